From an optimization exercise on the open Yosys and OpenROAD flow, aimed at small area; shortcuts taken in it are not production practice. At most, simulation tests tie the RTL to the original design; equivalence was not proved. Runs are listed by start time; runs that overlapped did not see each other's results, and the first one shown may already differ from the original design. Some runs may be left out. An edit can pass the tests and still lose a function that they never use. The RTL of runs 1 and 2 was laid out without a check of its function. Power and IR drop assume default switching activity.

`flow/design.v`:
```
module adder_32b (a , b, cin, cout, sum);
  input [31:0] a, b;
  input cin;
  output cout;
  output [31:0] sum;
  assign {cout, sum} = a + b + cin;
endmodule
module alu (a, b, ctrl, y, zero);
  input [31:0] a, b;
  input [2:0] ctrl;
  output [31:0] y;
  output zero;
  assign y =  (ctrl == 3'b000) ? (a & b) :
              (ctrl == 3'b001) ? (a | b) : 
              (ctrl == 3'b010) ? (a + b) :
              (ctrl == 3'b110) ? (a - b) : ((a<b) ? 32'd1: 32'd0);
  assign zero = (y == 32'd0) ? 1'b1 : 1'b0;
endmodule
module alu_controller (alu_op, func, operation);
  input [1:0] alu_op;
  input [5:0] func;
  output [2:0] operation;
  reg [2:0] operation;
  always @(alu_op, func)
  begin
    operation = 3'b000;
    if (alu_op == 2'b00)         
      operation = 3'b010;
    else if (alu_op == 2'b01)    
      operation = 3'b110;
    else if (alu_op == 2'b11)    
      operation = 3'b111;
    else
      begin
        case (func)
          6'b100000: operation = 3'b010;   
          6'b100011: operation = 3'b110;   
          6'b100100: operation = 3'b000;   
          6'b100101: operation = 3'b001;   
          6'b101010: operation = 3'b111;   
          default:   operation = 3'b000;
        endcase
      end
  end
endmodule
module controller ( opcode, func, zero, reg_dst, mem_to_reg, reg_write, 
                    alu_src, mem_read, mem_write, pc_src, operation,
		    reg_dst2, data_write, pc_src2
                  );
    input [5:0] opcode;
    input [5:0] func;
    input zero;
    output  reg_dst, mem_to_reg, reg_write, alu_src, 
            mem_read, mem_write, pc_src, reg_dst2,
            data_write;
    reg     reg_dst, mem_to_reg, reg_write, 
            alu_src, mem_read, mem_write,
	    reg_dst2, data_write; 
    output [1:0] pc_src2;
    reg [1:0] pc_src2;
    output [2:0] operation;
    reg [1:0] alu_op;     
    reg branch;   
    alu_controller ALU_CTRL(alu_op, func, operation);
    always @(opcode)
    begin
      {reg_dst, alu_src, mem_to_reg, reg_write, mem_read, mem_write, branch, alu_op,
       reg_dst2, data_write, pc_src2} = 13'd0;
      case (opcode)
        6'b000000 : {reg_dst, reg_write, alu_op} = 4'b1110;   
        6'b100011 : {alu_src, mem_to_reg, reg_write, mem_read} = 4'b1111; 
        6'b101011 : {alu_src, mem_write} = 2'b11;                                 
        6'b000100 : {branch, alu_op} = 3'b101; 
        6'b001001 : {reg_write, alu_src} = 2'b11;   
	6'b001010 : {reg_write, alu_src, alu_op} = 4'b1111;
	6'b000010 : pc_src2 = 2'b01;
	6'b000011 : {reg_write, reg_dst2, data_write, pc_src2} = 5'b11101;
	6'b000110 : pc_src2 = 2'b10;       
      endcase
    end
    assign pc_src = branch & zero;
endmodule
module mux2to1_32b (i0, i1, sel, y);
  input [31:0] i0, i1;
  input sel;
  output [31:0] y;
  assign y = (sel==1'b1) ? i1 : i0;
endmodule
module mux2to1_5b (i0, i1, sel, y);
  input [4:0] i0, i1;
  input sel;
  output [4:0] y;
  assign y = (sel==1'b1) ? i1 : i0;
endmodule
module mux3to1_32b (i0, i1, i2, sel, y);
  input [31:0] i0, i1, i2;
  input [1:0] sel;
  output [31:0] y;
  assign y = (sel == 2'b00) ? i0 : 
	     (sel == 2'b01) ? i1 :
	     (sel == 2'b10) ? i2 : i0;
endmodule
module reg_32b (d_in, sclr, ld, clk, d_out);
  input [31:0] d_in;
  input sclr, ld, clk;
  output [31:0] d_out;
  reg [31:0] d_out;
  always @(posedge clk)
  begin
    if (sclr==1'b1)
      d_out <= 32'd0;
    else if (ld)
      d_out <= d_in;
  end
endmodule
module reg_file (wr_data, rd_reg1, rd_reg2, wr_reg, reg_write, rst, clk, rd_data1, rd_data2);
  input [31:0] wr_data;
  input [4:0] rd_reg1, rd_reg2, wr_reg;
  input reg_write, rst, clk;
  output [31:0] rd_data1, rd_data2;
  reg [31:0] register_file [0:31];
  integer i;
  assign rd_data1 = (rd_reg1 == 5'b0) ? 32'd0 : register_file[rd_reg1];
  assign rd_data2 = (rd_reg2 == 5'b0) ? 32'd0 : register_file[rd_reg2];
  always @(posedge clk)
    if (rst == 1'b1)
      for (i=0; i<32 ; i=i+1 )
        register_file[i] <= 32'd0;
    else if (reg_write == 1'b1)
      if(wr_reg != 5'd0)
        register_file[wr_reg] <= wr_data;
endmodule
module shl2 (d_in, d_out);
  input [31:0] d_in;
  output [31:0] d_out;
  assign d_out = d_in << 2;
endmodule
module sign_ext (d_in, d_out);
  input [15:0] d_in;
  output [31:0] d_out;
  assign d_out = {{16{d_in[15]}}, d_in};
endmodule
module datapath ( clk, rst, inst_adr, inst,
                  data_adr, data_out, data_in, 
                  reg_dst, mem_to_reg, alu_src, pc_src, alu_ctrl, reg_write,
                  zero, reg_dst2, data_write, pc_src2
                 );
  input  clk, rst;
  output [31:0] inst_adr;
  input  [31:0] inst;
  output [31:0] data_adr;
  output [31:0] data_out;
  input  [31:0] data_in;
  input  reg_dst, mem_to_reg, alu_src, pc_src, reg_write, reg_dst2, data_write;
  input  [2:0] alu_ctrl;
  input  [1:0] pc_src2;
  output zero;
  wire [31:0] pc_out;
  wire [31:0] adder1_out;
  wire [31:0] read_data1, read_data2;
  wire [31:0] sgn_ext_out;
  wire [31:0] mux2_out;
  wire [31:0] alu_out;
  wire [31:0] adder2_out;
  wire [31:0] shl2_out;
  wire [31:0] mux3_out;
  wire [31:0] mux4_out;
  wire [31:0] mux5_out;
  wire [4:0] mux6_out;
  wire [31:0] mux7_out;
  wire [4:0]  mux1_out;
  wire [31:0] shl2_2_out;
  reg_32b PC(mux5_out, rst, 1'b1, clk, pc_out);
  adder_32b ADDER_1 (pc_out , 32'd4, 1'b0, , adder1_out);
  mux2to1_5b MUX_1(inst[20:16], inst[15:11], reg_dst, mux1_out);
  reg_file  RF(mux7_out, inst[25:21], inst[20:16], mux6_out, reg_write, rst, clk, read_data1, read_data2);
  sign_ext SGN_EXT(inst[15:0], sgn_ext_out);
  mux2to1_32b MUX_2(read_data2, sgn_ext_out, alu_src, mux2_out);
  alu ALU(read_data1, mux2_out, alu_ctrl, alu_out, zero);
  shl2 SHL2(sgn_ext_out, shl2_out);
  adder_32b ADDER_2(adder1_out, shl2_out, 1'b0, , adder2_out);
  mux2to1_32b MUX_3(adder1_out, adder2_out, pc_src, mux3_out);
  mux2to1_32b MUX_4(alu_out, data_in, mem_to_reg, mux4_out);
  mux3to1_32b MUX_5(mux3_out, shl2_2_out, read_data1, pc_src2, mux5_out);
  mux2to1_5b MUX_6(mux1_out, 5'd31, reg_dst2, mux6_out);
  mux2to1_32b MUX_7(mux4_out, adder1_out, data_write, mux7_out); 
  assign inst_adr = pc_out;
  assign data_adr = alu_out;
  assign data_out = read_data2;
  assign shl2_2_out = {adder1_out[31:28], inst[25:0], 2'b00};
endmodule
module mips_single_cycle (rst, clk, inst_adr, inst, data_adr, data_in, data_out, mem_read, mem_write);
  input rst, clk;
  output [31:0] inst_adr;
  input  [31:0] inst;
  output [31:0] data_adr;
  input  [31:0] data_in;
  output [31:0] data_out;
  output mem_read, mem_write;
  wire reg_dst, mem_to_reg, alu_src, pc_src, reg_write, zero, reg_dst2, data_write;
  wire [1:0] pc_src2;
  wire [2:0] alu_ctrl;
  datapath DP(  clk, rst, inst_adr, inst, data_adr, data_out, data_in, 
                reg_dst, mem_to_reg, alu_src, pc_src, alu_ctrl, reg_write, zero,
                reg_dst2, data_write, pc_src2
            );
  controller CU(  inst[31:26], inst[5:0], zero, reg_dst, mem_to_reg, reg_write, 
                  alu_src, mem_read, mem_write, pc_src, alu_ctrl, reg_dst2,
                  data_write, pc_src2
                );
endmodule
```
`flow/run.sh`:
```
#!/bin/bash
# synth_recipe.tcl (not shown) runs the flow's synth.tcl, then flattens the netlist and writes it again
# the make line also repeats each setting of config.mk as NAME=value (left out here)
make -C /OpenROAD-flow-scripts/flow DESIGN_CONFIG=/design/flow/config.mk WORK_HOME=/design/flow/orfs CLKGATE_MAP_FILE= SYNTH_SCRIPT=/design/flow/synth_recipe.tcl finish
```
`flow/config.mk`:
```
export PLATFORM = sky130hd
export DESIGN_NAME = mips_single_cycle
export DESIGN_NICKNAME = mips_single_cycle
export VERILOG_FILES = /design/flow/design.v
export SDC_FILE = /design/flow/constraint.sdc
export NUM_CORES = 4
export LEC_CHECK = 0
export CAP_MARGIN = 20
export CORE_MARGIN = 2
export CORE_UTILIZATION = 40
export SLEW_MARGIN = 20
```
`flow/constraint.sdc`:
```
create_clock -name core_clock -period 11.0 [get_ports {clk}]
set_input_delay 2.2000 -clock core_clock [delete_from_list [all_inputs] [get_ports {clk}]]
set_output_delay 2.2000 -clock core_clock [all_outputs]
set_load 0.01 [all_outputs]
```
==> results of run 1 <==
==> worst paths after layout <==
check             cells after the start              to                       start  slack [ps]
setup / recovery                     23    data_adr[31]                    inst[16]         360
hold / removal                        2  DP.PC.d_out[0]              DP.PC.d_out[0]         630
setup reg to reg                     21  DP.PC.d_out[3]  DP.RF.register_file[13][4]        3150
hold reg to reg                       2  DP.PC.d_out[0]              DP.PC.d_out[0]         630
==> worst max-delay path, stage by stage <==
cell	delay, ps
sky130_fd_sc_hd__buf_12	300
sky130_fd_sc_hd__buf_12	270
sky130_fd_sc_hd__buf_12	170
sky130_fd_sc_hd__mux4_2	490
sky130_fd_sc_hd__mux4_2	530
sky130_fd_sc_hd__mux2i_1	350
sky130_fd_sc_hd__nor2_1	130
sky130_fd_sc_hd__mux2i_1	220
sky130_fd_sc_hd__buf_4	160
sky130_fd_sc_hd__inv_1	40
sky130_fd_sc_hd__ha_1	270
sky130_fd_sc_hd__a2111oi_0	420
sky130_fd_sc_hd__o21ai_0	360
sky130_fd_sc_hd__nand4_1	280
sky130_fd_sc_hd__a21oi_1	150
sky130_fd_sc_hd__a41oi_1	350
sky130_fd_sc_hd__o21ai_0	290
sky130_fd_sc_hd__buf_4	220
sky130_fd_sc_hd__a2bb2oi_1	140
sky130_fd_sc_hd__a211oi_1	290
sky130_fd_sc_hd__buf_4	190
sky130_fd_sc_hd__inv_1	40
sky130_fd_sc_hd__clkdlybuf4s50_1	480
==> per-layer routing <==
metal	routed length, um	GRT usage [%]
met5	17	0
met4	12670	13.65
met2	110600	47.93
met3	29420	6.377
met1	90210	41.25
==> power by group through the flow <==
stage	Sequential, mW	Clock [mW]	Combinational, mW
after floorplan	4.67	0	1.78
after global placement	4.69	0	3.19
after detailed placement	4.70	0	3.19
after CTS	4.62	3.88	3.20
after global routing	4.63	4.03	3.46
final	4.62	3.86	3.33
==> layout make-up <==
class                   instances  share of cell area (%)
diodes                          2                0.007066
clock inverters                75                   1.254
multi-input cells            3164                   40.77
well taps                    2044                   3.611
inverters                     132                  0.7013
flip-flops and latches       1056                   44.32
repair buffers                402                   5.437
clock buffers                 125                   3.906
==> cell usage after synthesis (20+ instances only) <==
| cell type | count |
|---|---|
| sky130_fd_sc_hd__nand2_1 | 178 |
| sky130_fd_sc_hd__o22ai_1 | 33 |
| sky130_fd_sc_hd__a21oi_1 | 170 |
| sky130_fd_sc_hd__a211oi_1 | 24 |
| sky130_fd_sc_hd__dfxtp_1 | 32 |
| sky130_fd_sc_hd__o21ai_0 | 127 |
| sky130_fd_sc_hd__o21bai_1 | 20 |
| sky130_fd_sc_hd__buf_1 | 75 |
| sky130_fd_sc_hd__edfxtp_1 | 1024 |
| sky130_fd_sc_hd__nor3_1 | 29 |
| sky130_fd_sc_hd__clkbuf_1 | 360 |
| sky130_fd_sc_hd__ha_1 | 131 |
| sky130_fd_sc_hd__mux4_2 | 640 |
| sky130_fd_sc_hd__inv_1 | 130 |
| sky130_fd_sc_hd__xnor2_1 | 52 |
| sky130_fd_sc_hd__mux2_2 | 22 |
| sky130_fd_sc_hd__nor2_1 | 1190 |
| sky130_fd_sc_hd__a21o_1 | 26 |
| sky130_fd_sc_hd__mux2i_1 | 100 |
| sky130_fd_sc_hd__nand3_1 | 41 |
==> sequential cells by signal, summed over array words and instances, names as in the netlist <==
signal and cells:
DP.RF.register_file 1024, DP.PC.d_out 32
==> cell families (layout without fill, tap and decap cells) <==
family          after synthesis  in the layout
buf+inv                     577            734
mux                         762            762
xor+xnor                     64             64
simple gates               1585           1585
compound gates              589            589
flops                      1056           1056
fa+ha+maj                   132            132
other cells                   1             34
==> stage by stage <==
step	hold slack, ps	setup WS, ps
floorplan	498.1	1152
global placement	604.1	279.2
global route	615.9	119.5
CTS	625.6	220.3
detailed placement	612.8	229.5
finish	628.1	355.8
==> reports/summary.json, run 1 <==
{
  "dp.cells": {"value": 6793},
  "critPathCaptureType": {"value": "primary output"},
  "average_detailed_routed_wire_length_per_instance": {"value": 34.70, "unit": "um"},
  "power_frac_comb": {"value": 28.2, "unit": "%"},
  "fmaxAchievable": {"value": 93.95, "unit": "MHz"},
  "holdCritPathClass": {"value": "reg2reg"},
  "total_power": {"value": 11.81, "unit": "mW"},
  "async_sr_flop_fraction": {"value": 0, "unit": "%"},
  "final.min_clock_period": {"value": 10640, "unit": "ps"},
  "pwr-share-seq": {"value": 39.1, "unit": "%"},
  "die_height": {"value": 397.3, "unit": "um"},
  "internal_power": {"value": 7.852, "unit": "mW"},
  "place_area": {"value": 67020, "unit": "sq um"},
  "route.vias.total": {"value": 45596},
  "grt_antenna_before_repair": {"value": 8},
  "finish.cell_count_without_fillers": {"value": 7000},
  "most-common-layout-cells": {"value": "sky130_fd_sc_hd__nor2_1, sky130_fd_sc_hd__edfxtp_1, sky130_fd_sc_hd__mux4_2"},
  "timing.setup.tns": {"value": 0, "unit": "ps"},
  "fin_skew": {"value": 76.68, "unit": "ps"},
  "synthDistinctLibCells": {"value": 85},
  "timing_worst_slew_pin_value": {"value": 1140, "unit": "ps"},
  "synth-compound-area-share": {"value": 6.268, "unit": "%"},
  "htree_num_levels": {"value": 3},
  "floorplan.initialDensity": {"value": 40.20, "unit": "%"},
  "tritoncts.num_buffers": {"value": 108},
  "ff_latch_area": {"value": 31390, "unit": "sq um"},
  "rows": {"value": 144},
  "clkLatencyLatePin": {"value": 770, "unit": "ps"},
  "syn-instance-count": {"value": 4766},
  "static-leakage-power": {"value": 25.30, "unit": "nW"},
  "drc_violations_left": {"value": 0},
  "max_cap_violations": {"value": 0},
  "drtAntennaViolNets": {"value": 0},
  "grt_setup_unrepaired": {"value": "no"},
  "number_of_top_level_pins": {"value": 164},
  "layout.core_utilization": {"value": 46.03, "unit": "%"},
  "drt_wl_total": {"value": 242900, "unit": "um"},
  "grt_first_pass_wirelength": {"value": 340800, "unit": "um"},
  "power_density": {"value": 166.8, "unit": "nW/um^2"},
  "yosys.area_share.xor_xnor": {"value": 0.9061, "unit": "%"},
  "port_buffers": {"value": 163},
  "layout.cells.most_common": {"value": "sky130_fd_sc_hd__nor2_1"},
  "cp.required": {"value": 8800, "unit": "ps"},
  "gp_routability_congestion": {"value": 1.008},
  "drt_iter0_drc": {"value": 6672},
  "fillers": {"value": 13669},
  "synth-seq-cells": {"value": 1056},
  "grt_remaining_overflow": {"value": 0},
  "final_hold_viol_count": {"value": 0},
  "ctsHoldBuffers": {"value": 0},
  "dominantRegCellSynth": {"value": "sky130_fd_sc_hd__edfxtp_1"},
  "all_layer_gr_usage": {"value": 30.60, "unit": "%"},
  "setup.worst_path.start_class": {"value": "primary input"},
  "dpl.hpwl": {"value": 156300, "unit": "um"},
  "cts_resized": {"value": 0},
  "peak_ir_drop_on_the_vdd_network": {"value": 159.1, "unit": "uV"},
  "yosys-top-cells-area": {"value": "sky130_fd_sc_hd__edfxtp_1, sky130_fd_sc_hd__mux4_2, sky130_fd_sc_hd__nor2_1"},
  "synth_top_cell_by_area": {"value": "sky130_fd_sc_hd__edfxtp_1"},
  "switchingPower": {"value": 3.959, "unit": "mW"},
  "via_per_inst": {"value": 6.514},
  "critPathMaxFanout": {"value": 39},
  "cts_tree": {"value": "yes"},
  "die_area": {"value": 157800, "unit": "sq um"},
  "largest_net_degree_at_the_start_of_global_routing": {"value": 75},
  "areaGrowthSynthToFinish": {"value": 14.50, "unit": "%"},
  "multi_input_logic_area": {"value": 28870, "unit": "sq um"},
  "number_of_flops_mapped_to_enable_cells_by_yosys": {"value": 1024},
  "synth_simple_gate_area_share": {"value": 10.49, "unit": "%"},
  "yosysWarnings": {"value": 4},
  "post_synth_instance_area": {"value": 61860, "unit": "sq um"},
  "synth_adder_area_share": {"value": 2.682, "unit": "%"},
  "syn_area_per_cell": {"value": 12.98, "unit": "sq um"},
  "numClockSinks": {"value": 1056},
  "clk_transition_reported_paths": {"value": 80, "unit": "ps"},
  "critical_path_arrival": {"value": 8440, "unit": "ps"},
  "pwr-share-clk": {"value": 32.7, "unit": "%"},
  "final_layout_size_suffix_gt1_share": {"value": 24.44, "unit": "%"},
  "dominant_combinational_cell_family_by_area_after_synthesis": {"value": "multiplexers"},
  "worst_slew_margin_rel": {"value": 23.98, "unit": "%"},
  "first_pass_iters": {"value": 6},
  "max-clock-path-buffers": {"value": 3},
  "design.final.nets": {"value": 5062},
  "setup-violations-final": {"value": 0},
  "cts_post_setup_buffers_inserted": {"value": 0},
  "synth_sequential_area_ratio": {"value": 50.74, "unit": "%"},
  "run_status": {"value": "complete, no violations"},
  "dieWidth": {"value": 397.3, "unit": "um"},
  "clock-root-buffer": {"value": "sky130_fd_sc_hd__clkbuf_16"},
  "grt_pass1_vias": {"value": 45048},
  "postLayoutCellArea": {"value": 70830, "unit": "sq um"},
  "post_synth_mux_area_share": {"value": 25.32, "unit": "%"},
  "synth_top_cell_area_share": {"value": 49.71, "unit": "%"},
  "slew_viol_final": {"value": 0},
  "layout_worst_path_cycle_share": {"value": 96.77, "unit": "%"},
  "setup.worst_path.class": {"value": "in2out"},
  "switching_share": {"value": 33.52, "unit": "%"},
  "core_area": {"value": 153900, "unit": "sq um"}
}
==> run 2, diff against run 1 <==
==> flow/design.v (replaced) <==
module adder_32b (a, b, cin, cout, sum);
  input [31:0] a, b;
  input cin;
  output cout;
  output [31:0] sum;
  assign {cout, sum} = a + b + cin;
endmodule
module alu (a, b, sub, op_and, op_or, op_slt, y, eq);
  input  [31:0] a, b;
  input  sub, op_and, op_or, op_slt;
  output [31:0] y;
  output eq;
  wire [31:0] bx = b ^ {32{sub}};
  wire [31:0] s;
  wire        co;
  adder_32b ADD (a, bx, sub, co, s);
  assign eq = &(a ^ bx);
  assign y = op_and ? (a & b) :
             op_or  ? (a | b) :
             op_slt ? {31'd0, ~co} : s;
endmodule
module alu_controller (rtype, slti, beq, func, operation);
  input rtype, slti, beq;
  input [5:0] func;
  output reg [2:0] operation;
  always @(*) begin
    if (rtype)
      case (func)
        6'b100000: operation = 3'b010;   
        6'b100011: operation = 3'b110;   
        6'b100100: operation = 3'b000;   
        6'b100101: operation = 3'b001;   
        6'b101010: operation = 3'b111;   
        default:   operation = 3'b000;
      endcase
    else if (slti)
      operation = 3'b111;
    else if (beq)
      operation = 3'b110;
    else
      operation = 3'b010;
  end
endmodule
module controller (opcode, func, reg_dst, mem_to_reg, reg_write, alu_src,
                   mem_read, mem_write, br, jmp, jal, jr, sub, op_and, op_or, op_slt);
  input  [5:0] opcode;
  input  [5:0] func;
  output reg_dst, mem_to_reg, reg_write, alu_src, mem_read, mem_write;
  output br, jmp, jal, jr;
  output sub, op_and, op_or, op_slt;
  wire rtype = (opcode == 6'b000000);
  wire lw    = (opcode == 6'b100011);
  wire sw    = (opcode == 6'b101011);
  wire beq   = (opcode == 6'b000100);
  wire addi  = (opcode == 6'b001001);
  wire slti  = (opcode == 6'b001010);
  wire j     = (opcode == 6'b000010);
  wire jl    = (opcode == 6'b000011);
  wire jreg  = (opcode == 6'b000110);
  wire [2:0] operation;
  alu_controller ALU_CTRL (rtype, slti, beq, func, operation);
  assign reg_dst    = rtype;
  assign mem_to_reg = lw;
  assign reg_write  = rtype | lw | addi | slti | jl;
  assign alu_src    = lw | sw | addi | slti;
  assign mem_read   = lw;
  assign mem_write  = sw;
  assign br         = beq;
  assign jmp        = j | jl;
  assign jal        = jl;
  assign jr         = jreg;
  assign sub        = operation[2];
  assign op_slt     = operation[0] & operation[1];
  assign op_or      = operation[0] & ~operation[1];
  assign op_and     = ~operation[0] & ~operation[1];
endmodule
module mux2to1_32b (i0, i1, sel, y);
  input [31:0] i0, i1;
  input sel;
  output [31:0] y;
  assign y = sel ? i1 : i0;
endmodule
module mux2to1_5b (i0, i1, sel, y);
  input [4:0] i0, i1;
  input sel;
  output [4:0] y;
  assign y = sel ? i1 : i0;
endmodule
module mux3to1_32b (i0, i1, i2, sel, y);
  input [31:0] i0, i1, i2;
  input [1:0] sel;
  output [31:0] y;
  assign y = sel[1] ? i2 : sel[0] ? i1 : i0;
endmodule
module reg_32b (d_in, clk, d_out);
  input [31:0] d_in;
  input clk;
  output reg [31:0] d_out;
  always @(posedge clk)
    d_out <= d_in;
endmodule
module reg_file (wr_data, rd_reg1, rd_reg2, wr_reg, reg_write, rst, clk, rd_data1, rd_data2);
  input [31:0] wr_data;
  input [4:0] rd_reg1, rd_reg2, wr_reg;
  input reg_write, rst, clk;
  output [31:0] rd_data1, rd_data2;
  wire [32*32-1:0] r;
  wire [31:0] wdata = rst ? 32'd0 : wr_data;
  assign r[31:0] = 32'd0;
  genvar i;
  generate
    for (i = 1; i < 32; i = i + 1) begin : g
      reg [31:0] q;
      always @(posedge clk)
        if (rst | (reg_write & (wr_reg == i)))
          q <= wdata;
      assign r[i*32 +: 32] = q;
    end
  endgenerate
  reg [31:0] d1, d2;
  integer k;
  always @(*) begin
    d1 = 32'd0;
    d2 = 32'd0;
    for (k = 1; k < 32; k = k + 1) begin
      d1 = d1 | (r[k*32 +: 32] & {32{rd_reg1 == k}});
      d2 = d2 | (r[k*32 +: 32] & {32{rd_reg2 == k}});
    end
  end
  assign rd_data1 = d1;
  assign rd_data2 = d2;
endmodule
module shl2 (d_in, d_out);
  input [31:0] d_in;
  output [31:0] d_out;
  assign d_out = d_in << 2;
endmodule
module sign_ext (d_in, d_out);
  input [15:0] d_in;
  output [31:0] d_out;
  assign d_out = {{16{d_in[15]}}, d_in};
endmodule
module datapath (clk, rst, inst_adr, inst, data_adr, data_out, data_in,
                 reg_dst, mem_to_reg, alu_src, reg_write, jal, br, jmp, jr,
                 sub, op_and, op_or, op_slt);
  input  clk, rst;
  output [31:0] inst_adr;
  input  [31:0] inst;
  output [31:0] data_adr;
  output [31:0] data_out;
  input  [31:0] data_in;
  input  reg_dst, mem_to_reg, alu_src, reg_write, jal, br, jmp, jr;
  input  sub, op_and, op_or, op_slt;
  wire [31:0] pc, pc4, br_tgt, rd1, rd2, sx, b, y, wd, npc;
  wire [4:0]  wa;
  wire        eq;
  reg_32b PC (npc, clk, pc);
  adder_32b ADD4 (pc, 32'd4, 1'b0, , pc4);
  sign_ext SX (inst[15:0], sx);
  adder_32b ADDBR (pc4, {sx[29:0], 2'b00}, 1'b0, , br_tgt);
  assign wa = jal ? 5'd31 : (reg_dst ? inst[15:11] : inst[20:16]);
  reg_file RF (wd, inst[25:21], inst[20:16], wa, reg_write, rst, clk, rd1, rd2);
  mux2to1_32b BMUX (rd2, sx, alu_src, b);
  alu ALU (rd1, b, sub, op_and, op_or, op_slt, y, eq);
  mux3to1_32b WMUX (y, data_in, pc4, {jal, mem_to_reg}, wd);
  assign npc = rst ? 32'd0 :
               jr  ? rd1 :
               jmp ? {pc4[31:28], inst[25:0], 2'b00} :
               (br & eq) ? br_tgt : pc4;
  assign inst_adr = pc;
  assign data_adr = y;
  assign data_out = rd2;
endmodule
module mips_single_cycle (rst, clk, inst_adr, inst, data_adr, data_in, data_out, mem_read, mem_write);
  input rst, clk;
  output [31:0] inst_adr;
  input  [31:0] inst;
  output [31:0] data_adr;
  input  [31:0] data_in;
  output [31:0] data_out;
  output mem_read, mem_write;
  wire reg_dst, mem_to_reg, alu_src, reg_write, jal, br, jmp, jr, sub, op_and, op_or, op_slt;
  controller CU (inst[31:26], inst[5:0], reg_dst, mem_to_reg, reg_write, alu_src,
                 mem_read, mem_write, br, jmp, jal, jr, sub, op_and, op_or, op_slt);
  datapath DP (clk, rst, inst_adr, inst, data_adr, data_out, data_in,
               reg_dst, mem_to_reg, alu_src, reg_write, jal, br, jmp, jr,
               sub, op_and, op_or, op_slt);
endmodule
==> reports/summary.json, run 2 <==
{
  "run_status": {"value": "failed layout checks"},
  "layout.failed_checks": {"value": "negative setup slack"},
  "gp_routability_congestion": {"value": 1.018},
  "reg2reg_slack": {"value": 4670, "unit": "ps"},
  "timing.final.ws_setup": {"value": -39.58, "unit": "ps"},
  "max_cap_violations": {"value": 0},
  "timing_worst_slew_pin_value": {"value": 1281, "unit": "ps"},
  "async_sr_flop_fraction": {"value": 0, "unit": "%"},
  "rows": {"value": 128},
  "syn-instance-count": {"value": 3840},
  "setup.worst_path.start_class": {"value": "primary input"},
  "ctsHoldBuffers": {"value": 0},
  "clk_transition_reported_paths": {"value": 70, "unit": "ps"},
  "synth_commonest_cells": {"value": "sky130_fd_sc_hd__edfxtp_1, sky130_fd_sc_hd__a22oi_1, sky130_fd_sc_hd__nand2_1"},
  "grt_first_pass_wirelength": {"value": 364200, "unit": "um"},
  "yosysWarnings": {"value": 3},
  "clkLatencyLatePin": {"value": 750, "unit": "ps"},
  "largest_net_degree_at_the_start_of_global_routing": {"value": 63},
  "grt_pass1_vias": {"value": 41480},
  "synth_top_cell_area_share": {"value": 60.85, "unit": "%"},
  "grt_antenna_before_repair": {"value": 14},
  "peak_ir_drop_on_the_vdd_network": {"value": 133.2, "unit": "uV"},
  "worst_r2r_endpoint": {"value": "DP.RF.g[1].q[0]"},
  "design.final.nets": {"value": 4356},
  "cp.required": {"value": 8800, "unit": "ps"},
  "fmaxAchievable": {"value": 90.58, "unit": "MHz"},
  "max-clock-path-buffers": {"value": 3},
  "grt_use_met3": {"value": 16.46, "unit": "%"},
  "static-leakage-power": {"value": 21.34, "unit": "nW"},
  "post_synth_instance_area": {"value": 48950, "unit": "sq um"},
  "drt_wl_total": {"value": 275300, "unit": "um"},
  "dominantRegCellSynth": {"value": "sky130_fd_sc_hd__edfxtp_1"},
  "worst_slew_margin_rel": {"value": 14.42, "unit": "%"},
  "synth_top_cell_by_area": {"value": "sky130_fd_sc_hd__edfxtp_1"},
  "multi_input_logic_area": {"value": 18310, "unit": "sq um"},
  "port_buffers": {"value": 163},
  "numClockSinks": {"value": 1024},
  "grtUsageMet2": {"value": 62.60, "unit": "%"},
  "layout.cells.most_common": {"value": "sky130_fd_sc_hd__edfxtp_1"},
  "final.min_clock_period": {"value": 11040, "unit": "ps"},
  "synth-seq-cells": {"value": 1024},
  "groute.layer.met1.usage": {"value": 52.65, "unit": "%"},
  "holdCritPathClass": {"value": "reg2reg"},
  "cts_tree": {"value": "yes"},
  "fillers": {"value": 10663},
  "setup-violations-final": {"value": 1},
  "most-common-layout-cells": {"value": "sky130_fd_sc_hd__edfxtp_1, sky130_fd_sc_hd__a22oi_1, sky130_fd_sc_hd__buf_4"},
  "fin_skew": {"value": 56.26, "unit": "ps"},
  "clock-root-buffer": {"value": "sky130_fd_sc_hd__clkbuf_16"},
  "largest_register_ffs": {"value": 992},
  "first_pass_iters": {"value": 10},
  "die_area": {"value": 125200, "unit": "sq um"},
  "reg_top3": {"value": "DP.RF.g.q x992, DP.PC.d_out x32"},
  "critPathCaptureType": {"value": "primary output"},
  "ff_latch_area": {"value": 30430, "unit": "sq um"},
  "r2r-start": {"value": "DP.RF.g[28].q[0]"},
  "drc_violations_left": {"value": 0},
  "layout_worst_path_cycle_share": {"value": 100.4, "unit": "%"},
  "critical_path_arrival": {"value": 8840, "unit": "ps"},
  "drt_iter0_drc": {"value": 8436},
  "all_layer_gr_usage": {"value": 42.63, "unit": "%"},
  "ff2ff_path_depth": {"value": 24},
  "final_layout_size_suffix_gt1_share": {"value": 16.93, "unit": "%"},
  "grt_remaining_overflow": {"value": 0},
  "holdCritStartpoint": {"value": "DP.PC.d_out[1]"},
  "syn_area_per_cell": {"value": 12.75, "unit": "sq um"},
  "number_of_top_level_pins": {"value": 164},
  "htree_num_levels": {"value": 3},
  "synth_sequential_area_ratio": {"value": 62.16, "unit": "%"},
  "whs": {"value": 513.4, "unit": "ps"},
  "post-synth-top-count-cell": {"value": "sky130_fd_sc_hd__edfxtp_1"},
  "core_area": {"value": 121600, "unit": "sq um"},
  "largest-register": {"value": "DP.RF.g.q"},
  "average_detailed_routed_wire_length_per_instance": {"value": 46.30, "unit": "um"},
  "areaGrowthSynthToFinish": {"value": 21.57, "unit": "%"},
  "pre_cts_ws": {"value": -396.5, "unit": "ps"},
  "via_per_inst": {"value": 7.404},
  "dpl.hpwl": {"value": 173900, "unit": "um"},
  "die_height": {"value": 353.8, "unit": "um"},
  "grt_busiest_layer": {"value": "met2"},
  "final_hold_viol_count": {"value": 0},
  "dieWidth": {"value": 353.8, "unit": "um"},
  "yosys-top-cells-area": {"value": "sky130_fd_sc_hd__edfxtp_1, sky130_fd_sc_hd__a22oi_1, sky130_fd_sc_hd__a22o_1"},
  "floorplan.initialDensity": {"value": 40.27, "unit": "%"},
  "grt_setup_unrepaired": {"value": "no"},
  "route.vias.total": {"value": 44015},
  "tritoncts.num_buffers": {"value": 107},
  "synthDistinctLibCells": {"value": 86},
  "sink_of_the_worst_hold_path": {"value": "DP.PC.d_out[1]"},
  "slew_viol_final": {"value": 0},
  "number_of_flops_mapped_to_enable_cells_by_yosys": {"value": 992},
  "critPathMaxFanout": {"value": 17},
  "hold_path_depth": {"value": 2},
  "power_density": {"value": 252.3, "unit": "nW/um^2"},
  "drtAntennaViolNets": {"value": 0},
  "setup.worst_path.class": {"value": "in2out"}
}
run 2: changes by cell type in the layout (fill, tap and decap cells not counted), moves of 78 or more:
cell,before,now
sky130_fd_sc_hd__mux4_2,640,0
sky130_fd_sc_hd__inv_1,130,29
sky130_fd_sc_hd__nand2_1,116,253
sky130_fd_sc_hd__a22oi_1,9,659
sky130_fd_sc_hd__buf_4,213,344
sky130_fd_sc_hd__a22o_1,2,115
sky130_fd_sc_hd__nor2_1,1188,128
sky130_fd_sc_hd__a221oi_1,18,110
sky130_fd_sc_hd__nand3_1,40,118
run 2: worst max path at each step:
stage,start,to,slack [ps]
after global placement,inst[19],data_adr[30],-740
after detailed placement,inst[19],data_adr[30],-400
after floorplan,inst[19],data_adr[28],1770
after CTS,inst[19],data_adr[30],4
final,inst[21],data_adr[30],-40
after global routing,inst[18],data_adr[30],1
run 2: area by class of cell:
| type | count | area share (%) |
|---|---|---|
| Antenna cell | 2 | 0.008410 |
| Clock buffer | 126 | 4.741 |
| Clock inverter | 74 | 1.354 |
| Inverter | 31 | 0.1955 |
| Multi-Input combinational cell | 2517 | 30.77 |
| Sequential cell | 1024 | 51.13 |
| Tap cell | 1625 | 3.416 |
| Timing Repair Buffer | 546 | 8.389 |
run 2: through the flow:
step                      TNS, ps  cells  total power, mW  area (sq um)  utilization [%]
final                      -39.58   5945            15.02         59510            48.96
after global routing            0   5943            15.33         59510            48.96
after CTS                       0   5913            14.75         59160            48.67
after detailed placement   -823.3   5692            10.98         55300            45.49
after global placement      -2665   5692            11.05         55300            45.49
after floorplan                 0   3840            8.531         48950                -
run 2: critical path, cell delays in order:
cell,delay [ps]
sky130_fd_sc_hd__clkdlybuf4s50_1,590
sky130_fd_sc_hd__or2_1,430
sky130_fd_sc_hd__buf_4,210
sky130_fd_sc_hd__nor2_4,970
sky130_fd_sc_hd__buf_12,260
sky130_fd_sc_hd__a22o_1,160
sky130_fd_sc_hd__a221oi_1,50
sky130_fd_sc_hd__nand4_1,490
sky130_fd_sc_hd__ha_1,360
sky130_fd_sc_hd__a21oi_1,300
sky130_fd_sc_hd__nor2b_1,90
sky130_fd_sc_hd__a211o_1,310
sky130_fd_sc_hd__a21oi_1,200
sky130_fd_sc_hd__o22ai_1,140
sky130_fd_sc_hd__a2111oi_2,360
sky130_fd_sc_hd__buf_4,190
sky130_fd_sc_hd__nor4_1,50
sky130_fd_sc_hd__a211oi_1,340
sky130_fd_sc_hd__xor2_1,120
sky130_fd_sc_hd__o21ai_0,260
sky130_fd_sc_hd__buf_4,190
sky130_fd_sc_hd__clkdlybuf4s50_1,540
run 2: cells by family after synthesis:
group           Yosys count  synth area share (%)
xor+xnor                110                 1.968
fa+ha+maj                94                 2.275
simple gates            914                 9.252
mux                      48                 1.038
compound gates         1350                 20.87
buf+inv                 300                 2.436
flops                  1024                 62.16
run 2: routing by layer:
layer  wire, um  vias to the layer above  part of all wire, %
met3      43740                     1253                   16
li1           -                    16586                    -
met2     114800                     4532                   42
met4      22350                       16                  8.1
met1      94210                    21628                   34
met5        184                        -                0.067
run 2: what timing repair did:
item / 4_1_cts / 5_1_grt
gates cloned: 0 / 1
resized for setup: 4 / 16
pin swaps: 8 / 13
buffers inserted: 21 / 28
setup endpoints to repair: 5 / 4
run 2: power by group:
group | leakage, nW | internal [mW] | switching [mW] | total, mW
clock network | 1.73 | 2.15 | 1.68 | 3.84
registers | 10.4 | 6.32 | 0.919 | 7.24
logic | 9.23 | 1.26 | 2.68 | 3.94
total | 21.3 | 9.74 | 5.28 | 15.0
==> run 3, diff against run 2 <==
==> flow/design.v (replaced) <==
module adder_32b (a, b, cin, cout, sum);
  parameter N = 32;
  input  [N-1:0] a, b;
  input  cin;
  output cout;
  output [N-1:0] sum;
  wire [31:0] aa = a, bb = b;
  wire [31:0] p, g, c;
  wire co;
  pg4 PG [7:0] (aa, bb, p, g);
  cla32 CL (p, g, cin, c, co);
  xor_n #(N) SX (p[N-1:0], c[N-1:0], sum);
  assign cout = (N == 32) ? co : c[N];
endmodule
module cla32 (p, g, ci, c, co);
  input  [31:0] p, g;
  input  ci;
  output [31:0] c;
  output co;
  wire [7:0] bg, bp;
  bgp4 B [7:0] (p, g, bg, bp);
  wire g10, p10, g32, p32, g54, p54, g76, p76, g30, p30, g74, p74;
  gp2 L10 (bg[1], bp[1], bg[0], bp[0], g10, p10);
  gp2 L32 (bg[3], bp[3], bg[2], bp[2], g32, p32);
  gp2 L54 (bg[5], bp[5], bg[4], bp[4], g54, p54);
  gp2 L76 (bg[7], bp[7], bg[6], bp[6], g76, p76);
  gp2 L30 (g32, p32, g10, p10, g30, p30);
  gp2 L74 (g76, p76, g54, p54, g74, p74);
  wire [8:0] bc;
  assign bc[0] = ci;
  ao21 C1 (bp[0], bc[0], bg[0], bc[1]);
  ao21 C2 (p10, bc[0], g10, bc[2]);
  ao21 C4 (p30, bc[0], g30, bc[4]);
  ao21 C3 (bp[2], bc[2], bg[2], bc[3]);
  ao21 C5 (bp[4], bc[4], bg[4], bc[5]);
  ao21 C6 (p54, bc[4], g54, bc[6]);
  ao21 C8 (p74, bc[4], g74, bc[8]);
  ao21 C7 (bp[6], bc[6], bg[6], bc[7]);
  assign co = bc[8];
  genvar k;
  generate
    for (k = 0; k < 8; k = k + 1) begin : blk
      assign c[4*k] = bc[k];
      rip4 R (p[4*k +: 3], g[4*k +: 3], bc[k], c[4*k+1 +: 3]);
    end
  endgenerate
endmodule
module pg4 (a, b, p, g);
  input  [3:0] a, b;
  output [3:0] p, g;
  assign p = a ^ b;
  assign g = a & b;
endmodule
module rip4 (p, g, ci, c);
  input  [2:0] p, g;
  input  ci;
  output [3:1] c;
  assign c[1] = g[0] | p[0] & ci;
  assign c[2] = g[1] | p[1] & c[1];
  assign c[3] = g[2] | p[2] & c[2];
endmodule
module bgp4 (p, g, bg, bp);
  input  [3:0] p, g;
  output bg, bp;
  assign bg = g[3] | p[3] & (g[2] | p[2] & (g[1] | p[1] & g[0]));
  assign bp = &p;
endmodule
module gp2 (gh, ph, gl, pl, g, p);
  input gh, ph, gl, pl;
  output g, p;
  assign g = gh | ph & gl;
  assign p = ph & pl;
endmodule
module ao21 (a1, a2, b1, y);
  input a1, a2, b1;
  output y;
  assign y = a1 & a2 | b1;
endmodule
module xor_n (a, b, y);
  parameter N = 32;
  input  [N-1:0] a, b;
  output [N-1:0] y;
  assign y = a ^ b;
endmodule
module alu (a, b, sub, s, g, p, co, eq);
  input  [31:0] a, b;
  input  sub;   
  output [31:0] s, g, p;
  output co, eq;
  wire [31:0] c;
  pg4 PG [7:0] (a, b, p, g);
  cla32 CL (p, g, sub, c, co);
  xor_n #(32) SX (p, c, s);
  and_n #(32) EQ (p, eq);
endmodule
module and_n (a, y);
  parameter N = 32;
  input  [N-1:0] a;
  output y;
  assign y = &a;
endmodule
module controller (rst, opcode, func, mem_read, mem_write, reg_write, wa_rd, wa_31,
                   alu_src, sub, w_pc4, w_mem, w_sum, w_g, w_p, w_slt,
                   beq, n_jr, n_j, n_seq);
  input  rst;
  input  [5:0] opcode, func;
  output mem_read, mem_write, reg_write, wa_rd, wa_31, alu_src, sub;
  output w_pc4, w_mem, w_sum, w_g, w_p, w_slt;
  output beq, n_jr, n_j, n_seq;
  wire rtype = (opcode == 6'b000000);
  wire lw    = (opcode == 6'b100011);
  wire sw    = (opcode == 6'b101011);
  wire br    = (opcode == 6'b000100);
  wire addi  = (opcode == 6'b001001);
  wire slti  = (opcode == 6'b001010);
  wire j     = (opcode == 6'b000010);
  wire jal   = (opcode == 6'b000011);
  wire jr    = (opcode == 6'b000110);
  wire f_add = (func == 6'b100000);
  wire f_sub = (func == 6'b100011);
  wire f_or  = (func == 6'b100101);
  wire f_slt = (func == 6'b101010);
  wire f_and = ~(f_add | f_sub | f_or | f_slt);
  assign mem_read  = lw;
  assign mem_write = sw;
  assign reg_write = rtype | lw | addi | slti | jal;
  assign wa_rd     = rtype;
  assign wa_31     = jal;
  assign alu_src   = lw | sw | addi | slti;
  assign sub       = br | slti | (rtype & (f_sub | f_slt));
  assign w_pc4 = ~rst & jal;
  assign w_mem = ~rst & lw;
  assign w_sum = ~rst & (addi | (rtype & (f_add | f_sub)));
  assign w_g   = ~rst & rtype & (f_and | f_or);
  assign w_p   = ~rst & rtype & f_or;
  assign w_slt = ~rst & (slti | (rtype & f_slt));
  assign beq   = br;
  assign n_jr  = ~rst & jr;
  assign n_j   = ~rst & (j | jal);
  assign n_seq = ~rst & ~(jr | j | jal);
endmodule
module mux2to1_32b (rt, imm, sel, sub, y);
  input [31:0] rt;
  input [15:0] imm;
  input sel, sub;
  output [31:0] y;
  wire [31:0] sx = {{16{imm[15]}}, imm};
  genvar k;
  generate
    for (k = 0; k < 32; k = k + 1) begin : b
      bsel B (rt[k], sx[k], sel, sub, y[k]);
    end
  endgenerate
endmodule
module bsel (r, i, s, x, y);
  input r, i, s, x;
  output y;
  assign y = (s ? i : r) ^ x;
endmodule
module mux2to1_5b (i0, i1, sel, sel31, y);
  input [4:0] i0, i1;
  input sel, sel31;
  output [4:0] y;
  assign y = sel31 ? 5'd31 : sel ? i1 : i0;
endmodule
module mux3to1_32b (i0, i1, i2, s0, s1, s2, y);
  input [31:0] i0, i1, i2;
  input s0, s1, s2;
  output [31:0] y;
  wire [31:0] n;
  genvar k;
  generate
    for (k = 0; k < 32; k = k + 1) begin : b
      aoi222 A (i0[k], s0, i1[k], s1, i2[k], s2, n[k]);
    end
  endgenerate
  inv_n #(32) I (n, y);
endmodule
module wb_mux (pc4, mem, sum, g, p, slt, s_pc4, s_mem, s_sum, s_g, s_p, s_slt, y);
  input [31:0] pc4, mem, sum, g, p;
  input slt, s_pc4, s_mem, s_sum, s_g, s_p, s_slt;
  output [31:0] y;
  wire y0;
  genvar k;
  generate
    for (k = 1; k < 32; k = k + 1) begin : b
      ao5 A (pc4[k], s_pc4, mem[k], s_mem, sum[k], s_sum, g[k], s_g, p[k], s_p, y[k]);
    end
  endgenerate
  ao5 A0 (pc4[0], s_pc4, mem[0], s_mem, sum[0], s_sum, g[0], s_g, p[0], s_p, y0);
  ao21 S0 (slt, s_slt, y0, y[0]);
endmodule
module ao5 (a0, b0, a1, b1, a2, b2, a3, b3, a4, b4, y);
  input a0, b0, a1, b1, a2, b2, a3, b3, a4, b4;
  output y;
  assign y = (a0 & b0) | (a1 & b1) | (a2 & b2) | (a3 & b3) | (a4 & b4);
endmodule
module inv_n (a, y);
  parameter N = 1;
  input  [N-1:0] a;
  output [N-1:0] y;
  assign y = ~a;
endmodule
module reg_32b (d_in, clk, d_out);
  input [31:0] d_in;
  input clk;
  output reg [31:0] d_out;
  always @(posedge clk)
    d_out <= d_in;
endmodule
module reg_file (wr_data, rd_reg1, rd_reg2, wr_reg, reg_write, rst, clk, rd_data1, rd_data2);
  input [31:0] wr_data;
  input [4:0] rd_reg1, rd_reg2, wr_reg;
  input reg_write, rst, clk;
  output [31:0] rd_data1, rd_data2;
  wire [30:0] s1, s2;
  wire [31:0] col [0:31];
  genvar i, b;
  generate
    for (i = 1; i < 32; i = i + 1) begin : g
      reg [31:0] q;
      always @(posedge clk)
        if (rst | (reg_write & (wr_reg == i)))
          q <= wr_data;
      assign s1[i-1] = (rd_reg1 == i);
      assign s2[i-1] = (rd_reg2 == i);
    end
    for (b = 0; b < 32; b = b + 1) begin : c
      wire [30:0] r;
      for (i = 1; i < 32; i = i + 1) begin : w
        assign r[i-1] = g[i].q[b];
      end
      rd_bit RB1 (r, s1, rd_data1[b]);
      rd_bit RB2 (r, s2, rd_data2[b]);
    end
  endgenerate
endmodule
module rd_bit (r, s, y);
  input [30:0] r, s;
  output y;
  wire [10:0] n;
  genvar k;
  generate
    for (k = 0; k < 10; k = k + 1) begin : a
      aoi222 A (r[3*k], s[3*k], r[3*k+1], s[3*k+1], r[3*k+2], s[3*k+2], n[k]);
    end
  endgenerate
  assign n[10] = ~(r[30] & s[30]);
  assign y = ~&n;
endmodule
module aoi222 (a0, b0, a1, b1, a2, b2, y);
  input a0, b0, a1, b1, a2, b2;
  output y;
  assign y = ~((a0 & b0) | (a1 & b1) | (a2 & b2));
endmodule
module shl2 (imm, beq, eq, t);
  input [15:0] imm;
  input beq, eq;
  output [16:0] t;
  assign t = {imm[15], imm} & {17{beq & eq}};
endmodule
module datapath (clk, rst, inst_adr, inst, data_adr, data_out, data_in, mem_read, mem_write);
  input  clk, rst;
  output [31:0] inst_adr;
  input  [31:0] inst;
  output [31:0] data_adr;
  output [31:0] data_out;
  input  [31:0] data_in;
  output mem_read, mem_write;
  wire reg_write, wa_rd, wa_31, alu_src, sub;
  wire w_pc4, w_mem, w_sum, w_g, w_p, w_slt;
  wire beq, n_jr, n_j, n_seq;
  controller CU (rst, inst[31:26], inst[5:0], mem_read, mem_write, reg_write, wa_rd, wa_31,
                 alu_src, sub, w_pc4, w_mem, w_sum, w_g, w_p, w_slt,
                 beq, n_jr, n_j, n_seq);
  wire [31:0] pc, npc, rd1, rd2, wd, b, s, g, p;
  wire [29:0] seq;
  wire [4:0]  wa;
  wire co, eq;
  reg_32b PC (npc, clk, pc);
  mux2to1_5b WA (inst[20:16], inst[15:11], wa_rd, wa_31, wa);
  reg_file RF (wd, inst[25:21], inst[20:16], wa, reg_write, rst, clk, rd1, rd2);
  mux2to1_32b BM (rd2, inst[15:0], alu_src, sub, b);
  alu ALU (rd1, b, sub, s, g, p, co, eq);
  wb_mux WB ({seq, pc[1:0]}, data_in, s, g, p, ~co, w_pc4, w_mem, w_sum, w_g, w_p, w_slt, wd);
  wire [16:0] t;
  shl2 BT (inst[15:0], beq, eq, t);
  adder_32b #(30) PCADD (pc[31:2], {{13{t[16]}}, t}, 1'b1, , seq);
  mux3to1_32b NP (rd1, {seq[29:26], inst[25:0], 2'b00}, {seq, pc[1:0]}, n_jr, n_j, n_seq, npc);
  assign inst_adr = pc;
  assign data_adr = s;
  assign data_out = rd2;
endmodule
module mips_single_cycle (rst, clk, inst_adr, inst, data_adr, data_in, data_out, mem_read, mem_write);
  input rst, clk;
  output [31:0] inst_adr;
  input  [31:0] inst;
  output [31:0] data_adr;
  input  [31:0] data_in;
  output [31:0] data_out;
  output mem_read, mem_write;
  datapath DP (clk, rst, inst_adr, inst, data_adr, data_out, data_in, mem_read, mem_write);
endmodule
==> flow/flow/run.sh (new file) <==
#!/bin/bash
# The standard layout, except that the port buffers are the smallest
# buffer cell instead of a delay cell.
set -euo pipefail
export BUFFER_PORTS_ARGS="-buffer_cell sky130_fd_sc_hd__buf_1"
bash standard.sh > flow_make.log 2>&1
==> flow/standard.sh (new file) <==
#!/bin/bash
# synth_recipe.tcl (not shown) runs the flow's synth.tcl, then flattens the netlist and writes it again
# the make line also repeats each setting of config.mk as NAME=value (left out here)
make -C /OpenROAD-flow-scripts/flow DESIGN_CONFIG=/design/flow/config.mk WORK_HOME=/design/flow/orfs CLKGATE_MAP_FILE= SYNTH_SCRIPT=/design/flow/synth_recipe.tcl "${@:-finish}"
--- a/flow/config.mk
+++ b/flow/config.mk
@@ -5,7 +5,11 @@
 export SDC_FILE = /design/flow/constraint.sdc
 export NUM_CORES = 4
 export LEC_CHECK = 0
-export CAP_MARGIN = 20
+export CAP_MARGIN = 5
 export CORE_MARGIN = 2
 export CORE_UTILIZATION = 40
-export SLEW_MARGIN = 20
+export CTS_CLUSTER_DIAMETER = 90
+export CTS_CLUSTER_SIZE = 26
+export SETUP_SLACK_MARGIN = 0.1
+export SLEW_MARGIN = 5
+export SYNTH_HIERARCHICAL = 1
removed: flow/run.sh
==> reports/summary.json, run 3 <==
{
  "design.final.nets": {"value": 3212},
  "critPathCaptureType": {"value": "primary output"},
  "number_of_top_level_pins": {"value": 164},
  "final_hold_viol_count": {"value": 0},
  "reg_top3": {"value": "DP.RF.g.q x992, DP.PC.d_out x32"},
  "ff2ff_path_depth": {"value": 24},
  "numClockSinks": {"value": 1024},
  "layout_worst_path_cycle_share": {"value": 98.88, "unit": "%"},
  "yosysWarnings": {"value": 8},
  "drt_wl_total": {"value": 188200, "unit": "um"},
  "all_layer_gr_usage": {"value": 32.14, "unit": "%"},
  "most-common-layout-cells": {"value": "sky130_fd_sc_hd__edfxtp_1, sky130_fd_sc_hd__a222oi_1, sky130_fd_sc_hd__buf_4"},
  "dieWidth": {"value": 336.7, "unit": "um"},
  "setup.worst_path.start_class": {"value": "primary input"},
  "fmaxAchievable": {"value": 91.94, "unit": "MHz"},
  "drc_violations_left": {"value": 0},
  "max-clock-path-buffers": {"value": 3},
  "grt_pass1_vias": {"value": 33263},
  "holdCritPathClass": {"value": "reg2reg"},
  "areaGrowthSynthToFinish": {"value": 13.66, "unit": "%"},
  "clock-root-buffer": {"value": "sky130_fd_sc_hd__clkbuf_16"},
  "syn_area_per_cell": {"value": 16.49, "unit": "sq um"},
  "finish.cell_count_without_fillers": {"value": 4597},
  "switchingPower": {"value": 2.142, "unit": "mW"},
  "power_density": {"value": 153.1, "unit": "nW/um^2"},
  "cts_tree": {"value": "yes"},
  "tritoncts.num_buffers": {"value": 49},
  "run_status": {"value": "complete, no violations"},
  "clk_transition_reported_paths": {"value": 100, "unit": "ps"},
  "setup.worst_path.class": {"value": "in2out"},
  "slew_viol_final": {"value": 0},
  "final_layout_size_suffix_gt1_share": {"value": 12.39, "unit": "%"},
  "route.vias.total": {"value": 35425},
  "peak_ir_drop_on_the_vdd_network": {"value": 130.3, "unit": "uV"},
  "largest-register": {"value": "DP.RF.g.q"},
  "first_pass_iters": {"value": 13},
  "pwr-share-clk": {"value": 27.8, "unit": "%"},
  "die_height": {"value": 336.7, "unit": "um"},
  "largest_net_degree_at_the_start_of_global_routing": {"value": 37},
  "postLayoutCellArea": {"value": 50330, "unit": "sq um"},
  "timing_worst_slew_pin_value": {"value": 1392, "unit": "ps"},
  "timing.setup.tns": {"value": 0, "unit": "ps"},
  "via_per_inst": {"value": 7.706},
  "switching_share": {"value": 27.79, "unit": "%"},
  "static-leakage-power": {"value": 18.31, "unit": "nW"},
  "hold_path_depth": {"value": 2},
  "worst_slew_margin_rel": {"value": 7.123, "unit": "%"},
  "layout.cells.most_common": {"value": "sky130_fd_sc_hd__edfxtp_1"},
  "syn-instance-count": {"value": 2686},
  "port_buffers": {"value": 163},
  "grt_antenna_before_repair": {"value": 13},
  "floorplan.initialDensity": {"value": 40.18, "unit": "%"},
  "fillers": {"value": 9624},
  "average_detailed_routed_wire_length_per_instance": {"value": 40.93, "unit": "um"},
  "critPathMaxFanout": {"value": 14},
  "core_area": {"value": 110200, "unit": "sq um"},
  "die_area": {"value": 113400, "unit": "sq um"},
  "rows": {"value": 122},
  "critical_path_arrival": {"value": 8680, "unit": "ps"},
  "dpl.hpwl": {"value": 121600, "unit": "um"},
  "largest_register_ffs": {"value": 992},
  "grt_setup_unrepaired": {"value": "no"},
  "drt_iter0_drc": {"value": 9673},
  "post_synth_instance_area": {"value": 44280, "unit": "sq um"},
  "place_area": {"value": 48840, "unit": "sq um"},
  "dp.cells": {"value": 4521},
  "fin_skew": {"value": 56.60, "unit": "ps"},
  "final.min_clock_period": {"value": 10880, "unit": "ps"},
  "clkLatencyLatePin": {"value": 690, "unit": "ps"},
  "max_cap_violations": {"value": 0},
  "grt_first_pass_wirelength": {"value": 255900, "unit": "um"},
  "gp_routability_congestion": {"value": 1.026},
  "internal_power": {"value": 5.565, "unit": "mW"},
  "cp.required": {"value": 8800, "unit": "ps"},
  "grt_remaining_overflow": {"value": 0},
  "htree_num_levels": {"value": 2},
  "power_frac_comb": {"value": 13.5, "unit": "%"},
  "drtAntennaViolNets": {"value": 0},
  "pwr-share-seq": {"value": 58.7, "unit": "%"},
  "setup-violations-final": {"value": 0}
}
[run 3: per-stage QoR]
| step | power, mW | setup slack [ps] | hold slack [ps] | utilization [%] |
|---|---|---|---|---|
| 2_1_floorplan | 5.065 | 1057 | 548.1 | - |
| 3_3_place_gp | 5.576 | 199.3 | 614.6 | 44.32 |
| 3_5_place_dp | 5.591 | 163.9 | 620.1 | 44.32 |
| 4_1_cts | 7.646 | 158.1 | 646.8 | 45.64 |
| 5_1_grt | 7.862 | 240.3 | 696.5 | 45.67 |
| 6_report | 7.707 | 123.1 | 684.7 | 45.67 |
[run 3: path summary, 6_finish.rpt]
kind,slack [ps],end,startpoint
max,120,data_adr[31],inst[20]
min,680,DP.PC.d_out[0],DP.PC.d_out[0]
max reg2reg,3870,DP.RF.g[14].q[25],DP.RF.g[22].q[6]
min reg2reg,680,DP.PC.d_out[0],DP.PC.d_out[0]
[run 3: what timing repair did]
item                                    4_1_cts  5_1_grt
hold buffers                                  0        0
gates resized for setup                       0        5
setup buffers                                 0        0
endpoints found under the setup margin        0        2
[run 3: critical path, cell delays in order]
cell and delay, ps:
sky130_fd_sc_hd__buf_1 630, sky130_fd_sc_hd__nand2b_1 440, sky130_fd_sc_hd__nor3_2 900, sky130_fd_sc_hd__buf_4 460, sky130_fd_sc_hd__a222oi_1 160, sky130_fd_sc_hd__nand4_1 180, sky130_fd_sc_hd__a2111o_1 290, sky130_fd_sc_hd__mux2i_1 130
sky130_fd_sc_hd__xnor2_1 170, sky130_fd_sc_hd__ha_1 420, sky130_fd_sc_hd__a21oi_1 180, sky130_fd_sc_hd__o21ai_1 160, sky130_fd_sc_hd__a21o_1 240, sky130_fd_sc_hd__a21o_1 170, sky130_fd_sc_hd__a21o_1 300, sky130_fd_sc_hd__a21o_1 300
sky130_fd_sc_hd__a21o_1 210, sky130_fd_sc_hd__a21o_1 220, sky130_fd_sc_hd__a31o_1 280, sky130_fd_sc_hd__xor2_2 390, sky130_fd_sc_hd__buf_1 200
[run 3: area by class of cell]
| cell class | instances | area (sq um) | area share [%] |
|---|---|---|---|
| inverters | 33 | 123.9 | 0.2461 |
| well taps | 1488 | 1862 | 3.699 |
| clock inverters | 12 | 180.2 | 0.3580 |
| repair buffers | 364 | 2173 | 4.318 |
| multi-input cells | 1612 | 14280 | 28.37 |
| clock buffers | 63 | 1279 | 2.541 |
| flip-flops and latches | 1024 | 30430 | 60.46 |
| diodes | 1 | 2.502 | 0.004972 |
[run 3: power groups by stage]
stage / Clock, mW / Sequential, mW / Combinational (mW)
after floorplan: 0 / 4.58 / 0.483
after global placement: 0 / 4.59 / 0.983
after detailed placement: 0 / 4.61 / 0.985
after CTS: 2.14 / 4.52 / 0.990
after global routing: 2.27 / 4.54 / 1.06
final: 2.14 / 4.52 / 1.04
[run 3: routing by layer]
metal  vias up  part of all wire (%)  GRT usage (%)
met5         -                 0.061        0.04255
met4        16                   6.4          15.97
met3       637                    17          11.55
met2      3434                    43          48.36
met1     17701                    34          41.04
li1      13637                     -              -
==> run 4, diff against run 3 <==
--- a/flow/design.v
+++ b/flow/design.v
@@ -215,6 +215,8 @@
   output [31:0] rd_data1, rd_data2;
   wire [30:0] s1, s2;
   wire [31:0] col [0:31];
+  dec5 D1 (rd_reg1, s1);
+  dec5 D2 (rd_reg2, s2);
   genvar i, b;
   generate
     for (i = 1; i < 32; i = i + 1) begin : g
@@ -222,8 +224,6 @@
       always @(posedge clk)
         if (rst | (reg_write & (wr_reg == i)))
           q <= wr_data;
-      assign s1[i-1] = (rd_reg1 == i);
-      assign s2[i-1] = (rd_reg2 == i);
     end
     for (b = 0; b < 32; b = b + 1) begin : c
       wire [30:0] r;
@@ -235,6 +235,35 @@
     end
   endgenerate
 endmodule
+module dec5 (a, y);
+  input  [4:0] a;
+  output [30:0] y;
+  wire [3:0] lo;
+  wire [7:0] hi;
+  pre2 L (a[1:0], lo);
+  pre3 H (a[4:2], hi);
+  genvar k;
+  generate
+    for (k = 1; k < 32; k = k + 1) begin : d
+      and2 A (lo[k % 4], hi[k / 4], y[k-1]);
+    end
+  endgenerate
+endmodule
+module pre2 (a, y);
+  input  [1:0] a;
+  output [3:0] y;
+  assign y = 4'b0001 << a;
+endmodule
+module pre3 (a, y);
+  input  [2:0] a;
+  output [7:0] y;
+  assign y = 8'b00000001 << a;
+endmodule
+module and2 (a, b, y);
+  input a, b;
+  output y;
+  assign y = a & b;
+endmodule
 module rd_bit (r, s, y);
   input [30:0] r, s;
   output y;
==> reports/summary.json, run 4 <==
{
  "setup.worst_path.start_class": {"value": "primary input"},
  "number_of_top_level_pins": {"value": 164},
  "r2r-start": {"value": "DP.RF.g[22].q[30]"},
  "setup.worst_path.class": {"value": "in2out"},
  "reg2reg_slack": {"value": 3780, "unit": "ps"},
  "largest_register_ffs": {"value": 992},
  "static-leakage-power": {"value": 18.20, "unit": "nW"},
  "first_pass_iters": {"value": 17},
  "syn-instance-count": {"value": 2687},
  "areaGrowthSynthToFinish": {"value": 11.97, "unit": "%"},
  "switching_share": {"value": 27.61, "unit": "%"},
  "htree_num_levels": {"value": 2},
  "via_per_inst": {"value": 7.734},
  "grt_setup_unrepaired": {"value": "no"},
  "rows": {"value": 122},
  "fin_skew": {"value": 61.89, "unit": "ps"},
  "switchingPower": {"value": 2.117, "unit": "mW"},
  "fmaxAchievable": {"value": 96.63, "unit": "MHz"},
  "yosysWarnings": {"value": 8},
  "numClockSinks": {"value": 1024},
  "clk_transition_reported_paths": {"value": 100, "unit": "ps"},
  "setup-violations-final": {"value": 0},
  "drc_violations_left": {"value": 0},
  "reg_top3": {"value": "DP.RF.g.q x992, DP.PC.d_out x32"},
  "layout.cells.most_common": {"value": "sky130_fd_sc_hd__edfxtp_1"},
  "final_hold_viol_count": {"value": 0},
  "holdCritPathClass": {"value": "reg2reg"},
  "max-clock-path-buffers": {"value": 3},
  "slew_viol_final": {"value": 0},
  "ff2ff_path_depth": {"value": 24},
  "grt_remaining_overflow": {"value": 0},
  "clock-root-buffer": {"value": "sky130_fd_sc_hd__clkbuf_16"},
  "final.min_clock_period": {"value": 10350, "unit": "ps"},
  "largest-register": {"value": "DP.RF.g.q"},
  "core_area": {"value": 110400, "unit": "sq um"},
  "dieWidth": {"value": 337.3, "unit": "um"},
  "timing.setup.tns": {"value": 0, "unit": "ps"},
  "port_buffers": {"value": 163},
  "worst_r2r_endpoint": {"value": "DP.RF.g[17].q[29]"},
  "worst_slew_margin_rel": {"value": 10.76, "unit": "%"},
  "largest_net_degree_at_the_start_of_global_routing": {"value": 33},
  "run_status": {"value": "complete, no violations"},
  "critPathCaptureType": {"value": "primary output"},
  "power_frac_comb": {"value": 13.3, "unit": "%"},
  "die_height": {"value": 337.3, "unit": "um"},
  "max_cap_violations": {"value": 0},
  "grt_first_pass_wirelength": {"value": 255300, "unit": "um"},
  "clkLatencyLatePin": {"value": 690, "unit": "ps"},
  "drtAntennaViolNets": {"value": 0},
  "cts_resized": {"value": 0},
  "peak_ir_drop_on_the_vdd_network": {"value": 133.2, "unit": "uV"},
  "grt_antenna_before_repair": {"value": 10},
  "critPathMaxFanout": {"value": 18},
  "most-common-layout-cells": {"value": "sky130_fd_sc_hd__edfxtp_1, sky130_fd_sc_hd__a222oi_1, sky130_fd_sc_hd__buf_4"},
  "timing_worst_slew_pin_value": {"value": 1339, "unit": "ps"},
  "place_area": {"value": 48340, "unit": "sq um"},
  "route.vias.total": {"value": 35314},
  "whs": {"value": 565.6, "unit": "ps"},
  "dpl.hpwl": {"value": 119700, "unit": "um"},
  "internal_power": {"value": 5.551, "unit": "mW"},
  "floorplan.initialDensity": {"value": 40.27, "unit": "%"},
  "cts_post_setup_buffers_inserted": {"value": 0},
  "pwr-share-seq": {"value": 59.0, "unit": "%"},
  "tritoncts.num_buffers": {"value": 48},
  "power_density": {"value": 154.1, "unit": "nW/um^2"},
  "drt_iter0_drc": {"value": 9718},
  "ctsHoldBuffers": {"value": 0},
  "timing.critical_path.from": {"value": "inst[17]"},
  "all_layer_gr_usage": {"value": 31.80, "unit": "%"},
  "cp-endpoint": {"value": "data_adr[31]"},
  "die_area": {"value": 113800, "unit": "sq um"},
  "gp_routability_congestion": {"value": 0.9609},
  "layout_worst_path_cycle_share": {"value": 94.07, "unit": "%"},
  "average_detailed_routed_wire_length_per_instance": {"value": 41.08, "unit": "um"},
  "critical_path_arrival": {"value": 8150, "unit": "ps"},
  "postLayoutCellArea": {"value": 49760, "unit": "sq um"},
  "final_layout_size_suffix_gt1_share": {"value": 9.762, "unit": "%"},
  "cts_tree": {"value": "yes"},
  "syn_area_per_cell": {"value": 16.54, "unit": "sq um"},
  "design.final.nets": {"value": 3183},
  "cp.required": {"value": 8800, "unit": "ps"},
  "post_synth_instance_area": {"value": 44440, "unit": "sq um"},
  "drt_wl_total": {"value": 187600, "unit": "um"},
  "pwr-share-clk": {"value": 27.8, "unit": "%"},
  "grt_pass1_vias": {"value": 33154}
}
## run 4: worst max-delay path, cell delays in order
cell,delay [ps]
sky130_fd_sc_hd__buf_1,380
sky130_fd_sc_hd__and2b_2,360
sky130_fd_sc_hd__and2_1,630
sky130_fd_sc_hd__buf_4,400
sky130_fd_sc_hd__a222oi_1,510
sky130_fd_sc_hd__nand4_1,380
sky130_fd_sc_hd__a2111o_1,500
sky130_fd_sc_hd__mux2i_1,180
sky130_fd_sc_hd__xnor2_1,100
sky130_fd_sc_hd__ha_1,410
sky130_fd_sc_hd__nand2_1,100
sky130_fd_sc_hd__o21ai_1,90
sky130_fd_sc_hd__a21o_1,200
sky130_fd_sc_hd__a21o_1,170
sky130_fd_sc_hd__a21o_1,270
sky130_fd_sc_hd__a21o_1,250
sky130_fd_sc_hd__a21o_1,190
sky130_fd_sc_hd__a21o_1,190
sky130_fd_sc_hd__a31o_1,230
sky130_fd_sc_hd__xor2_1,190
sky130_fd_sc_hd__buf_1,180
## run 4: worst min path at each step
stage / startpoint / end / slack, ps / depth (start not counted)
2_1_floorplan: DP.PC.d_out[0] / DP.PC.d_out[0] / 550 / 2
3_3_place_gp: DP.PC.d_out[0] / DP.PC.d_out[0] / 500 / 2
3_5_place_dp: DP.PC.d_out[0] / DP.PC.d_out[0] / 530 / 2
4_1_cts: DP.PC.d_out[0] / DP.PC.d_out[0] / 560 / 2
5_1_grt: DP.PC.d_out[0] / DP.PC.d_out[0] / 590 / 2
6_report: DP.PC.d_out[0] / DP.PC.d_out[0] / 570 / 2
## run 4: final cells by class
class	instances	area (sq um)
antenna	5	12.51
clock buffer	56	1252
clock inverter	12	152.6
fill	9551	60600
inverter	36	135.1
multi-input combinational	1614	14030
sequential	1024	30430
tap	1488	1862
timing repair buffer	331	1886
## run 4: per-stage QoR
step                instances  total power, mW  setup slack (ps)  utilization, %
floorplan                2692            5.066              1057               -
global placement         4493            5.561             839.2           43.80
detailed placement       4493            5.574             839.6           43.80
CTS                      4561            7.612             867.5           45.08
global route             4561            7.809             586.4           45.08
finish                   4566            7.668             651.8           45.09
## run 4: per-layer routing
metal	wire [um]	GRT usage, %	up-vias	part of all wire, %
met3	32030	11.86	680	17
met5	79	0	-	0.042
met2	81000	47.94	3565	43
met4	11420	15.08	12	6.1
li1	-	-	13585	-
met1	63040	40.51	17472	34
## run 4: power by group through the flow
stage               combinational, mW  clock (mW)  sequential [mW]
floorplan                       0.482           0             4.58
global placement                0.969           0             4.59
detailed placement              0.969           0             4.61
CTS                             0.974        2.12             4.52
global route                     1.04        2.24             4.54
finish                           1.02        2.13             4.52
==> run 5, diff against run 4 <==
--- a/flow/design.v
+++ b/flow/design.v
@@ -215,6 +215,8 @@
   output [31:0] rd_data1, rd_data2;
   wire [30:0] s1, s2;
   wire [31:0] col [0:31];
+  wire [30:0] en;
+  wdec5 W (wr_reg, reg_write, rst, en);
   dec5 D1 (rd_reg1, s1);
   dec5 D2 (rd_reg2, s2);
   genvar i, b;
@@ -222,7 +224,7 @@
     for (i = 1; i < 32; i = i + 1) begin : g
       reg [31:0] q;
       always @(posedge clk)
-        if (rst | (reg_write & (wr_reg == i)))
+        if (en[i-1])
           q <= wr_data;
     end
     for (b = 0; b < 32; b = b + 1) begin : c
@@ -249,6 +251,27 @@
     end
   endgenerate
 endmodule
+module wdec5 (a, we, rst, y);
+  input  [4:0] a;
+  input  we, rst;
+  output [30:0] y;
+  wire [3:0] lo;
+  wire [7:0] hi;
+  pre2  L (a[1:0], lo);
+  pre3e H (a[4:2], we, hi);
+  genvar k;
+  generate
+    for (k = 1; k < 32; k = k + 1) begin : d
+      ao21 A (lo[k % 4], hi[k / 4], rst, y[k-1]);
+    end
+  endgenerate
+endmodule
+module pre3e (a, en, y);
+  input  [2:0] a;
+  input  en;
+  output [7:0] y;
+  assign y = {7'd0, en} << a;
+endmodule
 module pre2 (a, y);
   input  [1:0] a;
   output [3:0] y;
==> reports/summary.json, run 5 <==
{
  "die_height": {"value": 337.1, "unit": "um"},
  "run_status": {"value": "complete, no violations"},
  "max-clock-path-buffers": {"value": 3},
  "timing.setup.tns": {"value": 0, "unit": "ps"},
  "via_per_inst": {"value": 7.661},
  "largest-register": {"value": "DP.RF.g.q"},
  "numClockSinks": {"value": 1024},
  "areaGrowthSynthToFinish": {"value": 11.97, "unit": "%"},
  "most-common-layout-cells": {"value": "sky130_fd_sc_hd__edfxtp_1, sky130_fd_sc_hd__a222oi_1, sky130_fd_sc_hd__buf_4"},
  "cts_tree": {"value": "yes"},
  "fillers": {"value": 9568},
  "cts_post_setup_buffers_inserted": {"value": 0},
  "die_area": {"value": 113600, "unit": "sq um"},
  "holdCritPathClass": {"value": "reg2reg"},
  "total_power": {"value": 7.704, "unit": "mW"},
  "static-leakage-power": {"value": 18.32, "unit": "nW"},
  "clock-root-buffer": {"value": "sky130_fd_sc_hd__clkbuf_16"},
  "grt_busiest_layer": {"value": "met2"},
  "whs": {"value": 604.1, "unit": "ps"},
  "cp.required": {"value": 8800, "unit": "ps"},
  "slowest_delay": {"value": 750, "unit": "ps"},
  "rows": {"value": 122},
  "grt_pass1_vias": {"value": 33385},
  "setup-violations-final": {"value": 0},
  "grt_antenna_before_repair": {"value": 8},
  "grt_setup_unrepaired": {"value": "no"},
  "holdCritStartpoint": {"value": "DP.PC.d_out[1]"},
  "core_area": {"value": 110400, "unit": "sq um"},
  "drt_wl_total": {"value": 185900, "unit": "um"},
  "layout_worst_path_cycle_share": {"value": 95.69, "unit": "%"},
  "clkLatencyLatePin": {"value": 740, "unit": "ps"},
  "critical_path.cell_chain": {"value": "buf_1 -> nor3b_1 -> and2_1 -> buf_4 -> a222oi_1 -> nand4_1 -> a2111o_1 -> mux2i_1 -> xnor2_1 -> ha_1 -> a21oi_1 -> o21ai_1 -> a21o_1 -> a21o_1 -> a21o_1 -> a21o_1 -> a21o_1 -> a21o_1 -> a31o_1 -> xor2_1 -> buf_1"},
  "first_pass_iters": {"value": 15},
  "peak_ir_drop_on_the_vdd_network": {"value": 131.7, "unit": "uV"},
  "timing_worst_slew_pin_value": {"value": 1423, "unit": "ps"},
  "floorplan.initialDensity": {"value": 40.21, "unit": "%"},
  "crit_top_cell": {"value": "sky130_fd_sc_hd__a21o_1"},
  "grt_first_pass_wirelength": {"value": 254200, "unit": "um"},
  "finish.cell_count_without_fillers": {"value": 4557},
  "critPathMaxFanout": {"value": 21},
  "setup.worst_path.start_class": {"value": "primary input"},
  "yosysWarnings": {"value": 8},
  "grt_use_met3": {"value": 10.90, "unit": "%"},
  "clk_transition_reported_paths": {"value": 100, "unit": "ps"},
  "final_layout_size_suffix_gt1_share": {"value": 9.912, "unit": "%"},
  "ctsHoldBuffers": {"value": 0},
  "final.min_clock_period": {"value": 10530, "unit": "ps"},
  "grt_remaining_overflow": {"value": 0},
  "all_layer_gr_usage": {"value": 31.71, "unit": "%"},
  "largest_net_degree_at_the_start_of_global_routing": {"value": 37},
  "critPathSlowestCell": {"value": "sky130_fd_sc_hd__and2_1"},
  "design.final.nets": {"value": 3176},
  "dpl.hpwl": {"value": 120600, "unit": "um"},
  "max_cap_violations": {"value": 0},
  "ff2ff_path_depth": {"value": 24},
  "dieWidth": {"value": 337.1, "unit": "um"},
  "worst_slew_margin_rel": {"value": 5.110, "unit": "%"},
  "number_of_top_level_pins": {"value": 164},
  "layout.cells.most_common": {"value": "sky130_fd_sc_hd__edfxtp_1"},
  "critical_path_arrival": {"value": 8330, "unit": "ps"},
  "grtUsageMet2": {"value": 47.55, "unit": "%"},
  "groute.layer.met1.usage": {"value": 41.17, "unit": "%"},
  "slew_viol_final": {"value": 0},
  "tritoncts.num_buffers": {"value": 49},
  "critPathCaptureType": {"value": "primary output"},
  "drtAntennaViolNets": {"value": 0},
  "r2r-start": {"value": "DP.RF.g[28].q[19]"},
  "worst_r2r_endpoint": {"value": "DP.RF.g[27].q[29]"},
  "syn_area_per_cell": {"value": 16.62, "unit": "sq um"},
  "gp_routability_congestion": {"value": 1.009},
  "drt_iter0_drc": {"value": 9547},
  "reg2reg_slack": {"value": 3500, "unit": "ps"},
  "reg_top3": {"value": "DP.RF.g.q x992, DP.PC.d_out x32"},
  "fmaxAchievable": {"value": 95.00, "unit": "MHz"},
  "syn-instance-count": {"value": 2671},
  "dp.cells": {"value": 4485},
  "final_hold_viol_count": {"value": 0},
  "average_detailed_routed_wire_length_per_instance": {"value": 40.79, "unit": "um"},
  "fin_skew": {"value": 90.95, "unit": "ps"},
  "drc_violations_left": {"value": 0},
  "hold_path_depth": {"value": 2},
  "sink_of_the_worst_hold_path": {"value": "DP.PC.d_out[1]"},
  "route.vias.total": {"value": 34911},
  "htree_num_levels": {"value": 2},
  "setup.worst_path.class": {"value": "in2out"},
  "cts_resized": {"value": 0},
  "post_synth_instance_area": {"value": 44380, "unit": "sq um"},
  "power_density": {"value": 155.0, "unit": "nW/um^2"},
  "largest_register_ffs": {"value": 992},
  "port_buffers": {"value": 163}
}
==> run 5: worst max path at each step <==
stage	cells after the start	from	slack (ps)	to
2_1_floorplan	15	inst[31]	1060	data_adr[31]
4_1_cts	19	inst[25]	810	data_adr[31]
6_report	21	inst[20]	470	data_adr[31]
5_1_grt	21	inst[16]	440	data_adr[31]
3_5_place_dp	29	inst[20]	510	DP.RF.g[18].q[29]
3_3_place_gp	29	inst[20]	630	DP.RF.g[17].q[29]
==> run 5: layer usage <==
metal	wire, um	share of wire (%)	vias up
met1	64360	35	17480
li1	-	-	13554
met3	30020	16	611
met4	10780	5.8	8
met2	80610	43	3258
met5	96	0.052	-
==> run 5: per-stage QoR <==
step | setup WS [ps] | utilization [%] | cell area (sq um)
floorplan | 1057 | - | 44400
global placement | 628.5 | 43.65 | 48180
detailed placement | 508.2 | 43.65 | 48180
CTS | 814.8 | 45.02 | 49680
global route | 437.3 | 45.02 | 49680
finish | 473.9 | 45.02 | 49690
==> run 5: cell type report <==
class	count	area (sq um)	share of cell area [%]
inverters	33	123.9	0.2493
diodes	2	5.005	0.01007
multi-input cells	1608	13860	27.89
repair buffers	332	1907	3.838
clock buffers	53	1241	2.498
well taps	1488	1862	3.747
flip-flops and latches	1024	30430	61.24
clock inverters	17	262.8	0.5288
==> run 5: report_power, final <==
part	switching [mW]	total (mW)	internal (mW)
Combinational	0.740	0.999	0.259
Clock	1.31	2.18	0.874
Sequential	0.0884	4.52	4.43
Total	2.14	7.70	5.57
==> run 5: critical path: cells and delay by family <==
kind                       cells  cell delay [ps]
xor gates and xnor gates       2              500
AOI/OAI and AO/OA             11             2240
muxes                          1              100
adders and majority gates      1              430
buffers and inverters          3             1330
and+or+nand+nor                3             1490
==> run 6, diff against run 5 <==
--- a/flow/config.mk
+++ b/flow/config.mk
@@ -7,7 +7,7 @@
 export LEC_CHECK = 0
 export CAP_MARGIN = 5
 export CORE_MARGIN = 2
-export CORE_UTILIZATION = 40
+export CORE_UTILIZATION = 52
 export CTS_CLUSTER_DIAMETER = 90
 export CTS_CLUSTER_SIZE = 26
 export SETUP_SLACK_MARGIN = 0.1
==> reports/summary.json, run 6 <==
{
  "max-clock-path-buffers": {"value": 3},
  "clk_transition_reported_paths": {"value": 80, "unit": "ps"},
  "numClockSinks": {"value": 1024},
  "ctsHoldBuffers": {"value": 0},
  "areaGrowthSynthToFinish": {"value": 10.26, "unit": "%"},
  "slowest_delay": {"value": 990, "unit": "ps"},
  "first_pass_iters": {"value": 15},
  "rows": {"value": 107},
  "largest-register": {"value": "DP.RF.g.q"},
  "drt_wl_total": {"value": 177600, "unit": "um"},
  "total_power": {"value": 7.609, "unit": "mW"},
  "most-common-layout-cells": {"value": "sky130_fd_sc_hd__edfxtp_1, sky130_fd_sc_hd__a222oi_1, sky130_fd_sc_hd__buf_1"},
  "setup.worst_path.class": {"value": "in2out"},
  "max_cap_violations": {"value": 0},
  "worst_slew_margin_rel": {"value": 2.784, "unit": "%"},
  "largest_net_degree_at_the_start_of_global_routing": {"value": 38},
  "post_synth_instance_area": {"value": 44380, "unit": "sq um"},
  "syn_area_per_cell": {"value": 16.62, "unit": "sq um"},
  "setup.worst_path.start_class": {"value": "primary input"},
  "ff2ff_path_depth": {"value": 24},
  "final_hold_viol_count": {"value": 0},
  "floorplan.initialDensity": {"value": 52.28, "unit": "%"},
  "setup-violations-final": {"value": 0},
  "drtAntennaViolNets": {"value": 0},
  "pre_cts_ws": {"value": 619.6, "unit": "ps"},
  "fillers": {"value": 6723},
  "number_of_top_level_pins": {"value": 164},
  "grt_antenna_before_repair": {"value": 9},
  "reg_top3": {"value": "DP.RF.g.q x992, DP.PC.d_out x32"},
  "drc_violations_left": {"value": 0},
  "htree_num_levels": {"value": 2},
  "run_status": {"value": "complete, no violations"},
  "clock-root-buffer": {"value": "sky130_fd_sc_hd__clkbuf_16"},
  "via_per_inst": {"value": 8.175},
  "finish.cell_count_without_fillers": {"value": 4179},
  "slew_viol_final": {"value": 0},
  "dpl.hpwl": {"value": 112300, "unit": "um"},
  "final_layout_size_suffix_gt1_share": {"value": 8.929, "unit": "%"},
  "reg2reg_slack": {"value": 3960, "unit": "ps"},
  "critPathMaxFanout": {"value": 20},
  "die_height": {"value": 296.1, "unit": "um"},
  "final.min_clock_period": {"value": 10610, "unit": "ps"},
  "grt_setup_unrepaired": {"value": "no"},
  "cts_tree": {"value": "yes"},
  "core_area": {"value": 84880, "unit": "sq um"},
  "die_area": {"value": 87700, "unit": "sq um"},
  "peak_ir_drop_on_the_vdd_network": {"value": 157.6, "unit": "uV"},
  "cts_resized": {"value": 0},
  "all_layer_gr_usage": {"value": 39.58, "unit": "%"},
  "timing.setup.tns": {"value": 0, "unit": "ps"},
  "timing_worst_slew_pin_value": {"value": 1458, "unit": "ps"},
  "drt_iter0_drc": {"value": 8771},
  "n_antenna_cell": {"value": 0},
  "layout_worst_path_cycle_share": {"value": 96.44, "unit": "%"},
  "port_buffers": {"value": 163},
  "cp.required": {"value": 8800, "unit": "ps"},
  "critical_path_arrival": {"value": 8410, "unit": "ps"},
  "crit_top_cell": {"value": "sky130_fd_sc_hd__a21o_1"},
  "design.final.nets": {"value": 3143},
  "syn-instance-count": {"value": 2671},
  "fin_skew": {"value": 31.84, "unit": "ps"},
  "dieWidth": {"value": 296.1, "unit": "um"},
  "grt_first_pass_wirelength": {"value": 244000, "unit": "um"},
  "clkLatencyLatePin": {"value": 670, "unit": "ps"},
  "fmaxAchievable": {"value": 94.27, "unit": "MHz"},
  "hold_path_depth": {"value": 2},
  "layout.cells.most_common": {"value": "sky130_fd_sc_hd__edfxtp_1"},
  "tritoncts.num_buffers": {"value": 48},
  "critical_path.cell_chain": {"value": "buf_1 -> nor3b_1 -> and2_1 -> buf_4 -> a222oi_1 -> nand4_1 -> a2111o_1 -> mux2i_1 -> xnor2_1 -> ha_1 -> and4_1 -> a21o_1 -> a21o_1 -> a21o_1 -> a21o_1 -> a21o_1 -> a21o_1 -> a31o_1 -> xor2_1 -> buf_1"},
  "timing.final.ws_setup": {"value": 392.1, "unit": "ps"},
  "holdCritPathClass": {"value": "reg2reg"},
  "grt_pass1_vias": {"value": 32442},
  "layout.core_utilization": {"value": 57.65, "unit": "%"},
  "critPathCaptureType": {"value": "primary output"},
  "route.vias.total": {"value": 34165},
  "static-leakage-power": {"value": 18.11, "unit": "nW"},
  "power_density": {"value": 155.5, "unit": "nW/um^2"},
  "grt_remaining_overflow": {"value": 0},
  "largest_register_ffs": {"value": 992},
  "dp.cells": {"value": 4109},
  "average_detailed_routed_wire_length_per_instance": {"value": 42.51, "unit": "um"},
  "yosysWarnings": {"value": 8},
  "cts_post_setup_buffers_inserted": {"value": 0},
  "gp_routability_congestion": {"value": 0.9855},
  "critPathSlowestCell": {"value": "sky130_fd_sc_hd__and2_1"}
}
-- run 6: final timing paths --
check                            to             start
hold reg to reg      DP.PC.d_out[0]    DP.PC.d_out[0]
setup reg to reg  DP.RF.g[22].q[29]  DP.RF.g[1].q[21]
hold / removal       DP.PC.d_out[0]    DP.PC.d_out[0]
setup / recovery       data_adr[31]          inst[20]
-- run 6: where the power goes --
| part | switching (mW) | internal (mW) | leakage, nW |
|---|---|---|---|
| Combinational | 0.719 | 0.247 | 6.92 |
| Sequential | 0.0856 | 4.43 | 10.5 |
| Clock | 1.27 | 0.855 | 0.689 |
-- run 6: cell type report --
type	instances	area, sq um	share of cell area (%)
Clock buffer	61	1292	2.641
Clock inverter	9	118.9	0.2429
Timing Repair Buffer	300	1679	3.431
Sequential cell	1024	30430	62.19
Multi-Input combinational cell	1608	13860	28.32
Inverter	33	123.9	0.2531
Tap cell	1144	1431	2.925
-- run 6: critical path, delay by kind of cell --
| family | cells | cell delay (ps) |
|---|---|---|
| adders and majority gates | 1 | 390 |
| AOI/OAI and AO/OA | 9 | 1790 |
| and+or+nand+nor | 4 | 2160 |
| muxes | 1 | 120 |
| buffers and inverters | 3 | 1000 |
| xor gates and xnor gates | 2 | 710 |
-- run 6: layer usage --
layer	global-route usage [%]	wire [um]
met1	53.68	63680
met2	59.19	77540
met3	14.01	28880
met4	13.91	7421
met5	0.7206	120
-- run 6: per-stage QoR --
stage               hold WS [ps]  cell area (sq um)
floorplan                  548.1              44400
global placement           520.6              47520
detailed placement         531.9              47520
CTS                        552.5              48930
global route               578.3              48930
finish                     560.1              48930
==> run 7, diff against run 6 <==
--- a/flow/config.mk
+++ b/flow/config.mk
@@ -7,7 +7,7 @@
 export LEC_CHECK = 0
 export CAP_MARGIN = 5
 export CORE_MARGIN = 2
-export CORE_UTILIZATION = 52
+export CORE_UTILIZATION = 56
 export CTS_CLUSTER_DIAMETER = 90
 export CTS_CLUSTER_SIZE = 26
 export SETUP_SLACK_MARGIN = 0.1
==> reports/summary.json, run 7 <==
{
  "gp_routability_congestion": {"value": 1.001},
  "cts_resized": {"value": 0},
  "power_frac_comb": {"value": 12.8, "unit": "%"},
  "syn-instance-count": {"value": 2671},
  "final.min_clock_period": {"value": 10640, "unit": "ps"},
  "timing.setup.tns": {"value": 0, "unit": "ps"},
  "r2r-start": {"value": "DP.RF.g[25].q[19]"},
  "port_buffers": {"value": 163},
  "finish.cell_count_without_fillers": {"value": 4074},
  "clk_transition_reported_paths": {"value": 90, "unit": "ps"},
  "dp.cells": {"value": 4002},
  "areaGrowthSynthToFinish": {"value": 9.744, "unit": "%"},
  "whs": {"value": 549.8, "unit": "ps"},
  "tritoncts.num_buffers": {"value": 47},
  "worst_slew_margin_rel": {"value": 5.783, "unit": "%"},
  "worst_r2r_endpoint": {"value": "DP.RF.g[2].q[18]"},
  "critPathCaptureType": {"value": "primary output"},
  "grt_pass1_vias": {"value": 32493},
  "cts_post_setup_buffers_inserted": {"value": 0},
  "switchingPower": {"value": 2.040, "unit": "mW"},
  "cts_tree": {"value": "yes"},
  "peak_ir_drop_on_the_vdd_network": {"value": 136.1, "unit": "uV"},
  "critPathMaxFanout": {"value": 18},
  "cp.required": {"value": 8800, "unit": "ps"},
  "drtAntennaViolNets": {"value": 0},
  "reg2reg_slack": {"value": 3300, "unit": "ps"},
  "via_per_inst": {"value": 8.526},
  "layout_worst_path_cycle_share": {"value": 96.75, "unit": "%"},
  "timing.critical_path.from": {"value": "inst[18]"},
  "pwr-share-seq": {"value": 60.1, "unit": "%"},
  "route.vias.total": {"value": 34733},
  "first_pass_iters": {"value": 14},
  "layout.core_utilization": {"value": 61.85, "unit": "%"},
  "clock-root-buffer": {"value": "sky130_fd_sc_hd__clkbuf_16"},
  "ctsHoldBuffers": {"value": 0},
  "pwr-share-clk": {"value": 27.1, "unit": "%"},
  "most-common-layout-cells": {"value": "sky130_fd_sc_hd__edfxtp_1, sky130_fd_sc_hd__a222oi_1, sky130_fd_sc_hd__buf_1"},
  "static-leakage-power": {"value": 18.01, "unit": "nW"},
  "core_area": {"value": 78740, "unit": "sq um"},
  "final_layout_size_suffix_gt1_share": {"value": 8.477, "unit": "%"},
  "hold_path_depth": {"value": 2},
  "fin_skew": {"value": 53.00, "unit": "ps"},
  "largest_net_degree_at_the_start_of_global_routing": {"value": 37},
  "setup.worst_path.class": {"value": "in2out"},
  "post_synth_instance_area": {"value": 44380, "unit": "sq um"},
  "drc_violations_left": {"value": 0},
  "largest-register": {"value": "DP.RF.g.q"},
  "all_layer_gr_usage": {"value": 42.10, "unit": "%"},
  "numClockSinks": {"value": 1024},
  "dieWidth": {"value": 285.5, "unit": "um"},
  "switching_share": {"value": 27.12, "unit": "%"},
  "cp-endpoint": {"value": "data_adr[30]"},
  "layout.cells.most_common": {"value": "sky130_fd_sc_hd__edfxtp_1"},
  "setup.worst_path.start_class": {"value": "primary input"},
  "run_status": {"value": "complete, no violations"},
  "design.final.nets": {"value": 3130},
  "internal_power": {"value": 5.482, "unit": "mW"},
  "total_power": {"value": 7.522, "unit": "mW"},
  "drt_iter0_drc": {"value": 9769},
  "die_area": {"value": 81520, "unit": "sq um"},
  "largest_register_ffs": {"value": 992},
  "critical_path_arrival": {"value": 8440, "unit": "ps"},
  "max_cap_violations": {"value": 0},
  "average_detailed_routed_wire_length_per_instance": {"value": 43.30, "unit": "um"},
  "grt_first_pass_wirelength": {"value": 243800, "unit": "um"},
  "final_hold_viol_count": {"value": 0},
  "clkLatencyLatePin": {"value": 670, "unit": "ps"},
  "grt_antenna_before_repair": {"value": 9},
  "yosysWarnings": {"value": 8},
  "rows": {"value": 103},
  "timing_worst_slew_pin_value": {"value": 1413, "unit": "ps"},
  "fmaxAchievable": {"value": 93.96, "unit": "MHz"},
  "fillers": {"value": 5838},
  "die_height": {"value": 285.5, "unit": "um"},
  "floorplan.initialDensity": {"value": 56.36, "unit": "%"},
  "slew_viol_final": {"value": 0},
  "setup-violations-final": {"value": 0},
  "drt_wl_total": {"value": 176400, "unit": "um"},
  "max-clock-path-buffers": {"value": 3},
  "dpl.hpwl": {"value": 112000, "unit": "um"},
  "ff2ff_path_depth": {"value": 18},
  "reg_top3": {"value": "DP.RF.g.q x992, DP.PC.d_out x32"},
  "power_density": {"value": 154.4, "unit": "nW/um^2"},
  "syn_area_per_cell": {"value": 16.62, "unit": "sq um"},
  "grt_remaining_overflow": {"value": 0},
  "holdCritPathClass": {"value": "reg2reg"},
  "htree_num_levels": {"value": 2},
  "grt_setup_unrepaired": {"value": "no"},
  "number_of_top_level_pins": {"value": 164}
}
[run 7: power groups by stage]
stage | sequential [mW] | combinational [mW] | clock [mW]
finish | 4.52 | 0.962 | 2.04
global route | 4.54 | 0.985 | 2.16
CTS | 4.52 | 0.919 | 2.02
detailed placement | 4.61 | 0.915 | 0
global placement | 4.59 | 0.912 | 0
floorplan | 4.58 | 0.479 | 0
[run 7: cell type report]
| class | count | area, sq um | share of cell area, % |
|---|---|---|---|
| Clock inverter | 11 | 111.4 | 0.2286 |
| Antenna cell | 4 | 10.01 | 0.02055 |
| Inverter | 33 | 123.9 | 0.2543 |
| Sequential cell | 1024 | 30430 | 62.48 |
| Timing Repair Buffer | 288 | 1647 | 3.381 |
| Tap cell | 1050 | 1314 | 2.697 |
| Multi-Input combinational cell | 1608 | 13860 | 28.45 |
| Clock buffer | 56 | 1210 | 2.484 |
[run 7: critical path, stage by stage]
cell	delay (ps)
sky130_fd_sc_hd__buf_1	460
sky130_fd_sc_hd__and3b_2	290
sky130_fd_sc_hd__and2_1	560
sky130_fd_sc_hd__buf_4	450
sky130_fd_sc_hd__a222oi_1	720
sky130_fd_sc_hd__nand4_1	160
sky130_fd_sc_hd__a2111o_1	540
sky130_fd_sc_hd__mux2i_1	220
sky130_fd_sc_hd__xnor2_1	140
sky130_fd_sc_hd__ha_1	330
sky130_fd_sc_hd__a21oi_1	480
sky130_fd_sc_hd__o21ai_1	170
sky130_fd_sc_hd__a21o_1	220
sky130_fd_sc_hd__a21o_1	210
sky130_fd_sc_hd__a21o_1	200
sky130_fd_sc_hd__a21o_1	210
sky130_fd_sc_hd__a21o_1	200
sky130_fd_sc_hd__xor2_1	440
sky130_fd_sc_hd__buf_1	210
[run 7: through the flow]
stage | worst slack, ps | cell area [sq um]
after floorplan | 1057 | 44400
after global placement | 362.5 | 47360
after detailed placement | 353.3 | 47360
after CTS | 634.9 | 48680
after global routing | 332.4 | 48690
final | 357.0 | 48700
[run 7: worst min-delay path by stage]
stage / startpoint / end / slack, ps
2_1_floorplan: DP.PC.d_out[0] / DP.PC.d_out[0] / 550
3_3_place_gp: DP.PC.d_out[0] / DP.PC.d_out[0] / 520
3_5_place_dp: DP.PC.d_out[0] / DP.PC.d_out[0] / 520
4_1_cts: DP.PC.d_out[0] / DP.PC.d_out[0] / 550
5_1_grt: DP.PC.d_out[0] / DP.PC.d_out[0] / 590
6_report: DP.PC.d_out[0] / DP.PC.d_out[0] / 550
[run 7: per-layer routing]
layer | GRT usage, % | routed length (um) | vias to the layer above | part of all wire [%]
met5 | 0 | 69 | - | 0.039
met2 | 60.83 | 74660 | 3563 | 42
li1 | - | - | 13468 | -
met4 | 16.18 | 8333 | 12 | 4.7
met1 | 59.09 | 61790 | 17151 | 35
met3 | 14.51 | 31540 | 539 | 18
==> run 8, diff against run 7 <==
--- a/flow/config.mk
+++ b/flow/config.mk
@@ -7,7 +7,7 @@
 export LEC_CHECK = 0
 export CAP_MARGIN = 5
 export CORE_MARGIN = 2
-export CORE_UTILIZATION = 56
+export CORE_UTILIZATION = 62
 export CTS_CLUSTER_DIAMETER = 90
 export CTS_CLUSTER_SIZE = 26
 export SETUP_SLACK_MARGIN = 0.1
==> reports/summary.json, run 8 <==
{
  "run_status": {"value": "complete, no violations"},
  "average_detailed_routed_wire_length_per_instance": {"value": 43.21, "unit": "um"},
  "critical_path_arrival": {"value": 8200, "unit": "ps"},
  "grt_pass1_vias": {"value": 33171},
  "grt_antenna_before_repair": {"value": 4},
  "areaGrowthSynthToFinish": {"value": 10.38, "unit": "%"},
  "clock-root-buffer": {"value": "sky130_fd_sc_hd__clkbuf_16"},
  "slowest_delay": {"value": 930, "unit": "ps"},
  "peak_ir_drop_on_the_vdd_network": {"value": 177.2, "unit": "uV"},
  "all_layer_gr_usage": {"value": 45.88, "unit": "%"},
  "gp_routability_congestion": {"value": 1.043},
  "drt_wl_total": {"value": 173700, "unit": "um"},
  "critPathSlowestCell": {"value": "sky130_fd_sc_hd__and2_1"},
  "fin_skew": {"value": 45.42, "unit": "ps"},
  "syn-instance-count": {"value": 2671},
  "switchingPower": {"value": 2.056, "unit": "mW"},
  "final.min_clock_period": {"value": 10400, "unit": "ps"},
  "pwr-share-clk": {"value": 27.4, "unit": "%"},
  "cts_tree": {"value": "yes"},
  "cts_post_setup_buffers_inserted": {"value": 0},
  "dp.cells": {"value": 3954},
  "setup.worst_path.start_class": {"value": "primary input"},
  "largest-register": {"value": "DP.RF.g.q"},
  "cts_resized": {"value": 0},
  "timing.setup.tns": {"value": 0, "unit": "ps"},
  "port_buffers": {"value": 163},
  "finish.cell_count_without_fillers": {"value": 4021},
  "setup-violations-final": {"value": 0},
  "drc_violations_left": {"value": 0},
  "ctsHoldBuffers": {"value": 0},
  "grt_setup_unrepaired": {"value": "no"},
  "switching_share": {"value": 27.18, "unit": "%"},
  "dieWidth": {"value": 271.5, "unit": "um"},
  "most-common-layout-cells": {"value": "sky130_fd_sc_hd__edfxtp_1, sky130_fd_sc_hd__a222oi_1, sky130_fd_sc_hd__buf_4"},
  "cp.required": {"value": 8800, "unit": "ps"},
  "holdCritPathClass": {"value": "reg2reg"},
  "rows": {"value": 98},
  "timing.final.ws_setup": {"value": 603.9, "unit": "ps"},
  "critPathCaptureType": {"value": "primary output"},
  "die_height": {"value": 271.5, "unit": "um"},
  "numClockSinks": {"value": 1024},
  "drt_iter0_drc": {"value": 11054},
  "core_area": {"value": 71120, "unit": "sq um"},
  "design.final.nets": {"value": 3182},
  "tritoncts.num_buffers": {"value": 48},
  "pwr-share-seq": {"value": 59.8, "unit": "%"},
  "max-clock-path-buffers": {"value": 3},
  "syn_area_per_cell": {"value": 16.62, "unit": "sq um"},
  "final_hold_viol_count": {"value": 0},
  "post_synth_instance_area": {"value": 44380, "unit": "sq um"},
  "clkLatencyLatePin": {"value": 670, "unit": "ps"},
  "first_pass_iters": {"value": 15},
  "route.vias.total": {"value": 35539},
  "largest_net_degree_at_the_start_of_global_routing": {"value": 38},
  "layout.cells.most_common": {"value": "sky130_fd_sc_hd__edfxtp_1"},
  "layout_worst_path_cycle_share": {"value": 94.51, "unit": "%"},
  "final_layout_size_suffix_gt1_share": {"value": 9.902, "unit": "%"},
  "die_area": {"value": 73730, "unit": "sq um"},
  "static-leakage-power": {"value": 18.32, "unit": "nW"},
  "largest_register_ffs": {"value": 992},
  "pre_cts_ws": {"value": 649.1, "unit": "ps"},
  "total_power": {"value": 7.564, "unit": "mW"},
  "worst_slew_margin_rel": {"value": 4.530, "unit": "%"},
  "dpl.hpwl": {"value": 111900, "unit": "um"},
  "power_density": {"value": 154.4, "unit": "nW/um^2"},
  "htree_num_levels": {"value": 2},
  "timing_worst_slew_pin_value": {"value": 1432, "unit": "ps"},
  "number_of_top_level_pins": {"value": 164},
  "place_area": {"value": 47610, "unit": "sq um"},
  "fmaxAchievable": {"value": 96.19, "unit": "MHz"},
  "floorplan.initialDensity": {"value": 62.40, "unit": "%"},
  "internal_power": {"value": 5.508, "unit": "mW"},
  "slew_viol_final": {"value": 0},
  "drtAntennaViolNets": {"value": 0},
  "reg_top3": {"value": "DP.RF.g.q x992, DP.PC.d_out x32"},
  "grt_first_pass_wirelength": {"value": 241000, "unit": "um"},
  "critPathMaxFanout": {"value": 14},
  "power_frac_comb": {"value": 12.8, "unit": "%"},
  "yosysWarnings": {"value": 8},
  "setup.worst_path.class": {"value": "in2out"},
  "clk_transition_reported_paths": {"value": 100, "unit": "ps"},
  "via_per_inst": {"value": 8.838},
  "critical_path.cell_chain": {"value": "buf_1 -> buf_4 -> nor3b_1 -> and2_1 -> buf_4 -> a222oi_1 -> nand4_1 -> a2111o_1 -> mux2i_1 -> xnor2_1 -> ha_1 -> a21oi_1 -> o21ai_1 -> a21o_1 -> a21o_1 -> a21o_1 -> a21o_1 -> a21o_1 -> a21o_1 -> a31o_1 -> xor2_1 -> buf_1"},
  "postLayoutCellArea": {"value": 48980, "unit": "sq um"},
  "crit_top_cell": {"value": "sky130_fd_sc_hd__a21o_1"},
  "grt_remaining_overflow": {"value": 0},
  "max_cap_violations": {"value": 0}
}
## run 8: changes by cell type in the layout (fill, tap and decap cells not counted), moves of 2 or more
| cell | delta |
|---|---|
| sky130_fd_sc_hd__a21o_1 | +6 |
| sky130_fd_sc_hd__a21o_2 | -6 |
| sky130_fd_sc_hd__buf_4 | +52 |
| sky130_fd_sc_hd__clkbuf_1 | -2 |
| sky130_fd_sc_hd__clkinv_8 | +2 |
| sky130_fd_sc_hd__clkinvlp_4 | -2 |
| sky130_fd_sc_hd__diode_2 | -3 |
| sky130_fd_sc_hd__inv_6 | -2 |
| sky130_fd_sc_hd__inv_8 | +3 |
## run 8: cell type report
| cell class | count | area (sq um) |
|---|---|---|
| Sequential cell | 1024 | 30430 |
| Fill cell | 4834 | 22140 |
| Multi-Input combinational cell | 1608 | 13850 |
| Timing Repair Buffer | 339 | 2022 |
| Clock buffer | 55 | 1227 |
| Tap cell | 950 | 1189 |
| Clock inverter | 11 | 137.6 |
| Inverter | 33 | 123.9 |
| Antenna cell | 1 | 2.502 |
## run 8: metrics by stage
stage | util, % | hold WS [ps]
6_report | 68.88 | 566.8
2_1_floorplan | - | 548.1
5_1_grt | 68.87 | 597.3
4_1_cts | 68.87 | 553.8
3_5_place_dp | 66.95 | 529.1
3_3_place_gp | 66.95 | 530.4
## run 8: metal layers
| metal | GRT usage (%) | share of wire (%) | up-vias | routed length (um) |
|---|---|---|---|---|
| met5 | 0 | 0.032 | - | 55 |
| met4 | 20.24 | 6.4 | 8 | 11100 |
| met3 | 19.82 | 20 | 749 | 34470 |
| met2 | 65.26 | 41 | 4025 | 71350 |
| met1 | 61.70 | 33 | 17200 | 56770 |
| li1 | - | - | 13557 | - |
## run 8: critical path: cells and delay by family
family | cells | cell delay [ps]
AO/OA/AOI/OAI | 11 | 2340
AND/OR/NAND/NOR | 3 | 1390
buffers and inverters | 4 | 1370
adder cells (fa/ha/maj) | 1 | 410
XOR/XNOR | 2 | 340
multiplexers | 1 | 140
## run 8: power groups by stage
| stage | logic (mW) | registers, mW | clock network, mW |
|---|---|---|---|
| after floorplan | 0.479 | 4.58 | 0 |
| after global placement | 0.899 | 4.59 | 0 |
| after detailed placement | 0.907 | 4.61 | 0 |
| after CTS | 0.912 | 4.52 | 2.04 |
| after global routing | 0.982 | 4.54 | 2.17 |
| final | 0.968 | 4.52 | 2.07 |
## run 8: worst paths after layout
path / startpoint / cells after the start / slack [ps] / to
worst max-delay path: inst[19] / 22 / 600 / data_adr[31]
worst min-delay path: DP.PC.d_out[1] / 2 / 570 / DP.PC.d_out[1]
worst max register to register: DP.RF.g[16].q[27] / 24 / 3630 / DP.RF.g[13].q[28]
worst min register to register: DP.PC.d_out[1] / 2 / 570 / DP.PC.d_out[1]

## port drivers added, routing unchanged
The flow's constraints put no driver on any port. The routed layouts listed below were extracted and timed again, unchanged, in two steps.
Step 1, drivers: a clkbuf_16 drives clk and a buf_2 each remaining input, both assumed.
Step 2 times the ports against the registers' clock, not the clock port: input delays grow and output delays shrink by t, the midpoint of the rising clock arrivals with the driver on.
Slacks: ideal ports / drivers / drivers and shift; pairs: ideal ports / drivers.
run	shift t [ns]	slack for setup (ns)	worst data-port slew with drivers (ns)	cell pins on the clock port's net
run 1	0.817	0.356 / 0.263 / 0.263	0.14	1
run 2	0.791	-0.040 / -0.100 / -0.100	0.10	1
run 3	0.732	0.123 / 0.088 / 0.088	0.16	1
run 4	0.728	0.652 / 0.617 / 0.462	0.08	1
run 5	0.762	0.474 / 0.443 / 0.016	0.19	1
run 6	0.718	0.392 / 0.358 / 0.358	0.11	1
run 7	0.718	0.357 / 0.319 / -0.070	0.05	1
run 8	0.720	0.604 / 0.578 / 0.350	0.12	1
With both steps, setup timing fails in run 7, where it was met with ideal ports. For run 5, which loses most, drivers alone change the setup slack by -0.031 ns; drivers and shift together by -0.458 ns.
